What follows belongs to an exercise in optimizing a design on an open flow for small area; a production flow would make more cautious choices.
Only simulation tests tie the RTL to the original design; equivalence was not proved.
Order is by start time. A run may have started before the one above it ended, and the first run may already hold edits.
Not every run is shown, and edits may drop behaviour that the tests do not exercise.
The clock cells of runs 5 to 10 come from the design's own scripts or RTL, not from TritonCTS.
The clock port is modelled as an ideal driver, which makes a skipped or thinned clock tree look cheaper than it is; a real chip needs a root buffer or a tree.
Power and IR drop assume default switching activity.

===== flow/design.v =====
`timescale 1ns / 1ps
module parking_meter(
	input add1,
	input add2,
	input add3,
	input add4,
	input rst1,
	input rst2,
	input clk,
	input rst,
	output [6:0] led_seg,
	output a1,
	output a2,
	output a3,
	output a4,
	output [3:0] val1,
	output [3:0] val2,
	output [3:0] val3,
	output [3:0] val4
   );
	reg clk_div_100_reg;
	reg [13:0] bin_time;
	reg [1:0] flash;
	wire clk_div_100;
	reg [6:0] counter;
	always @(posedge clk) begin
		if (rst) begin
			counter <= 7'b000_0000;
			clk_div_100_reg <= 0;
		end
		else begin
			if (counter == 7'b110_0010) begin
				clk_div_100_reg <= ~clk_div_100_reg;
				counter <= counter + 1'b1;
			end
			else if (counter == 7'b110_0011) begin
				counter <= 7'b000_0000;
				clk_div_100_reg <= ~clk_div_100_reg;
			end
			else
				counter <= counter + 1'b1;
		end
	end
	assign clk_div_100 = clk_div_100_reg;
	always @(posedge clk) begin
		if (rst)
			bin_time <= 0;
		else if (rst1)
			bin_time <= 16;
		else if (rst2)
			bin_time <= 150;
		else if (add1) begin
			if (9999-bin_time >= 60)
				bin_time <= bin_time + 60;
			else
				bin_time <= 9999;
		end
		else if (add2) begin
			if (9999-bin_time >= 120)
				bin_time <= bin_time + 120;
			else
				bin_time <= 9999;
		end
		else if (add3) begin
			if (9999-bin_time >= 180)
				bin_time <= bin_time + 180;
			else
				bin_time <= 9999;
		end
		else if (add4) begin
			if (9999-bin_time >= 300)
				bin_time <= bin_time + 300;
			else
				bin_time <= 9999;
		end
		else if (clk_div_100) begin
			if (bin_time != 0)
				bin_time <= bin_time - 1;
		end
	end
	always @(*) begin
		if (bin_time == 0)
			flash = 2'b01;
		else if (bin_time <= 180)
			flash = 2'b10;
		else
			flash = 2'b00;
	end
	reg [6:0] count;
	reg off;
	always @(posedge clk) begin
		if (rst) begin
			count <= 7'b000_0000;
			off <= 0;
		end
		else if (flash == 2'b00)
			off <= 0;
		else if (flash == 2'b01) begin
			if (count == 7'b011_0001) begin
				off <= ~off;
				count <= 7'b000_0000;
			end
			else
				count <= count + 1;
		end
		else if (flash == 2'b10)
			off <= 0;
	end
	BCDencoder bcd_test(.bin_time(bin_time), .val1(val1), .val2(val2), .val3(val3), .val4(val4));
	sevenseg led_test(.bin_time(bin_time), .clk(clk), .rst(rst), .off(off), .flash(flash), .clk_div_100(clk_div_100),
							.dig1(val1), .dig2(val2), .dig3(val3), .dig4(val4), .a1(a1), .a2(a2), .a3(a3), .a4(a4), 
							.led_seg(led_seg));
endmodule
module BCDencoder(
	input [13:0] bin_time,
	output [3:0] val1,
	output [3:0] val2,
	output [3:0] val3,
	output [3:0] val4
	);
	assign val1 = bin_time % 10;
	assign val2 = (bin_time/10) % 10;
	assign val3 = (bin_time/100) % 10;
	assign val4 = (bin_time/1000) % 10;
endmodule
module sevenseg(
	input [13:0] bin_time,
	input clk,
	input rst,
	input off,
	input [1:0] flash,
	input clk_div_100,
	input [3:0] dig1,
	input [3:0] dig2,
	input [3:0] dig3,
	input [3:0] dig4,
	output a1,
	output a2,
	output a3,
	output a4,
	output [6:0] led_seg
	);
	reg a1_reg;
	reg a2_reg;
	reg a3_reg;
	reg a4_reg;
	reg [6:0] led_seg_reg;
	function [6:0] ledsegdisplay;
		input [4:0] digit;
		begin
			case (digit)
			0: ledsegdisplay = 7'b000_0001;
			1: ledsegdisplay = 7'b100_1111;
			2: ledsegdisplay = 7'b001_0010;
			3: ledsegdisplay = 7'b000_0110;
			4: ledsegdisplay = 7'b100_1100;
			5: ledsegdisplay = 7'b010_0100;
			6: ledsegdisplay = 7'b010_0000;
			7: ledsegdisplay = 7'b000_1111;
			8: ledsegdisplay = 7'b000_0000;
			9: ledsegdisplay = 7'b000_0100;
			endcase
		end
	endfunction
	reg [1:0] counter;
	always @(posedge clk) begin
		if (rst) begin
			counter <= 0;
		end
		else
			counter <= counter + 1;
	end
	always @(*) begin
		case (counter)
		0: begin a1_reg = 0; a2_reg = 1; a3_reg = 1; a4_reg = 1; end
		1: begin a1_reg = 1; a2_reg = 0; a3_reg = 1; a4_reg = 1; end
		2: begin a1_reg = 1; a2_reg = 1; a3_reg = 0; a4_reg = 1; end
		default: begin a1_reg = 1; a2_reg = 1; a3_reg = 1; a4_reg = 0; end
		endcase
	end
	always @(*) begin
		if (off)
			led_seg_reg = 7'b111_1111;
		else if (flash == 2'b10) begin
			if ((bin_time % 2) == 1)
				led_seg_reg = 7'b111_1111;
			else begin
				case (counter)
			0: begin
				led_seg_reg = ledsegdisplay(dig1);
				end
			1: begin
				led_seg_reg = ledsegdisplay(dig2);
				end
			2: begin
				led_seg_reg = ledsegdisplay(dig3);
				end
			3: begin
				led_seg_reg = ledsegdisplay(dig4);
				end
			endcase
			end
		end
		else begin
			case (counter)
			0: begin
				led_seg_reg = ledsegdisplay(dig1);
				end
			1: begin
				led_seg_reg = ledsegdisplay(dig2);
				end
			2: begin
				led_seg_reg = ledsegdisplay(dig3);
				end
			3: begin
				led_seg_reg = ledsegdisplay(dig4);
				end
			endcase
		end
	end
	assign a1 = a1_reg;
	assign a2 = a2_reg;
	assign a3 = a3_reg;
	assign a4 = a4_reg;
	assign led_seg = led_seg_reg;
endmodule

===== flow/run.sh =====
#!/bin/bash
# synth_recipe.tcl (not shown) runs the flow's synth.tcl, then flattens the netlist and writes it again
# the make line also repeats each setting of config.mk as NAME=value (left out here)
make -C /OpenROAD-flow-scripts/flow DESIGN_CONFIG=/design/flow/config.mk WORK_HOME=/design/flow/orfs CLKGATE_MAP_FILE= SYNTH_SCRIPT=/design/flow/synth_recipe.tcl finish

===== flow/config.mk =====
export PLATFORM = sky130hd
export DESIGN_NAME = parking_meter
export DESIGN_NICKNAME = parking_meter
export VERILOG_FILES = /design/flow/design.v
export SDC_FILE = /design/flow/constraint.sdc
export NUM_CORES = 4
export LEC_CHECK = 0
export ABC_AREA = 1
export CAP_MARGIN = 20
export CORE_MARGIN = 2
export CORE_UTILIZATION = 40
export SLEW_MARGIN = 20

===== flow/constraint.sdc =====
create_clock -name core_clock -period 20.0 [get_ports {clk}]
set_input_delay 4.0000 -clock core_clock [delete_from_list [all_inputs] [get_ports {clk}]]
set_output_delay 4.0000 -clock core_clock [all_outputs]
set_load 0.01 [all_outputs]

==> reports/results.tsv, run 1 <==
metric	value	unit
run status	finished clean	
power per standard cell area	124	nW/um^2
final worst path period need	15.11	ns
area of the mapped netlist	10000	um^2
Synth warnings	2	
post-CTS setup-driven buffer insertion count	0	
total CTS buffers	5	
Worst Max-Slew Pin Slew	1.03	ns
DRT iter0 DRCs	873	
adder-cell share of the synthesized area	4.86	%
largest incremental delay on the critical path	0.75	ns
Core Box Area	24500	um^2
placed wire-length estimate	23.9	mm
Synth async-reset ratio	0	%
max FFs per register	14	
CTS clk-pin slew, worst paths	0.06	ns
starting density of the core	41.1	%
Max clock buf depth	2	
wire length per cell after detailed routing	13.6	um
XOR/XNOR Fraction of Synth Area	6.79	%
number of top-level pins	35	
finished layout cell area	10700	um^2
synthesized flop and latch total	32	
synthesized instance count	1890	
die area	26400	um^2
CP startpoint kind	flop	
endpoint class of the critical path	output port	
maximum operating frequency	0.0662	GHz
EDFF count, synth	0	
most common cell type on the critical path	nand2_1	
biggest area consumer among synthesized cells	nand2_1	
CTS tree	yes	
global-route usage over all layers	22.8	%
biggest area contributors in the synthesized netlist	nand2_1 (21%), nand3_1 (9.2%), inv_1 (9.0%), nor2_1 (7.7%), dfxtp_1 (6.4%)	
final RePlAce weighted congestion	0.944	
site row count	57	
leakage	0.00589	uW
first-pass GRT wire length	50.8	mm
number of antenna violations at the first check in global routing	0	
growth of design area from synthesis to finish	6.45	%
insertion delay to the later sink of the worst-skew pair	0.29	ns
buffers added on ports	34	
proportion of layout cells with a drive suffix above 1	9.10	%
top-area cell type share of the netlist area	20.7	%
WS Path Type	reg2out	
main combinational cell family by area after synthesis	simple AND/OR/NAND/NOR gates	
final number of max-transition violations	0	
met3 demand-to-capacity share in global routing	1.50	%
final clock skew	0.0112	ns
Final Hold Violating Endpoints	0	
total negative slack for setup checks	0	ns
sequential cell area fraction in the yosys report	6.38	%
list of most frequent post-synthesis cells	nand2_1 (555), inv_1 (242), nor2_1 (207)	
predominant post-synthesis flop cell	dfxtp_1	
net count of the finished layout	1937	
overflow left after global routing	0	
met2 capacity usage during global routing	39.1	%
die outline width	162	um
maximum level of the CTS H-tree	2	
share of the clock period used by the worst path	75.5	%
count of hold buffers inserted by post-cts repair	0	
total of cells resized after clock tree synthesis	0	
Largest regs	bin_time: 14 flops, count: 7 flops, counter: 7 flops	
vias in the first global route	10700	
root buf cell	clkbuf_16	
share of synthesized cell area in and, or, nand and nor gates	53.7	%
setup-violating endpoint count in the final report	0	
required time of the critical path	16.00	ns
Crit path arrival time	11.11	ns
highest ir drop seen on vdd	104	uV
complex-gate fraction of the synthesized area	14.5	%
largest register by flop count	bin_time	
pin count of the biggest net entering global routing	40	
maximum capacitance violations	0	
routed vias/inst	5.31	
TritonCTS sink count	32	
length of the first detailed-routing pass in iterations	5	
Total Routed Length	30.2	mm
count of cell types in the netlist	66	
residual DRC count	0	
synthesized area per cell	5.31	um^2
Final ANT Viol Nets	0	
total nets after synthesis	1937	
fraction of synthesized area in multiplexers	0	%
final antenna diode count	0	
met1 demand-to-capacity share in global routing	31.2	%
Slowest-stage cell, CP	nand3b_2	
total cell area at the placement stage	10500	um^2
DR vias	11800	
max-slew headroom at the worst pin	30.6	%
Die Span Y	162	um
layer with the highest usage	met2	
RSZ-0062 raised after global routing	no	
critical path fanouts, max	39	
count leader, synth	nand2_1	
type of the most critical hold path	reg2reg	
[placed cells by master (no fill, tap or decap), types with 11 or more instances in the layout]
| cell | count |
|---|---|
| nand2_1 | 555 |
| inv_1 | 242 |
| nor2_1 | 207 |
| nand3_1 | 185 |
| o21ai_0 | 86 |
| xor2_1 | 65 |
| a21oi_1 | 63 |
| nand4_1 | 60 |
| nand2_2 | 46 |
| ha_1 | 39 |
| clkdlybuf4s50_1 | 34 |
| inv_2 | 32 |
| dfxtp_1 | 32 |
| nand3_2 | 20 |
| nor2_2 | 19 |
| o21ai_1 | 15 |
| nor3_1 | 15 |
| a31oi_1 | 12 |
| nand3b_1 | 12 |
| clkinv_1 | 11 |
| xnor2_1 | 11 |
[layer usage]
layer	routed length, um	up-vias	share of wire, %
met2	13800	288	46
met4	605	0	2.0
met3	1410	37	4.7
li1	-	6142	-
met5	0	-	0
met1	14300	5299	47
[power breakdown]
group	switching, uW	total [uW]	internal (uW)	leakage [uW]
sequential	4.01	70.4	66.4	0.000261
combinational	778	1160	384	0.00555
clock	32.5	91.0	58.5	0.0000798
total	814	1320	509	0.00589
[metrics by stage]
step	hold slack [ns]	utilization (%)	setup WS (ns)	power [uW]	cells
2_1_floorplan	0.422	-	9.35	972	1890
3_3_place_gp	0.439	43.0	5.54	1210	2207
3_5_place_dp	0.445	43.0	5.28	1210	2207
4_1_cts	0.452	43.7	4.91	1310	2215
5_1_grt	0.481	43.7	3.62	1480	2215
6_report	0.452	43.7	4.89	1320	2215
[path summary, 6_finish.rpt]
path | startpoint | endpoint | slack [ns] | cells past startpoint
worst max-delay path | bin_time[12] | led_seg[3] | 4.89 | 53
worst min-delay path | clk_div_100_reg | clk_div_100_reg | 0.45 | 1
worst max register to register | bin_time[2] | bin_time[2] | 16.27 | 11
worst min register to register | clk_div_100_reg | clk_div_100_reg | 0.45 | 1
[kinds of logic after synthesis]
group | count (synthesis)
AOI/OAI and AO/OA | 245
xor gates and xnor gates | 77
adders and majority gates | 39
buffers and inverters | 333
DFF | 32
and+or+nand+nor | 1164
[critical path, delay by kind of cell, from the launching register on]
family | cells | cell delay [ns]
flip-flops | 1 | 0.67
adder cells (fa/ha/maj) | 1 | 0.19
AO/OA/AOI/OAI | 1 | 0.23
AND/OR/NAND/NOR | 47 | 8.66
buffers and inverters | 4 | 1.02
[area by class of cell]
cell class                      instances  area [um^2]
Sequential cell                        32          641
Fill cell                            2732        13800
Clock inverter                          3         42.5
Multi-Input combinational cell       1525         8010
Timing Repair Buffer                   41          393
Inverter                              285         1070
Clock buffer                            5          125
Tap cell                              324          405
==> inputs of run 2 (changes only) <==
==> flow/design.v (replaced) <==
module parking_meter(
	input add1,
	input add2,
	input add3,
	input add4,
	input rst1,
	input rst2,
	input clk,
	input rst,
	output [6:0] led_seg,
	output a1,
	output a2,
	output a3,
	output a4,
	output [3:0] val1,
	output [3:0] val2,
	output [3:0] val3,
	output [3:0] val4
);
	reg [6:0] div;
	wire tick = div[6] & div[5] & div[1] & div[0];	 
	always @(posedge clk)
		if (rst | tick)
			div <= 7'd0;
		else
			div <= div + 1'b1;
	reg [3:0] d0, d1, d2, d3;
	wire zero = ~|{d3, d2, d1, d0};
	wire add = add1 | add2 | add3 | add4;
	wire [3:0] at = add1 ? 4'd6 : add2 ? 4'd2 : add3 ? 4'd8 : 4'd0;
	wire [1:0] ah = add1 ? 2'd0 : (add2 | add3) ? 2'd1 : 2'd3;
	wire [4:0] s1 = d1 + at;
	wire c1 = s1 >= 5'd10;
	wire [3:0] t1 = c1 ? s1 - 5'd10 : s1;
	wire [4:0] s2 = d2 + ah + c1;
	wire c2 = s2 >= 5'd10;
	wire [3:0] t2 = c2 ? s2 - 5'd10 : s2;
	wire ovf = c2 & (d3 == 4'd9);
	wire [3:0] t3 = d3 + c2;
	wire b0 = d0 == 4'd0;
	wire b1 = b0 & (d1 == 4'd0);
	wire b2 = b1 & (d2 == 4'd0);
	wire [3:0] m0 = b0 ? 4'd9 : d0 - 1'b1;
	wire [3:0] m1 = !b0 ? d1 : (d1 == 4'd0) ? 4'd9 : d1 - 1'b1;
	wire [3:0] m2 = !b1 ? d2 : (d2 == 4'd0) ? 4'd9 : d2 - 1'b1;
	wire [3:0] m3 = !b2 ? d3 : d3 - 1'b1;
	always @(posedge clk)
		if (rst)
			{d3, d2, d1, d0} <= 16'h0000;
		else if (rst1)
			{d3, d2, d1, d0} <= 16'h0016;
		else if (rst2)
			{d3, d2, d1, d0} <= 16'h0150;
		else if (add) begin
			if (ovf)
				{d3, d2, d1, d0} <= 16'h9999;
			else
				{d3, d2, d1} <= {t3, t2, t1};
		end
		else if (tick & !zero)
			{d3, d2, d1, d0} <= {m3, m2, m1, m0};
	wire le180 = (d3 == 4'd0) & ((d2 == 4'd0) |
		((d2 == 4'd1) & (!d1[3] | (!d1[0] & (d0 == 4'd0)))));
	reg [5:0] bc;
	reg off;
	always @(posedge clk)
		if (rst) begin
			bc <= 6'd0;
			off <= 1'b0;
		end
		else if (!zero)
			off <= 1'b0;
		else if (bc[5] & bc[4] & bc[0]) begin	 
			bc <= 6'd0;
			off <= ~off;
		end
		else
			bc <= bc + 1'b1;
	wire [1:0] scan = div[1:0];
	assign a1 = scan != 2'd0;
	assign a2 = scan != 2'd1;
	assign a3 = scan != 2'd2;
	assign a4 = scan != 2'd3;
	reg [3:0] dig;
	always @(*)
		case (scan)
		2'd0: dig = d0;
		2'd1: dig = d1;
		2'd2: dig = d2;
		default: dig = d3;
		endcase
	reg [6:0] seg;
	always @(*)
		case (dig)
		4'd0: seg = 7'b000_0001;
		4'd1: seg = 7'b100_1111;
		4'd2: seg = 7'b001_0010;
		4'd3: seg = 7'b000_0110;
		4'd4: seg = 7'b100_1100;
		4'd5: seg = 7'b010_0100;
		4'd6: seg = 7'b010_0000;
		4'd7: seg = 7'b000_1111;
		default: seg = dig[0] ? 7'b000_0100 : 7'b000_0000;	 
		endcase
	assign led_seg = (off | (le180 & d0[0])) ? 7'b111_1111 : seg;
	assign val1 = d0;
	assign val2 = d1;
	assign val3 = d2;
	assign val4 = d3;
endmodule
==> run 2 against run 1 <==
Non-clock buffer count decreased by 7. Global-route usage decreased by 3.2 points. Total power decreased by 87%. Count of clock-buffer cells in the layout increased by 1. Combinational power decreased by 95%. Still clean. Synthesized area decreased by 75%. Via count decreased by 80%. Largest power group is now registers. Worst hold slack improved by 0.035 ns. Sequential power decreased by 6.7%. Critical endpoint is now d3[3].
==> reports/results.tsv, run 2 <==
metric	value	unit
power per standard cell area	58.4	nW/um^2
biggest area contributors in the synthesized netlist	dfxtp_1 (24%), nand2_1 (11%), ha_1 (8.6%), inv_1 (7.3%), nor2_1 (6.8%)	
CTS tree	yes	
length of the first detailed-routing pass in iterations	4	
max-slew headroom at the worst pin	47.7	%
pin count of the biggest net entering global routing	14	
total of cells resized after clock tree synthesis	0	
Crit Reg-Reg Endpoint	d3[3]	
highest ir drop seen on vdd	34.6	uV
proportion of layout cells with a drive suffix above 1	10.8	%
synthesized area per cell	6.88	um^2
total negative slack for setup checks	0	ns
final number of max-transition violations	0	
count of hold buffers inserted by post-cts repair	0	
wire length per cell after detailed routing	12.9	um
Synth warnings	1	
end point of the most critical hold path	bc[5]	
reg2reg start	d1[1]	
biggest area consumer among synthesized cells	dfxtp_1	
post-route worst hold slack	0.487	ns
endpoint class of the critical path	flop	
maximum operating frequency	0.123	GHz
finished layout cell area	2980	um^2
run status	finished clean	
R2R Setup Slk	15.87	ns
RSZ-0062 raised after global routing	no	
TritonCTS sink count	30	
root buf cell	clkbuf_8	
final clock skew	0.00575	ns
synthesized flop and latch total	30	
WS Path Type	in2reg	
hold path startpoint	bc[5]	
Cells on Worst Hold Path	2	
buffers added on ports	34	
Total Routed Length	6.13	mm
total cell area at the placement stage	2880	um^2
CTS clk-pin slew, worst paths	0.07	ns
count leader, synth	nand2_1	
final design utilization	50.0	%
required time of the critical path	20.23	ns
starting density of the core	41.7	%
setup slack after layout	11.89	ns
placed wire-length estimate	4.87	mm
total CTS buffers	5	
final antenna diode count	0	
Core Box Area	5960	um^2
maximum capacitance violations	0	
Worst Max-Slew Pin Slew	0.781	ns
total nets after synthesis	389	
share of the clock period used by the worst path	40.5	%
CP startpoint kind	input port	
vias in the first global route	2157	
DRT iter0 DRCs	133	
growth of design area from synthesis to finish	20.0	%
worst r2r path cells	24	
most common library cell in the layout ignoring fill and taps	nand2_1	
leading cell types in the layout, fill and taps excluded	nand2_1 (72), inv_1 (48), nor2_1 (45), clkdlybuf4s50_1 (34), dfxtp_1 (30)	
first-pass GRT wire length	10.2	mm
Max clock buf depth	2	
Largest regs	div: 7 flops, bc: 6 flops	
predominant post-synthesis flop cell	dfxtp_1	
die area	6850	um^2
EDFF count, synth	0	
type of the most critical hold path	reg2reg	
top-area cell type share of the netlist area	24.2	%
die outline width	82.8	um
Final Hold Violating Endpoints	0	
Setup Slack @ Placement	11.59	ns
number of antenna violations at the first check in global routing	0	
post-CTS setup-driven buffer insertion count	0	
count of cell types in the netlist	38	
list of most frequent post-synthesis cells	nand2_1 (72), inv_1 (48), nor2_1 (45)	
critical path fanouts, max	5	
routed vias/inst	4.99	
site row count	28	
final worst path period need	8.11	ns
Final ANT Viol Nets	0	
maximum level of the CTS H-tree	2	
DR vias	2366	
insertion delay to the later sink of the worst-skew pair	0.29	ns
largest register by flop count	div	
synthesized instance count	361	
Crit path arrival time	8.34	ns
setup-violating endpoint count in the final report	0	
sequential cell area fraction in the yosys report	24.2	%
leakage	0.00132	uW
Die Span Y	82.8	um
max FFs per register	7	
net count of the finished layout	426	
global-route usage over all layers	19.6	%
final RePlAce weighted congestion	0.841	
Synth async-reset ratio	0	%
area of the mapped netlist	2480	um^2
residual DRC count	0	
number of top-level pins	35	
overflow left after global routing	0	
Crit. Startpoint	add1	
==> run 2: cell types whose count changed after synthesis, moves of 56 or more <==
cell     change
nand4_1     -56
nor2_1     -162
inv_1      -194
nand2_1    -483
o21ai_0     -62
nand3_1    -164
==> run 2: kinds of logic (layout without fill, tap and decap cells) <==
logic type / after synthesis / count (layout) / share of synthesized area [%]
AND/OR/NAND/NOR: 172 / 172 / 34.1
AO/OA/AOI/OAI: 66 / 66 / 16.1
buffers and inverters: 59 / 97 / 9.68
flip-flops: 30 / 30 / 24.2
adder cells (fa/ha/maj): 20 / 20 / 11.0
XOR/XNOR: 14 / 14 / 4.94
==> run 2: worst max-delay path: stages <==
cell and delay, ns:
clkdlybuf4s50_1 0.53, inv_1 0.10, nand2_1 0.09, ha_1 0.22, fa_1 0.48, inv_1 0.06
ha_1 0.19, nand2_1 0.07, nand2_1 0.05, nand2_1 0.15, inv_1 0.08, fa_1 0.41
fa_1 0.42, inv_1 0.08, nand2_1 0.05, nand2_1 0.07, inv_1 0.06, ha_1 0.22
o21ai_1 0.08, nand2_1 0.10, nand2_2 0.11, ha_1 0.18, nand3_1 0.09, xor2_1 0.15
o21ai_0 0.15, nor2_1 0.06, nor2_1 0.09
==> run 2: worst max-delay path by stage <==
stage                  to
floorplan           d3[3]
global placement    d3[3]
detailed placement  d3[3]
CTS                 d3[3]
global route        d3[3]
finish              d3[3]
==> run 2: where the power goes <==
group	internal [uW]	switching [uW]
Sequential	62.1	3.61
Combinational	24.0	31.4
Clock	27.6	25.2
Total	114	60.2
==> run 2: layout make-up <==
cell class,count,area [um^2]
timing repair buffer,34,340
multi-input combinational,272,1640
sequential,30,601
tap,75,93.8
clock inverter,2,12.5
clock buffer,6,82.6
inverter,55,206
fill,609,2980
==> run 2: metal layers <==
metal	vias to the layer above	part of all wire [%]	track usage (%)	wire length, um
met3	6	5.4	3.03	332
met1	1067	49	27.1	2990
met4	0	0.93	5.41	57
met5	-	0	0	0
met2	53	45	31.6	2750
li1	1240	-	-	-
==> run 2: stage by stage <==
stage	std cells	power, uW
2_1_floorplan	361	103
3_3_place_gp	466	122
3_5_place_dp	466	122
4_1_cts	474	175
5_1_grt	474	185
6_report	474	174
==> inputs of run 3 (changes only) <==
==> flow/flow/run.sh (new file) <==
#!/bin/bash
# Own layout flow: the standard synthesis, then an area-only re-mapping of the
# combinational logic between the (untouched) registers, then the standard
# layout steps with small port buffers and a small clock tree.
set -euo pipefail
W=$(pwd)
R=$W/orfs/results/$FLOW_PLATFORM/parking_meter/base
YOSYS=${YOSYS_EXE:-$FLOW_HOME/../tools/install/yosys/bin/yosys}
[ -x "$YOSYS" ] || YOSYS=yosys

bash standard.sh synth > $W/synth.log 2>&1

cp $R/1_2_yosys.v $W/std_synth.v
sed -e "s#@IN@#$W/std_synth.v#; s#@OUT@#$W/remap.v#; s#@ABC@#$W/flow/area.abc#; s#@LIB@#$FLOW_HOME/platforms/$FLOW_PLATFORM/lib/sky130_fd_sc_hd__tt_025C_1v80.lib#g" \
  flow/remap.ys > $W/remap.ys
$YOSYS -s $W/remap.ys > $W/remap.log 2>&1
cp $W/remap.v $R/1_2_yosys.v

export BUFFER_PORTS_ARGS="-buffer_cell sky130_fd_sc_hd__buf_1"
export CTS_ARGS="-sink_clustering_enable -repair_clock_nets -dont_use_dummy_load -root_buf sky130_fd_sc_hd__clkbuf_4 -buf_list sky130_fd_sc_hd__clkbuf_4 -sink_clustering_size 40 -sink_clustering_max_diameter 200"
bash standard.sh finish > $W/finish.log 2>&1
==> flow/flow/area.abc (new file) <==
strash
&get -n
&deepsyn -T 120
&put
dch -f
amap
topo
==> flow/flow/remap.ys (new file) <==
read_liberty -ignore_miss_func @LIB@
blackbox sky130_fd_sc_hd__df* sky130_fd_sc_hd__edf* sky130_fd_sc_hd__sdf* sky130_fd_sc_hd__sedf* sky130_fd_sc_hd__dl* sky130_fd_sc_hd__conb*
read_verilog @IN@
hierarchy -top parking_meter
flatten
opt_clean
techmap
opt -fast
abc -liberty @LIB@ -script @ABC@
opt_clean -purge
hilomap -singleton -hicell sky130_fd_sc_hd__conb_1 HI -locell sky130_fd_sc_hd__conb_1 LO
stat -liberty @LIB@
write_verilog -noattr -noexpr @OUT@
==> flow/standard.sh (new file) <==
#!/bin/bash
# synth_recipe.tcl (not shown) runs the flow's synth.tcl, then flattens the netlist and writes it again
# the make line also repeats each setting of config.mk as NAME=value (left out here)
make -C /OpenROAD-flow-scripts/flow DESIGN_CONFIG=/design/flow/config.mk WORK_HOME=/design/flow/orfs CLKGATE_MAP_FILE= SYNTH_SCRIPT=/design/flow/synth_recipe.tcl "${@:-finish}"
removed: flow/run.sh
==> run 3 against run 2 <==
Maximum frequency grew 20%. First-iteration DRC count decreased by 0.75%. Sequential cell count stayed put. Largest cell class unchanged. Clock power is 39% lower. Synthesized area down 33%. Utilization fell by 2.8 points. Critical endpoint is now d2[0]. Sequential share of layout area increased by 12 points. Still clean. Critical path depth is 11 lower. Combinational power shrank 61%. Final area shrank 37%. Setup slack better by 1.4 ns.
==> reports/results.tsv, run 3 <==
metric	value	unit
residual DRC count	0	
leakage	0.000674	uW
placed wire-length estimate	3.53	mm
final antenna diode count	0	
first-pass GRT wire length	7.08	mm
total negative slack for setup checks	0	ns
Final ANT Viol Nets	0	
cells traversed along the worst timing path	buf_1 > or3_1 > nor2_1 > clkinv_1 > nor2_1 > clkinv_1 > nor2_1 > clkinv_1 > nor2_1 > nand2_1 > nor2_1 > nand2_1 > o21ai_0 > a21oi_1 > nor4_1 > nor3_1	
area of the mapped netlist	1660	um^2
Final Hold Violating Endpoints	0	
CTS clk-pin slew, worst paths	0.08	ns
endpoint class of the critical path	flop	
vias in the first global route	1513	
CTS tree	yes	
TritonCTS sink count	30	
number of antenna violations at the first check in global routing	0	
final number of max-transition violations	0	
total of cells resized after clock tree synthesis	0	
Worst Max-Slew Pin Slew	0.597	ns
total CTS buffers	5	
largest register by flop count	div	
Cells on Worst Hold Path	1	
worst r2r path cells	15	
pin count of the biggest net entering global routing	11	
post-CTS setup-driven buffer insertion count	0	
DRT iter0 DRCs	132	
largest incremental delay on the critical path	0.40	ns
WS Path Type	in2reg	
share of the clock period used by the worst path	33.6	%
maximum operating frequency	0.149	GHz
family of cells with the greatest summed delay on the critical path	simple AND/OR/NAND/NOR gates	
synthesized instance count	249	
required time of the critical path	20.20	ns
root buf cell	clkbuf_4	
Max clock buf depth	2	
CP startpoint kind	input port	
length of the first detailed-routing pass in iterations	4	
wire length per cell after detailed routing	13.3	um
final clock skew	0.0209	ns
run status	finished clean	
power per standard cell area	61.6	nW/um^2
Slowest-stage cell, CP	or3_1	
combined buffer and inverter count along the critical path	4	
maximum level of the CTS H-tree	2	
count of hold buffers inserted by post-cts repair	0	
die area	4690	um^2
leading cell types in the layout, fill and taps excluded	nor2_1 (55), clkinv_1 (40), buf_1 (34), dfxtp_1 (30), nand2_1 (26)	
die outline width	68.5	um
type of the most critical hold path	reg2reg	
most common library cell in the layout ignoring fill and taps	nor2_1	
proportion of layout cells with a drive suffix above 1	1.74	%
Total Routed Length	4.50	mm
most common cell type on the critical path	nor2_1	
max FFs per register	7	
insertion delay to the later sink of the worst-skew pair	0.34	ns
DR vias	1836	
Crit path arrival time	6.93	ns
final worst path period need	6.73	ns
Die Span Y	68.5	um
max-slew headroom at the worst pin	59.8	%
RSZ-0062 raised after global routing	no	
site row count	23	
routed vias/inst	5.43	
Synth warnings	1	
maximum capacitance violations	0	
total number of cells along the worst setup path	16	
final RePlAce weighted congestion	0.827	
global-route usage over all layers	20.4	%
post-route worst hold slack	0.463	ns
net count of the finished layout	298	
buffers added on ports	34	
starting density of the core	41.5	%
synthesized area per cell	6.67	um^2
growth of design area from synthesis to finish	13.7	%
setup-violating endpoint count in the final report	0	
Largest regs	div: 7 flops, bc: 6 flops	
highest ir drop seen on vdd	40.6	uV
total nets after synthesis	257	
Core Box Area	4000	um^2
critical path fanouts, max	4	
overflow left after global routing	0	
number of top-level pins	35	
run 3: changes by cell type in the layout (fill, tap and decap cells not counted), sizes merged, moves of 18 or more:
cell           previous run  this run
buf                       0        34
nand3                    23         5
clkinv                    1        40
nand2                    82        26
clkdlybuf4s50            34         0
inv                      55         0
run 3: per-stage QoR:
stage	util, %	setup slack (ns)	instances	power, uW	cell area, um^2
after floorplan	-	13.63	249	78.7	1660
after global placement	46.3	12.86	333	85.9	1850
final	47.2	13.27	338	116	1890
after detailed placement	46.3	12.97	333	85.6	1850
after CTS	47.2	13.30	338	116	1890
after global routing	47.2	12.92	338	122	1890
run 3: layout make-up:
class / instances / area [um^2]
well taps: 50 / 62.6
repair buffers: 34 / 128
multi-input cells: 179 / 911
flip-flops and latches: 30 / 601
fillers: 409 / 2110
inverters: 40 / 150
clock buffers: 5 / 37.5
run 3: path summary, 6_finish.rpt:
kind | from | to | slack, ns
hold / removal | div[0] | div[0] | 0.46
hold reg to reg | div[0] | div[0] | 0.46
setup / recovery | add3 | d2[0] | 13.27
setup reg to reg | d1[2] | d0[1] | 16.65
run 3: metal layers:
metal / share of wire, % / vias to the layer above / GRT usage (%)
met2: 46 / 57 / 31.7
met4: 1.4 / 0 / 7.00
li1: - / 956 / -
met1: 48 / 816 / 27.7
met3: 4.7 / 7 / 4.44
met5: 0 / - / 0
run 3: power by group:
group / switching (uW) / leakage [uW] / total (uW) / internal, uW
Sequential: 1.67 / 0.000244 / 62.9 / 61.2
Combinational: 14.1 / 0.000407 / 21.5 / 7.35
Clock: 20.4 / 0.0000230 / 32.1 / 11.7
Total: 36.1 / 0.000674 / 116 / 80.3
==> inputs of run 4 (changes only) <==
==> flow/design.v (replaced) <==
module parking_meter(
	input add1,
	input add2,
	input add3,
	input add4,
	input rst1,
	input rst2,
	input clk,
	input rst,
	output [6:0] led_seg,
	output a1,
	output a2,
	output a3,
	output a4,
	output [3:0] val1,
	output [3:0] val2,
	output [3:0] val3,
	output [3:0] val4
);
	reg [1:0] j;	 
	reg [4:0] s;
	always @(posedge clk)
		if (rst) begin
			j <= 2'b00;
			s <= 5'b00000;
		end
		else begin
			j <= {j[0], ~j[1]};
			s <= {s[3], ~s[2], ~s[1], ~s[0], ~(s[0] | s[1]) ^ ~(s[3] ^ s[4])};
		end
	wire tick = j[1] & ~j[0] & s[0] & s[1] & s[2] & ~s[3];
	reg [3:0] d0, d1, d2, d3;
	wire z0 = ~(d0[0] | d0[1] | d0[2] | d0[3]);
	wire z1 = ~(d1[0] | d1[1] | d1[2] | d1[3]);
	wire z2 = ~(d2[0] | d2[1] | d2[2] | d2[3]);
	wire z3 = ~(d3[0] | d3[1] | d3[2] | d3[3]);
	wire zero = z0 & z1 & z2 & z3;
	function [3:0] dn(input [3:0] d);
		dn = {(d[3] & d[0]) | ~(d[3] | d[2] | d[1] | d[0]),
			(d[0] | d[1]) ? d[2] : (~d[2] & d[3]),
			d[0] ? d[1] : (~d[1] & (d[2] | d[3])),
			~d[0]};
	endfunction
	wire LD = rst | rst1 | rst2;
	wire K1 = ~rst & rst1;
	wire K2 = ~rst & ~rst1 & rst2;
	wire anyadd = add1 | add2 | add3 | add4;
	wire AD = ~LD & anyadd;
	wire p1 = add1;
	wire p2 = ~add1 & add2;
	wire p3 = ~add1 & ~add2 & add3;
	wire DEC = ~LD & ~anyadd & tick & ~zero;
	wire E0 = DEC, E1 = DEC & z0, E2 = E1 & z1, E3 = E2 & z2;
	wire l = d1[0];
	wire x0 = d1[1], x1 = d1[2], x2 = d1[3];
	wire [2:0] h_p1 = {x1 & x0, x1 ^ x0, ~x0 & ~x2};
	wire [2:0] h_p3 = {x0 & ~x1, ~x1 & ~x0, ~x2 & ~(x1 ^ x0)};
	wire [2:0] h_p4 = {~x2 & ~x1 & ~x0, x2 | (x1 & x0), x2 | (x1 & ~x0)};
	wire m4 = AD ? p3 : (E1 & ~l);
	wire A1 = AD & p1, A2 = AD & p2;
	wire [2:0] hn = (h_p3 & {3{A1}}) | (h_p1 & {3{A2}}) | (h_p4 & {3{m4}}) | ({x2, x1, x0} & {3{~(A1 | A2 | m4)}});
	wire c1 = p1 ? (x1 | x2) : p2 ? x2 : p3 ? (x0 | x1 | x2) : 1'b0;
	wire [1:0] v = p1 ? {1'b0, c1} : (p2 | p3) ? {c1, ~c1} : 2'd3;
	wire [4:0] s2 = {1'b0, d2} + {3'b000, v};
	wire c2 = s2 > 5'd9;
	wire [3:0] t2 = c2 ? s2[3:0] + 4'd6 : s2[3:0];
	wire SAT = AD & c2 & d3[3] & d3[0];
	wire I3 = AD & c2;	 
	wire [3:0] u3 = {d3[0] & d3[1] & d3[2], d3[0] & d3[1], d3[0] & ~d3[3], ~(d3[3] & d3[0])};
	always @(posedge clk) begin
		d0 <= (d0 & {4{~(LD | SAT | E0)}}) | (dn(d0) & {4{E0}}) | {SAT, K1, K1, SAT};
		d1 <= ({hn, l ^ E1} & {4{~(LD | SAT)}}) | {SAT, K2, 1'b0, SAT | K1 | K2};
		d2 <= (d2 & {4{~(LD | AD | E2)}}) | (dn(d2) & {4{E2}}) | (t2 & {4{AD & ~SAT}}) | {SAT, 2'b00, SAT | K2};
		d3 <= (d3 & {4{~(LD | I3 | E3)}}) | (dn(d3) & {4{E3}}) | ((d3 ^ u3) & {4{I3}});
	end
	reg [5:0] bc;
	reg off;
	always @(posedge clk)
		if (rst) begin
			bc <= 6'd0;
			off <= 1'b0;
		end
		else if (!zero)
			off <= 1'b0;
		else if (bc[5] & bc[4] & bc[0]) begin	 
			bc <= 6'd0;
			off <= ~off;
		end
		else
			bc <= bc + 1'b1;
	wire q0 = ~(j[1] | j[0]);
	wire q1 = ~j[1] & j[0];
	wire q2 = j[1] & j[0];
	wire q3 = j[1] & ~j[0];
	assign a1 = ~q0;
	assign a2 = ~q1;
	assign a3 = ~q2;
	assign a4 = ~q3;
	wire [3:0] dsel = ({4{q0}} & d0) | ({4{q1}} & d1) | ({4{q2}} & d2) | ({4{q3}} & d3);
	wire blank = off | (d0[0] & z3 & ~(d2[3] | d2[2] | d2[1]) & ~(d2[0] & d1[3]));
	wire [3:0] dig = {dsel[3] | blank, dsel[2], dsel[1] | blank, dsel[0]};
	reg [6:0] seg;
	always @(*)
		casez (dig)
		4'b0000: seg = 7'b000_0001;
		4'b0001: seg = 7'b100_1111;
		4'b0010: seg = 7'b001_0010;
		4'b0011: seg = 7'b000_0110;
		4'b0100: seg = 7'b100_1100;
		4'b0101: seg = 7'b010_0100;
		4'b0110: seg = 7'b010_0000;
		4'b0111: seg = 7'b000_1111;
		4'b1?1?: seg = 7'b111_1111;
		4'b1?00: seg = 7'b000_0000;
		default: seg = 7'b000_0100;
		endcase
	assign led_seg = seg;
	assign val1 = d0;
	assign val2 = d1;
	assign val3 = d2;
	assign val4 = d3;
endmodule
==> flow/flow/area.abc (replaced) <==
strash
&get -n
&deepsyn -T 300
&put
dch -f
amap
topo
--- a/flow/flow/remap.ys
+++ b/flow/flow/remap.ys
@@ -6,7 +6,9 @@
 opt_clean
 techmap
 opt -fast
-abc -liberty @LIB@ -script @ABC@
+abc -liberty @LIB@ -script @ABC@ -dont_use sky130_fd_sc_hd__lpflow_bleeder_1 -dont_use sky130_fd_sc_hd__lpflow_clkbufkapwr_1 -dont_use sky130_fd_sc_hd__lpflow_clkbufkapwr_16 -dont_use sky130_fd_sc_hd__lpflow_clkbufkapwr_2 -dont_use sky130_fd_sc_hd__lpflow_clkbufkapwr_4 -dont_use sky130_fd_sc_hd__lpflow_clkbufkapwr_8 -dont_use sky130_fd_sc_hd__lpflow_clkinvkapwr_1 -dont_use sky130_fd_sc_hd__lpflow_clkinvkapwr_16 -dont_use sky130_fd_sc_hd__lpflow_clkinvkapwr_2 -dont_use sky130_fd_sc_hd__lpflow_clkinvkapwr_4 -dont_use sky130_fd_sc_hd__lpflow_clkinvkapwr_8 -dont_use sky130_fd_sc_hd__lpflow_decapkapwr_12 -dont_use sky130_fd_sc_hd__lpflow_decapkapwr_3 -dont_use sky130_fd_sc_hd__lpflow_decapkapwr_4 -dont_use sky130_fd_sc_hd__lpflow_decapkapwr_6 -dont_use sky130_fd_sc_hd__lpflow_decapkapwr_8 -dont_use sky130_fd_sc_hd__lpflow_inputiso0n_1 -dont_use sky130_fd_sc_hd__lpflow_inputiso0p_1 -dont_use sky130_fd_sc_hd__lpflow_inputiso1n_1 -dont_use sky130_fd_sc_hd__lpflow_inputiso1p_1 -dont_use sky130_fd_sc_hd__lpflow_inputisolatch_1 -dont_use sky130_fd_sc_hd__lpflow_isobufsrc_1 -dont_use sky130_fd_sc_hd__lpflow_isobufsrc_16 -dont_use sky130_fd_sc_hd__lpflow_isobufsrc_2 -dont_use sky130_fd_sc_hd__lpflow_isobufsrc_4 -dont_use sky130_fd_sc_hd__lpflow_isobufsrc_8 -dont_use sky130_fd_sc_hd__lpflow_isobufsrckapwr_16 -dont_use sky130_fd_sc_hd__lpflow_lsbuf_lh_hl_isowell_tap_1 -dont_use sky130_fd_sc_hd__lpflow_lsbuf_lh_hl_isowell_tap_2 -dont_use sky130_fd_sc_hd__lpflow_lsbuf_lh_hl_isowell_tap_4 -dont_use sky130_fd_sc_hd__lpflow_lsbuf_lh_isowell_4 -dont_use sky130_fd_sc_hd__lpflow_lsbuf_lh_isowell_tap_1 -dont_use sky130_fd_sc_hd__lpflow_lsbuf_lh_isowell_tap_2 -dont_use sky130_fd_sc_hd__lpflow_lsbuf_lh_isowell_tap_4 -dont_use sky130_fd_sc_hd__probe_p_8 -dont_use sky130_fd_sc_hd__probec_p_8
+opt_clean -purge
+rename -hide w:*.*
 opt_clean -purge
 hilomap -singleton -hicell sky130_fd_sc_hd__conb_1 HI -locell sky130_fd_sc_hd__conb_1 LO
 stat -liberty @LIB@
==> run 4 against run 3 <==
Highest routed layer unchanged. Die area fell by 6.7%. Non-clock buffer count did not move. Cell count fell by 8.6%. Setup slack got worse by 0.14 ns. Synthesized cell count fell by 11%. Largest power group unchanged. Synthesized area fell by 7.2%. Final area fell by 6.4%. Worst hold slack got worse by 0.057 ns. Utilization rose by 0.70 points. Sequential power rose by 2%. Combinational power barely moved.
==> reports/results.tsv, run 4 <==
metric	value	unit
post-CTS setup-driven buffer insertion count	0	
endpoint class of the critical path	output port	
growth of design area from synthesis to finish	14.6	%
Max clock buf depth	2	
vias in the first global route	1474	
Net Sw Power	36.1	uW
overflow left after global routing	0	
power per standard cell area	66.4	nW/um^2
global-route usage over all layers	19.4	%
RSZ-0062 raised after global routing	no	
CTS tree	yes	
max-slew headroom at the worst pin	53.6	%
WS Path Type	reg2out	
wire length per cell after detailed routing	12.5	um
DRT iter0 DRCs	59	
final antenna diode count	0	
total nets after synthesis	230	
final clock skew	0.00700	ns
critical path fanouts, max	6	
sequential share of power	54.8	%
insertion delay to the later sink of the worst-skew pair	0.33	ns
routed vias/inst	5.38	
final number of max-transition violations	0	
setup-violating endpoint count in the final report	0	
final worst path period need	6.87	ns
starting density of the core	41.8	%
share of power burned in combinational logic	18.2	%
largest register by flop count	bc	
Total Routed Length	3.85	mm
total negative slack for setup checks	0	ns
Fillers	422	
buffers added on ports	34	
synthesized instance count	222	
placed wire-length estimate	2.99	mm
number of top-level pins	35	
residual DRC count	0	
family of cells with the greatest summed delay on the critical path	compound AO/OA/AOI/OAI gates	
synthesized area per cell	6.95	um^2
Final Hold Violating Endpoints	0	
total CTS buffers	5	
Final ANT Viol Nets	0	
most common cell type on the critical path	clkinv_1	
die area	4370	um^2
maximum capacitance violations	0	
leakage	0.000601	uW
Core Box Area	3690	um^2
first-pass GRT wire length	6.43	mm
type of the most critical hold path	reg2reg	
pin count of the biggest net entering global routing	18	
CP startpoint kind	flop	
total power	117	uW
Slowest-stage cell, CP	a311oi_1	
TritonCTS sink count	30	
largest incremental delay on the critical path	0.56	ns
length of the first detailed-routing pass in iterations	4	
share of the clock period used by the worst path	34.3	%
switching share of total power	30.7	%
site row count	22	
Largest regs	bc: 6 flops, s: 5 flops	
internal cell power	81.3	uW
maximum operating frequency	0.146	GHz
cells traversed along the worst timing path	clkinv_1 > nand2_1 > o22ai_1 > a311oi_1 > o221ai_1 > a41o_1 > nor2_1 > clkinv_1 > o21ai_0 > buf_1	
Crit path arrival time	2.87	ns
die outline width	66.1	um
net count of the finished layout	271	
Die Span Y	66.1	um
most common library cell in the layout ignoring fill and taps	nor2_1	
final RePlAce weighted congestion	0.889	
Worst Max-Slew Pin Slew	0.691	ns
leading cell types in the layout, fill and taps excluded	nor2_1 (48), buf_1 (34), dfxtp_1 (30), clkinv_1 (28), nand2_1 (20)	
DR vias	1662	
finished layout cell area	1770	um^2
combined buffer and inverter count along the critical path	3	
CTS clk-pin slew, worst paths	0.09	ns
Synth warnings	1	
required time of the critical path	16.00	ns
number of antenna violations at the first check in global routing	0	
highest ir drop seen on vdd	36.3	uV
area of the mapped netlist	1540	um^2
maximum level of the CTS H-tree	2	
total of cells resized after clock tree synthesis	0	
total cell area at the placement stage	1730	um^2
clock network fraction of design power	27.0	%
proportion of layout cells with a drive suffix above 1	1.92	%
run status	finished clean	
count of hold buffers inserted by post-cts repair	0	
root buf cell	clkbuf_4	
max FFs per register	6	
==> run 4: cell type report <==
cell class	count	area (um^2)	share of cell area (%)
multi-input combinational	164	837	47.3
timing repair buffer	34	128	7.22
tap	48	60.1	3.40
inverter	28	105	5.94
sequential	30	601	34.0
clock buffer	5	37.5	2.12
==> run 4: worst paths after layout <==
| path | to | cells past startpoint | slack (ns) | start |
|---|---|---|---|---|
| max | led_seg[5] | 10 | 13.13 | j[0] |
| min | s[3] | 1 | 0.41 | s[2] |
| max reg2reg | d2[3] | 12 | 17.08 | d1[3] |
| min reg2reg | s[3] | 1 | 0.41 | s[2] |
==> run 4: through the flow <==
step / hold WS, ns / setup WS (ns) / util [%] / instances
after floorplan: 0.385 / 13.47 / - / 222
after global placement: 0.390 / 12.89 / 46.9 / 304
after global routing: 0.434 / 12.87 / 47.9 / 309
after CTS: 0.405 / 13.18 / 47.9 / 309
after detailed placement: 0.396 / 12.92 / 46.9 / 304
final: 0.406 / 13.13 / 47.9 / 309
==> run 4: metal layers <==
metal  GRT usage (%)  up-vias  wire, um
met5               0        -         0
met2            30.5       34      1680
met1            25.2      755      1920
met3            4.94        6       217
li1                -      867         -
met4            7.65        0        45
==> run 4: power groups by stage <==
stage / combinational [uW] / sequential, uW / clock, uW
after CTS: 21.5 / 64.4 / 32.2
after global routing: 24.5 / 64.8 / 35.8
after detailed placement: 21.4 / 65.8 / 0
final: 21.4 / 64.3 / 31.7
after global placement: 21.4 / 65.8 / 0
after floorplan: 14.6 / 65.6 / 0
==> inputs of run 5 (changes only) <==
==> flow/flow/run.sh (replaced) <==
#!/bin/bash
# Own layout flow:
#  1. the standard synthesis (standard.sh synth), unchanged;
#  2. an area-only re-mapping of the combinational logic between the
#     registers (the registers themselves are kept as they are);
#  3. the standard floorplan and placement, with buf_1 port buffers;
#  4. a small clock tree made by hand (mcts.tcl) in place of CTS;
#  5. the standard routing and finishing steps.
# Each tool's output goes to a log file of its own in this folder.
set -euo pipefail
W=$(pwd)
R=$W/orfs/results/$FLOW_PLATFORM/parking_meter/base
YOSYS=${YOSYS_EXE:-$FLOW_HOME/../tools/install/yosys/bin/yosys}
[ -x "$YOSYS" ] || YOSYS=yosys
OPENROAD=${OPENROAD_EXE:-$FLOW_HOME/../tools/install/OpenROAD/bin/openroad}
[ -x "$OPENROAD" ] || OPENROAD=openroad

bash standard.sh synth > $W/synth.log 2>&1

cp $R/1_2_yosys.v $W/std_synth.v
sed -e "s#@IN@#$W/std_synth.v#; s#@OUT@#$W/remap.v#; s#@ABC@#$W/flow/area.abc#; s#@LIB@#$FLOW_HOME/platforms/$FLOW_PLATFORM/lib/sky130_fd_sc_hd__tt_025C_1v80.lib#g" \
  flow/remap.ys > $W/remap.ys
$YOSYS -s $W/remap.ys > $W/remap.log 2>&1
cp $W/remap.v $R/1_2_yosys.v

export BUFFER_PORTS_ARGS="-buffer_cell sky130_fd_sc_hd__buf_1"
bash standard.sh place > $W/place.log 2>&1

RESULTS=$R CLK_PORT=clk CLK_BUF=sky130_fd_sc_hd__clkbuf_8 CLK_NBUF=2 \
  $OPENROAD -no_init -exit $W/flow/mcts.tcl > $W/mcts.log 2>&1

bash standard.sh finish > $W/finish.log 2>&1
==> flow/flow/mcts.tcl (new file) <==
# Clock tree made by hand: the clock port drives a few clock buffers, each
# next to a cluster of registers (k-means on their placed positions).
set P $::env(FLOW_HOME)/platforms/$::env(FLOW_PLATFORM)
set R $::env(RESULTS)
read_lef $P/lef/sky130_fd_sc_hd.tlef
read_lef $P/lef/sky130_fd_sc_hd_merged.lef
read_liberty $P/lib/sky130_fd_sc_hd__tt_025C_1v80.lib
read_db $R/3_place.odb
read_sdc $R/3_place.sdc
source $P/setRC.tcl

set db [ord::get_db]
set block [ord::get_db_block]
set clk [$block findNet $::env(CLK_PORT)]
set master [$db findMaster $::env(CLK_BUF)]
set nb $::env(CLK_NBUF)

set sinks {}
foreach it [$clk getITerms] {
  set b [[$it getInst] getBBox]
  lappend sinks [list $it [expr {([$b xMin] + [$b xMax]) / 2.0}] [expr {([$b yMin] + [$b yMax]) / 2.0}]]
}
set n [llength $sinks]
# k-means, started from sinks spread along the sorted x order
set sorted [lsort -real -index 1 $sinks]
set cx {}; set cy {}
for {set k 0} {$k < $nb} {incr k} {
  set s [lindex $sorted [expr {int(($k + 0.5) * $n / $nb)}]]
  lappend cx [lindex $s 1]; lappend cy [lindex $s 2]
}
for {set iter 0} {$iter < 50} {incr iter} {
  # balanced assignment: nearest free cluster first, at most cap sinks each
  set cap [expr {($n + $nb - 1) / $nb}]
  set pairs {}
  set i 0
  foreach s $sinks {
    for {set k 0} {$k < $nb} {incr k} {
      lappend pairs [list $i $k [expr {abs([lindex $s 1] - [lindex $cx $k]) + abs([lindex $s 2] - [lindex $cy $k])}]]
    }
    incr i
  }
  set asg [lrepeat $n -1]
  set load [lrepeat $nb 0]
  foreach p [lsort -real -index 2 $pairs] {
    lassign $p i k d
    if {[lindex $asg $i] < 0 && [lindex $load $k] < $cap} {
      lset asg $i $k
      lset load $k [expr {[lindex $load $k] + 1}]
    }
  }
  set ncx {}; set ncy {}
  for {set k 0} {$k < $nb} {incr k} {
    set sx 0; set sy 0; set m 0
    foreach s $sinks a $asg { if {$a == $k} { set sx [expr {$sx + [lindex $s 1]}]; set sy [expr {$sy + [lindex $s 2]}]; incr m } }
    if {$m > 0} { lappend ncx [expr {$sx / $m}]; lappend ncy [expr {$sy / $m}] } else { lappend ncx [lindex $cx $k]; lappend ncy [lindex $cy $k] }
  }
  set cx $ncx; set cy $ncy
}
for {set k 0} {$k < $nb} {incr k} {
  set net [odb::dbNet_create $block clknet_${k}_$::env(CLK_PORT)]
  $net setSigType CLOCK
  set inst [odb::dbInst_create $block $master clkbuf_${k}_$::env(CLK_PORT)]
  [$inst findITerm A] connect $clk
  [$inst findITerm X] connect $net
  set w [[$inst getMaster] getWidth]
  $inst setLocation [expr {int([lindex $cx $k] - $w / 2)}] [expr {int([lindex $cy $k])}]
  $inst setPlacementStatus PLACED
  set m 0
  foreach s $sinks a $asg {
    if {$a == $k} { set it [lindex $s 0]; $it disconnect; $it connect $net; incr m }
  }
  puts "manual cts: buffer $k drives $m registers"
}
detailed_placement
check_placement -verbose
set_propagated_clock [all_clocks]
estimate_parasitics -placement
set worst 0
foreach p [get_pins -hierarchical */CLK] { set s [get_property $p slew_max]; if {$s > $worst} { set worst $s } }
puts "manual cts: worst register clock slew (placement estimate) $worst"
report_checks -path_delay min_max
write_db $R/4_1_cts.odb
unset_propagated_clock [all_clocks]
write_sdc -no_timestamp $R/4_cts.sdc
==> run 5 against run 4 <==
Still clean on timing, DRC and antenna. Clock skew is 0.012 ns higher. Global-route usage shrank 1.6 points. Setup slack got worse by 0.11 ns. Critical path depth grew 5. Sequential power about the same. Die area stayed put. Synthesized cell count did not move. Register-to-register slack barely moved. Maximum frequency fell by 1.6%. Critical endpoint is now d1[2]. Largest cell class unchanged.
==> reports/results.tsv, run 5 <==
metric	value	unit
CP startpoint kind	input port	
maximum operating frequency	0.143	GHz
type of the most critical hold path	reg2reg	
growth of design area from synthesis to finish	13.9	%
insertion delay to the later sink of the worst-skew pair	0.16	ns
length of the first detailed-routing pass in iterations	4	
number of antenna violations at the first check in global routing	0	
residual DRC count	0	
final clock skew	0.0185	ns
net count of the finished layout	268	
leakage	0.000593	uW
DR vias	1651	
share of the clock period used by the worst path	34.9	%
final antenna diode count	0	
first-pass GRT wire length	6.33	mm
max FFs per register	6	
setup-violating endpoint count in the final report	0	
CTS clk-pin slew, worst paths	0.11	ns
max-slew headroom at the worst pin	54.2	%
Total Routed Length	3.77	mm
Die Span Y	66.1	um
proportion of layout cells with a drive suffix above 1	0.775	%
starting density of the core	41.8	%
synthesized instance count	222	
largest register by flop count	bc	
Setup Slack @ Placement	12.92	ns
most common library cell in the layout ignoring fill and taps	nor2_1	
Largest regs	bc: 6 flops, s: 5 flops	
required time of the critical path	20.12	ns
final worst path period need	6.97	ns
Final ANT Viol Nets	0	
maximum capacitance violations	0	
R2R Setup Slk	17.09	ns
run status	finished clean	
final RePlAce weighted congestion	0.889	
number of top-level pins	35	
critical path fanouts, max	5	
Worst Max-Slew Pin Slew	0.683	ns
area of the mapped netlist	1540	um^2
total nets after synthesis	230	
highest ir drop seen on vdd	42.1	uV
worst r2r path cells	12	
endpoint class of the critical path	flop	
buffers added on ports	34	
pin count of the biggest net entering global routing	18	
total negative slack for setup checks	0	ns
vias in the first global route	1454	
WS Path Type	in2reg	
leading cell types in the layout, fill and taps excluded	nor2_1 (48), buf_1 (34), dfxtp_1 (30), clkinv_1 (28), nand2_1 (20)	
power per standard cell area	63.3	nW/um^2
Core Box Area	3690	um^2
RSZ-0062 raised after global routing	no	
overflow left after global routing	0	
setup slack after layout	13.03	ns
die outline width	66.1	um
Final Hold Violating Endpoints	0	
Cells on Worst Hold Path	1	
Synth warnings	1	
placed wire-length estimate	2.99	mm
wire length per cell after detailed routing	12.3	um
DRT iter0 DRCs	74	
routed vias/inst	5.40	
final number of max-transition violations	0	
synthesized area per cell	6.95	um^2
Crit path arrival time	7.09	ns
Fillers	424	
global-route usage over all layers	17.7	%
die area	4370	um^2
total power	111	uW
site row count	22	
## run 5: changes by cell type in the layout (fill, tap and decap cells not counted)
cell      delta
clkbuf_4     -5
clkbuf_8     +2
## run 5: layer usage
metal  part of all wire, %  wire [um]  global-route usage [%]
met1                    51       1910                    24.9
met2                    44       1650                    30.5
met3                   4.2        159                    1.36
met4                   1.2         47                    2.04
met5                     0          0                       0
## run 5: worst paths after layout
path / end / from
worst max-delay path: d1[2] / add1
worst min-delay path: s[3] / s[2]
worst max register to register: d2[3] / d1[3]
worst min register to register: s[3] / s[2]
## run 5: area by class of cell
type                            instances  area, um^2  area share, %
Tap cell                               48        60.1           3.42
Buffer                                  2        27.5           1.57
Inverter                               28         105           5.98
Timing Repair Buffer                   34         128           7.26
Sequential cell                        30         601           34.2
Multi-Input combinational cell        164         837           47.6
## run 5: worst max-delay path: stages
cell and delay, ns:
buf_1 0.08, nor2_1 0.25, clkinv_1 0.15, or3_1 0.43, nor3_1 0.21, nand2_1 0.17
nor2_1 0.28, clkinv_1 0.12, or3_1 0.38, nand2_1 0.12, clkinv_1 0.13, nor3_1 0.35
clkinv_1 0.12, a31oi_1 0.19, o21a_1 0.12
## run 5: report_power, final
part | internal [uW] | total (uW) | switching (uW)
logic | 7.58 | 21.4 | 13.8
clock network | 9.29 | 25.5 | 16.2
registers | 62.0 | 64.4 | 2.32
## run 5: through the flow
step	utilization, %	instance area [um^2]	std cells	hold slack (ns)
after floorplan	-	1540	222	0.385
after global placement	46.9	1730	304	0.390
after detailed placement	46.9	1730	304	0.396
after global routing	47.7	1760	306	0.438
final	47.7	1760	306	0.407
==> inputs of run 6 (changes only) <==
--- a/flow/design.v
+++ b/flow/design.v
@@ -61,10 +61,81 @@
 	wire [2:0] hn = (h_p3 & {3{A1}}) | (h_p1 & {3{A2}}) | (h_p4 & {3{m4}}) | ({x2, x1, x0} & {3{~(A1 | A2 | m4)}});
 	wire c1 = p1 ? (x1 | x2) : p2 ? x2 : p3 ? (x0 | x1 | x2) : 1'b0;
 	wire [1:0] v = p1 ? {1'b0, c1} : (p2 | p3) ? {c1, ~c1} : 2'd3;
-	wire [4:0] s2 = {1'b0, d2} + {3'b000, v};
-	wire c2 = s2 > 5'd9;
-	wire [3:0] t2 = c2 ? s2[3:0] + 4'd6 : s2[3:0];
-	wire SAT = AD & c2 & d3[3] & d3[0];
+	function [4:0] badd(input [1:0] v, input [3:0] d);
+		case ({v, d})
+		6'd0: badd = 5'b00000;
+		6'd1: badd = 5'b00001;
+		6'd2: badd = 5'b00010;
+		6'd3: badd = 5'b00011;
+		6'd4: badd = 5'b00100;
+		6'd5: badd = 5'b00101;
+		6'd6: badd = 5'b00110;
+		6'd7: badd = 5'b00111;
+		6'd8: badd = 5'b01000;
+		6'd9: badd = 5'b01001;
+		6'd10: badd = 5'b01000;
+		6'd11: badd = 5'b01001;
+		6'd12: badd = 5'b01000;
+		6'd13: badd = 5'b01001;
+		6'd14: badd = 5'b01000;
+		6'd15: badd = 5'b01001;
+		6'd16: badd = 5'b00001;
+		6'd17: badd = 5'b00010;
+		6'd18: badd = 5'b00011;
+		6'd19: badd = 5'b00100;
+		6'd20: badd = 5'b00101;
+		6'd21: badd = 5'b00110;
+		6'd22: badd = 5'b00111;
+		6'd23: badd = 5'b01000;
+		6'd24: badd = 5'b01001;
+		6'd25: badd = 5'b10000;
+		6'd26: badd = 5'b01001;
+		6'd27: badd = 5'b10000;
+		6'd28: badd = 5'b01001;
+		6'd29: badd = 5'b10000;
+		6'd30: badd = 5'b01001;
+		6'd31: badd = 5'b10000;
+		6'd32: badd = 5'b00010;
+		6'd33: badd = 5'b00011;
+		6'd34: badd = 5'b00100;
+		6'd35: badd = 5'b00101;
+		6'd36: badd = 5'b00110;
+		6'd37: badd = 5'b00111;
+		6'd38: badd = 5'b01000;
+		6'd39: badd = 5'b01001;
+		6'd40: badd = 5'b10000;
+		6'd41: badd = 5'b10001;
+		6'd42: badd = 5'b10000;
+		6'd43: badd = 5'b10001;
+		6'd44: badd = 5'b10000;
+		6'd45: badd = 5'b10001;
+		6'd46: badd = 5'b10000;
+		6'd47: badd = 5'b10001;
+		6'd48: badd = 5'b00011;
+		6'd49: badd = 5'b00100;
+		6'd50: badd = 5'b00101;
+		6'd51: badd = 5'b00110;
+		6'd52: badd = 5'b00111;
+		6'd53: badd = 5'b01000;
+		6'd54: badd = 5'b01001;
+		6'd55: badd = 5'b10000;
+		6'd56: badd = 5'b10001;
+		6'd57: badd = 5'b10010;
+		6'd58: badd = 5'b10001;
+		6'd59: badd = 5'b10010;
+		6'd60: badd = 5'b10001;
+		6'd61: badd = 5'b10010;
+		6'd62: badd = 5'b10001;
+		6'd63: badd = 5'b10010;
+		default: badd = 5'b00000;
+		endcase
+	endfunction
+	wire [4:0] bs = badd(v, d2);
+	wire c2 = bs[4];
+	wire [3:0] t2 = bs[3:0];
+	wire p4 = ~(p1 | p2 | p3);
+	wire SAT = AD & d3[3] & d3[0] & ((p1 & d2[3] & d2[0] & (d1[3] | d1[2])) | (p2 & d2[3] & (d2[0] | d1[3]))
+		| (p3 & d2[3] & (d2[0] | d1[3] | d1[2] | d1[1])) | (p4 & (d2[3] | (d2[2] & d2[1] & d2[0]))));
 	wire I3 = AD & c2;	 
 	wire [3:0] u3 = {d3[0] & d3[1] & d3[2], d3[0] & d3[1], d3[0] & ~d3[3], ~(d3[3] & d3[0])};
 	always @(posedge clk) begin
--- a/flow/flow/run.sh
+++ b/flow/flow/run.sh
@@ -18,9 +18,25 @@
 bash standard.sh synth > $W/synth.log 2>&1
 
 cp $R/1_2_yosys.v $W/std_synth.v
-sed -e "s#@IN@#$W/std_synth.v#; s#@OUT@#$W/remap.v#; s#@ABC@#$W/flow/area.abc#; s#@LIB@#$FLOW_HOME/platforms/$FLOW_PLATFORM/lib/sky130_fd_sc_hd__tt_025C_1v80.lib#g" \
-  flow/remap.ys > $W/remap.ys
-$YOSYS -s $W/remap.ys > $W/remap.log 2>&1
+LIB=$FLOW_HOME/platforms/$FLOW_PLATFORM/lib/sky130_fd_sc_hd__tt_025C_1v80.lib
+for k in 1 2 3 4; do
+  sed -e "s#@SEED@#$k#" flow/area.abc > $W/area_$k.abc
+  sed -e "s#@IN@#$W/std_synth.v#; s#@OUT@#$W/remap_$k.v#; s#@ABC@#$W/area_$k.abc#; s#@LIB@#$LIB#g" \
+    flow/remap.ys > $W/remap_$k.ys
+  $YOSYS -s $W/remap_$k.ys > $W/remap_$k.log 2>&1 &
+done
+wait
+best=
+bestarea=
+for k in 1 2 3 4; do
+  a=$(grep -o "Chip area for module '.parking_meter': [0-9.]*" $W/remap_$k.log | tail -1 | awk '{print $NF}')
+  echo "seed $k: area $a" >> $W/remap_choice.log
+  if [ -n "$a" ] && { [ -z "$bestarea" ] || awk -v a=$a -v b=$bestarea 'BEGIN{exit !(a < b)}'; }; then
+    best=$k; bestarea=$a
+  fi
+done
+echo "chosen seed $best: area $bestarea" >> $W/remap_choice.log
+cp $W/remap_$best.v $W/remap.v
 cp $W/remap.v $R/1_2_yosys.v
 
 export BUFFER_PORTS_ARGS="-buffer_cell sky130_fd_sc_hd__buf_1"
==> flow/flow/area.abc (replaced) <==
strash
&get -n
&deepsyn -T 300 -S @SEED@
&put
dch -f
amap -m
topo
==> run 6 against run 5 <==
Still clean. Register-to-register slack better by 0.19 ns. Via count is 2.9% lower. Final area is 0.78% lower. Setup slack better by 0.42 ns. Die area is 0.85% lower. Maximum frequency is 6.3% higher. Critical path depth is 2 lower. Synthesized cell count is 1.8% higher. Critical endpoint is now d3[3]. Largest cell class unchanged.
==> reports/results.tsv, run 6 <==
metric	value	unit
leading cell types in the layout, fill and taps excluded	nor2_1 (60), buf_1 (34), dfxtp_1 (30), clkinv_1 (25)	
Final Hold Violating Endpoints	0	
site row count	22	
highest ir drop seen on vdd	55.4	uV
largest incremental delay on the critical path	0.47	ns
Cells on Worst Hold Path	1	
post-layout instance count excluding filler cells	310	
endpoint class of the critical path	flop	
Fillers	390	
Slowest-stage cell, CP	or3_1	
WS Path Type	in2reg	
total nets after synthesis	234	
number of antenna violations at the first check in global routing	0	
maximum operating frequency	0.152	GHz
area of the mapped netlist	1530	um^2
vias in the first global route	1455	
net count of the finished layout	272	
Die Span Y	65.8	um
area taken by flip-flops and latches	601	um^2
CP startpoint kind	input port	
leakage	0.000597	uW
proportion of layout cells with a drive suffix above 1	0.763	%
max FFs per register	6	
final RePlAce weighted congestion	0.871	
run status	finished clean	
overflow left after global routing	0	
starting density of the core	41.8	%
global-route usage over all layers	18.3	%
most common library cell in the layout ignoring fill and taps	nor2_1	
routed vias/inst	5.17	
buffers added on ports	34	
Final ANT Viol Nets	0	
final worst path period need	6.56	ns
final clock skew	0.0176	ns
largest register by flop count	bc	
cells traversed along the worst timing path	buf_1 > or3_1 > nor4_1 > nand2_1 > nor2_1 > clkinv_1 > nor3_1 > nor2b_1 > nor2_1 > a21oi_1 > nand2_1 > a31oi_1 > nor2_1	
Crit Reg-Reg Endpoint	d3[3]	
synthesized area per cell	6.77	um^2
wire length per cell after detailed routing	12.5	um
share of the clock period used by the worst path	32.8	%
placed wire-length estimate	3.12	mm
max-slew headroom at the worst pin	61.6	%
first-pass GRT wire length	6.45	mm
Worst Max-Slew Pin Slew	0.570	ns
maximum capacitance violations	0	
synthesized instance count	226	
die outline width	65.8	um
most common cell type on the critical path	nor2_1	
pin count of the biggest net entering global routing	16	
power per standard cell area	63.3	nW/um^2
final antenna diode count	0	
reg2reg start	j[1]	
Largest regs	bc: 6 flops, s: 5 flops	
R2R Setup Slk	17.28	ns
DR vias	1603	
Synth warnings	1	
worst r2r path cells	12	
residual DRC count	0	
growth of design area from synthesis to finish	14.1	%
hold path startpoint	s[2]	
critical path fanouts, max	6	
length of the first detailed-routing pass in iterations	4	
insertion delay to the later sink of the worst-skew pair	0.16	ns
Core Box Area	3660	um^2
total negative slack for setup checks	0	ns
setup-violating endpoint count in the final report	0	
Crit path arrival time	6.62	ns
family of cells with the greatest summed delay on the critical path	simple AND/OR/NAND/NOR gates	
RSZ-0062 raised after global routing	no	
type of the most critical hold path	reg2reg	
Placed Instances	308	
die area	4330	um^2
number of top-level pins	35	
final number of max-transition violations	0	
combined buffer and inverter count along the critical path	2	
area of the multi-input gates	835	um^2
DRT iter0 DRCs	134	
CTS clk-pin slew, worst paths	0.11	ns
Total Routed Length	3.87	mm
required time of the critical path	20.06	ns
end point of the most critical hold path	s[3]	
## run 6: worst reg2reg max path, stage by stage (launching register included)
cell	delay, ns
dfxtp_1	0.43
nand2_1	0.19
nor4_1	0.34
nand2_1	0.17
nor2_1	0.23
clkinv_1	0.13
nor3_1	0.26
nor2b_1	0.31
nor2_1	0.07
a21oi_1	0.16
nand2_1	0.11
a31oi_1	0.17
nor2_1	0.05
## run 6: layout make-up
cell class | instances | area share [%]
repair buffers | 34 | 7.32
flip-flops and latches | 30 | 34.4
multi-input cells | 171 | 47.8
well taps | 48 | 3.44
plain buffers | 2 | 1.58
inverters | 25 | 5.38
## run 6: layer usage
metal | vias up | GRT usage [%] | routed length, um
li1 | 847 | - | -
met1 | 718 | 24.6 | 1810
met2 | 33 | 32.4 | 1840
met3 | 5 | 1.53 | 171
met4 | 0 | 2.86 | 54
met5 | - | 0 | 0
## run 6: worst max-delay path by stage
stage | start | to | slack [ns] | depth (start not counted)
floorplan | add2 | d3[3] | 13.73 | 12
global placement | add1 | d3[3] | 13.38 | 13
detailed placement | add1 | d3[3] | 13.28 | 13
global route | add1 | d3[3] | 13.16 | 13
finish | add1 | d3[3] | 13.44 | 13
## run 6: power breakdown
group          switching (uW)  total [uW]  internal [uW]
combinational            14.0        21.1           7.10
clock                    15.9        25.2           9.28
sequential               2.19        64.2           62.0
## run 6: stage by stage
stage / cell area [um^2] / hold slack [ns] / power [uW] / setup slack [ns] / utilization [%]
final: 1740 / 0.406 / 110 / 13.44 / 47.6
after global placement: 1720 / 0.392 / 86.5 / 13.38 / 46.9
after global routing: 1740 / 0.424 / 117 / 13.16 / 47.6
after floorplan: 1530 / 0.385 / 79.6 / 13.73 / -
after detailed placement: 1720 / 0.400 / 86.6 / 13.28 / 46.9
==> inputs of run 7 (changes only) <==
--- a/flow/design.v
+++ b/flow/design.v
@@ -169,7 +169,7 @@
 	assign a4 = ~q3;
 	wire [3:0] dsel = ({4{q0}} & d0) | ({4{q1}} & d1) | ({4{q2}} & d2) | ({4{q3}} & d3);
 	wire blank = off | (d0[0] & z3 & ~(d2[3] | d2[2] | d2[1]) & ~(d2[0] & d1[3]));
-	wire [3:0] dig = {dsel[3] | blank, dsel[2], dsel[1] | blank, dsel[0]};
+	wire [3:0] dig = {dsel[3] | blank, dsel[2] | blank, dsel[1], dsel[0]};
 	reg [6:0] seg;
 	always @(*)
 		casez (dig)
@@ -181,8 +181,8 @@
 		4'b0101: seg = 7'b010_0100;
 		4'b0110: seg = 7'b010_0000;
 		4'b0111: seg = 7'b000_1111;
-		4'b1?1?: seg = 7'b111_1111;
-		4'b1?00: seg = 7'b000_0000;
+		4'b11??: seg = 7'b111_1111;
+		4'b10?0: seg = 7'b000_0000;
 		default: seg = 7'b000_0100;
 		endcase
 	assign led_seg = seg;
--- a/flow/flow/run.sh
+++ b/flow/flow/run.sh
@@ -19,30 +19,40 @@
 
 cp $R/1_2_yosys.v $W/std_synth.v
 LIB=$FLOW_HOME/platforms/$FLOW_PLATFORM/lib/sky130_fd_sc_hd__tt_025C_1v80.lib
-for k in 1 2 3 4; do
-  sed -e "s#@SEED@#$k#" flow/area.abc > $W/area_$k.abc
-  sed -e "s#@IN@#$W/std_synth.v#; s#@OUT@#$W/remap_$k.v#; s#@ABC@#$W/area_$k.abc#; s#@LIB@#$LIB#g" \
-    flow/remap.ys > $W/remap_$k.ys
-  $YOSYS -s $W/remap_$k.ys > $W/remap_$k.log 2>&1 &
+for wave in 0 1; do
+  for j in 1 2 3 4; do
+    k=$((wave * 4 + j))
+    sed -e "s#@SEED@#$k#" flow/area.abc > $W/area_$k.abc
+    sed -e "s#@IN@#$W/std_synth.v#; s#@OUT@#$W/remap_$k.v#; s#@ABC@#$W/area_$k.abc#; s#@LIB@#$LIB#g" \
+      flow/remap.ys > $W/remap_$k.ys
+    $YOSYS -s $W/remap_$k.ys > $W/remap_$k.log 2>&1 &
+  done
+  wait
 done
-wait
 best=
 bestarea=
-for k in 1 2 3 4; do
-  a=$(grep -o "Chip area for module '.parking_meter': [0-9.]*" $W/remap_$k.log | tail -1 | awk '{print $NF}')
-  echo "seed $k: area $a" >> $W/remap_choice.log
+for k in 1 2 3 4 5 6 7 8; do
+  a=$(grep -o "Chip area for module '.parking_meter': [0-9.]*" $W/remap_$k.log | tail -1 | awk '{print $NF}' || true)
+  echo "run $k: area $a" >> $W/remap_choice.log
   if [ -n "$a" ] && { [ -z "$bestarea" ] || awk -v a=$a -v b=$bestarea 'BEGIN{exit !(a < b)}'; }; then
     best=$k; bestarea=$a
   fi
 done
-echo "chosen seed $best: area $bestarea" >> $W/remap_choice.log
+echo "chosen run $best: area $bestarea" >> $W/remap_choice.log
 cp $W/remap_$best.v $W/remap.v
 cp $W/remap.v $R/1_2_yosys.v
 
 export BUFFER_PORTS_ARGS="-buffer_cell sky130_fd_sc_hd__buf_1"
 bash standard.sh place > $W/place.log 2>&1
 
-RESULTS=$R CLK_PORT=clk CLK_BUF=sky130_fd_sc_hd__clkbuf_8 CLK_NBUF=2 \
+# three clkbuf_4 next to three equal clusters of registers; if the estimated
+# register clock slew comes out high, two clkbuf_8 instead
+RESULTS=$R CLK_PORT=clk CLK_BUF=sky130_fd_sc_hd__clkbuf_4 CLK_NBUF=3 \
   $OPENROAD -no_init -exit $W/flow/mcts.tcl > $W/mcts.log 2>&1
+slew=$(grep -o "worst register clock slew (placement estimate) [0-9.e-]*" $W/mcts.log | awk '{print $NF}' || true)
+if [ -z "$slew" ] || awk -v s=$slew 'BEGIN{exit !(s > 0.118)}'; then
+  RESULTS=$R CLK_PORT=clk CLK_BUF=sky130_fd_sc_hd__clkbuf_8 CLK_NBUF=2 \
+    $OPENROAD -no_init -exit $W/flow/mcts.tcl > $W/mcts2.log 2>&1
+fi
 
 bash standard.sh finish > $W/finish.log 2>&1
--- a/flow/config.mk
+++ b/flow/config.mk
@@ -9,4 +9,5 @@
 export CAP_MARGIN = 20
 export CORE_MARGIN = 2
 export CORE_UTILIZATION = 40
+export PLACE_DENSITY = 0.9
 export SLEW_MARGIN = 20
==> run 7 against run 6 <==
Total power up 0.29%. Maximum frequency down 4.1%. Largest cell class unchanged. Critical path type unchanged. Sequential cell count unchanged. Global-route usage up 1.0 points. Wire length up 3.6%. First-iteration DRC count up 30%. Highest routed layer unchanged. Sequential share of layout area up 0.37 points.
==> reports/results.tsv, run 7 <==
metric	value	unit
net count of the finished layout	262	
setup slack after layout	13.16	ns
Crit path arrival time	6.95	ns
total number of cells along the worst setup path	13	
hold path startpoint	s[2]	
final RePlAce weighted congestion	1.04	
maximum operating frequency	0.146	GHz
synthesized instance count	216	
area taken by flip-flops and latches	601	um^2
final clock skew	0.0126	ns
largest register by flop count	bc	
endpoint class of the critical path	flop	
R2R Setup Slk	17.11	ns
post-layout instance count excluding filler cells	300	
Die Span Y	65.4	um
wire length per cell after detailed routing	13.4	um
pin count of the biggest net entering global routing	16	
final antenna diode count	0	
buffers added on ports	34	
final number of max-transition violations	0	
power per standard cell area	64.2	nW/um^2
run status	finished clean	
critical path fanouts, max	6	
share of the clock period used by the worst path	34.2	%
number of top-level pins	35	
residual DRC count	0	
post-route worst hold slack	0.409	ns
synthesized area per cell	6.99	um^2
Worst Max-Slew Pin Slew	0.689	ns
Largest regs	bc: 6 flops, s: 5 flops	
leakage	0.000591	uW
worst r2r path cells	11	
CP startpoint kind	input port	
max-slew headroom at the worst pin	53.7	%
die outline width	65.4	um
maximum capacitance violations	0	
Total Routed Length	4.01	mm
Cells on Worst Hold Path	1	
type of the most critical hold path	reg2reg	
Final Hold Violating Endpoints	0	
site row count	22	
Placed Instances	298	
reg2reg start	d1[3]	
combined buffer and inverter count along the critical path	3	
area of the multi-input gates	805	um^2
Fillers	378	
first-pass GRT wire length	6.72	mm
area of the mapped netlist	1510	um^2
proportion of layout cells with a drive suffix above 1	0.794	%
growth of design area from synthesis to finish	14.2	%
RSZ-0062 raised after global routing	no	
WS Path Type	in2reg	
Crit. Startpoint	add1	
total nets after synthesis	224	
total negative slack for setup checks	0	ns
cells traversed along the worst timing path	buf_1 > or3_1 > nor2_1 > clkinv_1 > or3_1 > nor4_1 > nand3_1 > clkinv_1 > a21oi_1 > a221oi_1 > a21oi_1 > a31oi_1 > o221a_1	
Final ANT Viol Nets	0	
DRT iter0 DRCs	174	
final design utilization	47.5	%
vias in the first global route	1543	
global-route usage over all layers	19.3	%
highest ir drop seen on vdd	28.6	uV
required time of the critical path	20.11	ns
Setup Slack @ Placement	13.05	ns
leading cell types in the layout, fill and taps excluded	nor2_1 (51), buf_1 (34), dfxtp_1 (30), clkinv_1 (28), nand2_1 (17)	
setup-violating endpoint count in the final report	0	
starting density of the core	41.6	%
Synth warnings	1	
die area	4280	um^2
Slowest-stage cell, CP	nor4_1	
overflow left after global routing	0	
max FFs per register	6	
routed vias/inst	5.60	
placed wire-length estimate	3.11	mm
insertion delay to the later sink of the worst-skew pair	0.16	ns
number of antenna violations at the first check in global routing	0	
length of the first detailed-routing pass in iterations	4	
most common library cell in the layout ignoring fill and taps	nor2_1	
DR vias	1679	
Core Box Area	3630	um^2
final worst path period need	6.84	ns
CTS clk-pin slew, worst paths	0.10	ns
largest incremental delay on the critical path	0.57	ns
family of cells with the greatest summed delay on the critical path	simple AND/OR/NAND/NOR gates	
## run 7: area by class of cell
type / count / area share (%)
tap: 48 / 3.48
inverter: 28 / 6.09
timing repair buffer: 34 / 7.40
buffer: 2 / 1.60
multi-input combinational: 158 / 46.6
sequential: 30 / 34.8
## run 7: power by group
| group | total [uW] | leakage [uW] | internal [uW] | switching [uW] |
|---|---|---|---|---|
| Sequential | 64.1 | 0.000246 | 62.0 | 2.15 |
| Clock | 24.7 | 0.0000144 | 9.26 | 15.4 |
| Combinational | 22.0 | 0.000331 | 7.48 | 14.5 |
| Total | 111 | 0.000591 | 78.7 | 32.0 |
## run 7: path summary, 6_finish.rpt
kind | to
hold / removal | s[3]
setup reg to reg | d3[3]
setup / recovery | d1[1]
hold reg to reg | s[3]
## run 7: through the flow
| step | area [um^2] | total power, uW |
|---|---|---|
| finish | 1730 | 111 |
| global route | 1730 | 116 |
| detailed placement | 1700 | 87.0 |
| global placement | 1700 | 86.2 |
| floorplan | 1510 | 79.8 |
## run 7: per-layer routing
layer  share of wire, %  GRT usage, %
met4                1.4          5.21
met1                 44          24.4
met2                 45          34.2
met3                9.3          2.91
met5                  0             0
## run 7: worst reg2reg max path: stages, from the launching register on
cell and delay [ns]:
dfxtp_1 0.46, clkinv_1 0.16, nand2_1 0.12, nor2_1 0.07, or2_0 0.24, a31oi_1 0.26
o21ai_0 0.26, nor3_1 0.63, nor2_1 0.24, clkinv_1 0.17, o22a_1 0.16, nor2_1 0.03
==> inputs of run 8 (changes only) <==
--- a/flow/flow/run.sh
+++ b/flow/flow/run.sh
@@ -20,8 +20,8 @@
 cp $R/1_2_yosys.v $W/std_synth.v
 LIB=$FLOW_HOME/platforms/$FLOW_PLATFORM/lib/sky130_fd_sc_hd__tt_025C_1v80.lib
 for wave in 0 1; do
-  for j in 1 2 3 4; do
-    k=$((wave * 4 + j))
+  for j in 1 2 3 4 5 6 7 8; do
+    k=$((wave * 8 + j))
     sed -e "s#@SEED@#$k#" flow/area.abc > $W/area_$k.abc
     sed -e "s#@IN@#$W/std_synth.v#; s#@OUT@#$W/remap_$k.v#; s#@ABC@#$W/area_$k.abc#; s#@LIB@#$LIB#g" \
       flow/remap.ys > $W/remap_$k.ys
@@ -31,7 +31,7 @@
 done
 best=
 bestarea=
-for k in 1 2 3 4 5 6 7 8; do
+for k in $(seq 1 16); do
   a=$(grep -o "Chip area for module '.parking_meter': [0-9.]*" $W/remap_$k.log | tail -1 | awk '{print $NF}' || true)
   echo "run $k: area $a" >> $W/remap_choice.log
   if [ -n "$a" ] && { [ -z "$bestarea" ] || awk -v a=$a -v b=$bestarea 'BEGIN{exit !(a < b)}'; }; then
@@ -50,7 +50,7 @@
 RESULTS=$R CLK_PORT=clk CLK_BUF=sky130_fd_sc_hd__clkbuf_4 CLK_NBUF=3 \
   $OPENROAD -no_init -exit $W/flow/mcts.tcl > $W/mcts.log 2>&1
 slew=$(grep -o "worst register clock slew (placement estimate) [0-9.e-]*" $W/mcts.log | awk '{print $NF}' || true)
-if [ -z "$slew" ] || awk -v s=$slew 'BEGIN{exit !(s > 0.118)}'; then
+if [ -z "$slew" ] || awk -v s=$slew 'BEGIN{exit !(s > 0.124)}'; then
   RESULTS=$R CLK_PORT=clk CLK_BUF=sky130_fd_sc_hd__clkbuf_8 CLK_NBUF=2 \
     $OPENROAD -no_init -exit $W/flow/mcts.tcl > $W/mcts2.log 2>&1
 fi
==> run 8 against run 7 <==
Die area unchanged. Critical path type unchanged. Sequential power about the same. Sequential share of layout area increased by 0.10 points. Sequential cell count unchanged. Highest routed layer unchanged. Critical endpoint unchanged. Via count decreased by 0.12%. Largest power group unchanged. Total power fell by 2.4%. Synthesized area is the same. First-iteration DRC count grew 54%. Global-route usage grew 0.22 points. Synthesized cell count did not move. Combinational power about the same. Maximum frequency up 0.41%.
==> reports/results.tsv, run 8 <==
metric	value	unit
run status	finished clean	
net count of the finished layout	263	
length of the first detailed-routing pass in iterations	7	
Final ANT Viol Nets	0	
insertion delay to the later sink of the worst-skew pair	0.18	ns
routed length on met1	1.69	mm
synthesized area per cell	6.99	um^2
clock network fraction of design power	20.5	%
post-route worst hold slack	0.411	ns
Core Box Area	3630	um^2
highest ir drop seen on vdd	28.2	uV
Largest regs	bc: 6 flops, s: 5 flops	
critical path fanouts, max	6	
number of top-level pins	35	
growth of design area from synthesis to finish	13.9	%
die outline width	65.4	um
overflow left after global routing	0	
required time of the critical path	20.13	ns
DRT iter0 DRCs	268	
total negative slack for setup checks	0	ns
Total Routed Length	3.96	mm
worst r2r path cells	11	
number of antenna violations at the first check in global routing	0	
final antenna diode count	0	
Final Hold Violating Endpoints	0	
proportion of layout cells with a drive suffix above 1	1.19	%
Net Sw Power	31.4	uW
WS Path Type	in2reg	
leading cell types in the layout, fill and taps excluded	nor2_1 (51), buf_1 (34), dfxtp_1 (30), clkinv_1 (28), nand2_1 (17)	
final clock skew	0.0231	ns
setup-violating endpoint count in the final report	0	
max-slew headroom at the worst pin	54.9	%
final worst path period need	6.81	ns
endpoint class of the critical path	flop	
highest metal layer with signal wires	met4	
largest register by flop count	bc	
total nets after synthesis	224	
starting density of the core	41.6	%
switching share of total power	29.1	%
CP startpoint kind	input port	
CTS clk-pin slew, worst paths	0.12	ns
share of power burned in combinational logic	20.2	%
largest incremental delay on the critical path	0.56	ns
site row count	22	
residual DRC count	0	
share of the clock period used by the worst path	34.1	%
routed vias/inst	5.57	
Die Span Y	65.4	um
Crit path arrival time	6.94	ns
Synth warnings	1	
placed wire-length estimate	3.11	mm
cells traversed along the worst timing path	buf_1 > or3_1 > nor2_1 > clkinv_1 > or3_1 > nor4_1 > nand3_1 > clkinv_1 > a21oi_1 > a221oi_1 > a21oi_1 > a31oi_1 > o221a_1	
Slowest-stage cell, CP	nor4_1	
synthesized instance count	216	
pin count of the biggest net entering global routing	13	
total power	108	uW
routed wire length on met3	397	um
sequential share of power	59.3	%
maximum operating frequency	0.147	GHz
die area	4280	um^2
max FFs per register	6	
leakage	0.000590	uW
final number of max-transition violations	0	
buffers added on ports	34	
Worst Max-Slew Pin Slew	0.671	ns
type of the most critical hold path	reg2reg	
final RePlAce weighted congestion	1.04	
internal cell power	76.7	uW
DR vias	1677	
area of the mapped netlist	1510	um^2
Cells on Worst Hold Path	1	
DR WL met2	1.83	mm
global-route usage over all layers	19.5	%
first-pass GRT wire length	6.78	mm
RSZ-0062 raised after global routing	no	
wire length per cell after detailed routing	13.2	um
vias in the first global route	1575	
most common library cell in the layout ignoring fill and taps	nor2_1	
power per standard cell area	62.8	nW/um^2
maximum capacitance violations	0	
-- run 8: changes by cell type in the layout (fill, tap and decap cells not counted), sizes merged --
cell and change:
clkbuf +1
-- run 8: final timing paths --
check	startpoint	end	slack, ns
worst max-delay path	add1	d1[1]	13.19
worst max register to register	d1[3]	d3[3]	17.08
worst min-delay path	s[2]	s[3]	0.41
worst min register to register	s[2]	s[3]	0.41
-- run 8: cell type report --
| type | count | area, um^2 |
|---|---|---|
| flip-flops and latches | 30 | 601 |
| plain buffers | 3 | 22.5 |
| multi-input cells | 158 | 805 |
| fillers | 380 | 1910 |
| inverters | 28 | 105 |
| well taps | 48 | 60.1 |
| repair buffers | 34 | 128 |
-- run 8: power by group through the flow --
stage	clock network [uW]	logic [uW]	registers [uW]
final	22.1	21.9	64.1
after global routing	24.8	24.5	64.5
after detailed placement	0	21.6	65.4
after global placement	0	20.8	65.4
after floorplan	0	14.4	65.4
-- run 8: metal layers --
layer | vias to the layer above | global-route usage [%]
met2 | 90 | 34.7
met5 | - | 0
met4 | 0 | 5.21
met1 | 741 | 24.4
met3 | 5 | 3.25
li1 | 841 | -
-- run 8: through the flow --
step	setup WS [ns]	utilization [%]	cell area, um^2	cells
floorplan	13.45	-	1510	216
global placement	13.20	46.7	1700	298
detailed placement	13.05	46.7	1700	298
global route	12.92	47.3	1720	301
finish	13.19	47.3	1720	301
-- run 8: critical path: cells and delay by family --
family,cells,cell delay (ns)
and+or+nand+nor,5,1.73
buffers and inverters,3,0.32
AOI/OAI and AO/OA,5,0.88
==> inputs of run 9 (changes only) <==
--- a/flow/flow/run.sh
+++ b/flow/flow/run.sh
@@ -19,9 +19,10 @@
 
 cp $R/1_2_yosys.v $W/std_synth.v
 LIB=$FLOW_HOME/platforms/$FLOW_PLATFORM/lib/sky130_fd_sc_hd__tt_025C_1v80.lib
+SEEDS=(5 17 18 19 20 21 22 23 24 25 26 27 28 29 30 31)
 for wave in 0 1; do
-  for j in 1 2 3 4 5 6 7 8; do
-    k=$((wave * 8 + j))
+  for j in 0 1 2 3 4 5 6 7; do
+    k=${SEEDS[$((wave * 8 + j))]}
     sed -e "s#@SEED@#$k#" flow/area.abc > $W/area_$k.abc
     sed -e "s#@IN@#$W/std_synth.v#; s#@OUT@#$W/remap_$k.v#; s#@ABC@#$W/area_$k.abc#; s#@LIB@#$LIB#g" \
       flow/remap.ys > $W/remap_$k.ys
@@ -31,14 +32,14 @@
 done
 best=
 bestarea=
-for k in $(seq 1 16); do
+for k in ${SEEDS[@]}; do
   a=$(grep -o "Chip area for module '.parking_meter': [0-9.]*" $W/remap_$k.log | tail -1 | awk '{print $NF}' || true)
-  echo "run $k: area $a" >> $W/remap_choice.log
+  echo "seed $k: area $a" >> $W/remap_choice.log
   if [ -n "$a" ] && { [ -z "$bestarea" ] || awk -v a=$a -v b=$bestarea 'BEGIN{exit !(a < b)}'; }; then
     best=$k; bestarea=$a
   fi
 done
-echo "chosen run $best: area $bestarea" >> $W/remap_choice.log
+echo "chosen seed $best: area $bestarea" >> $W/remap_choice.log
 cp $W/remap_$best.v $W/remap.v
 cp $W/remap.v $R/1_2_yosys.v
 
==> run 9 against run 8 <==
Wire length did not move. Critical path depth stayed put. Sequential share of layout area unchanged. Register-to-register slack is essentially flat.
==> reports/results.tsv, run 9 <==
metric	value	unit
run status	finished clean	
Slowest-stage cell, CP	nor4_1	
family of cells with the greatest summed delay on the critical path	simple AND/OR/NAND/NOR gates	
Fillers	380	
Final ANT Viol Nets	0	
final antenna diode count	0	
setup slack after layout	13.19	ns
CTS clk-pin slew, worst paths	0.12	ns
number of top-level pins	35	
Final Hold Violating Endpoints	0	
highest ir drop seen on vdd	28.2	uV
largest register by flop count	bc	
net count of the finished layout	263	
final RePlAce weighted congestion	1.04	
final number of max-transition violations	0	
die outline width	65.4	um
synthesized area per cell	6.99	um^2
insertion delay to the later sink of the worst-skew pair	0.18	ns
total cell area at the placement stage	1700	um^2
routed vias/inst	5.57	
Setup Slack @ Placement	13.05	ns
type of the most critical hold path	reg2reg	
Total Routed Length	3.96	mm
Die Span Y	65.4	um
finished layout cell area	1720	um^2
growth of design area from synthesis to finish	13.9	%
R2R Setup Slk	17.08	ns
WS Path Type	in2reg	
pin count of the biggest net entering global routing	13	
maximum operating frequency	0.147	GHz
Core Box Area	3630	um^2
synthesized instance count	216	
area of the multi-input gates	805	um^2
die area	4280	um^2
residual DRC count	0	
length of the first detailed-routing pass in iterations	7	
max FFs per register	6	
global-route usage over all layers	19.5	%
CP startpoint kind	input port	
placed wire-length estimate	3.11	mm
Largest regs	bc: 6 flops, s: 5 flops	
Worst Max-Slew Pin Slew	0.671	ns
DR vias	1677	
area taken by flip-flops and latches	601	um^2
max-slew headroom at the worst pin	54.9	%
share of the clock period used by the worst path	34.1	%
vias in the first global route	1575	
setup-violating endpoint count in the final report	0	
required time of the critical path	20.13	ns
DRT iter0 DRCs	268	
Crit path arrival time	6.94	ns
endpoint class of the critical path	flop	
site row count	22	
Synth warnings	1	
wire length per cell after detailed routing	13.2	um
starting density of the core	41.6	%
power per standard cell area	62.8	nW/um^2
number of antenna violations at the first check in global routing	0	
overflow left after global routing	0	
final clock skew	0.0231	ns
most common library cell in the layout ignoring fill and taps	nor2_1	
leading cell types in the layout, fill and taps excluded	nor2_1 (51), buf_1 (34), dfxtp_1 (30), clkinv_1 (28), nand2_1 (17)	
cells traversed along the worst timing path	buf_1 > or3_1 > nor2_1 > clkinv_1 > or3_1 > nor4_1 > nand3_1 > clkinv_1 > a21oi_1 > a221oi_1 > a21oi_1 > a31oi_1 > o221a_1	
maximum capacitance violations	0	
critical path fanouts, max	6	
total nets after synthesis	224	
combined buffer and inverter count along the critical path	3	
final worst path period need	6.81	ns
area of the mapped netlist	1510	um^2
buffers added on ports	34	
RSZ-0062 raised after global routing	no	
leakage	0.000590	uW
first-pass GRT wire length	6.78	mm
proportion of layout cells with a drive suffix above 1	1.19	%
largest incremental delay on the critical path	0.56	ns
total negative slack for setup checks	0	ns
run 9: per-layer routing:
metal | vias up | global-route usage [%] | part of all wire [%]
li1 | 841 | - | -
met1 | 741 | 24.4 | 43
met2 | 90 | 34.7 | 46
met3 | 5 | 3.25 | 10
met4 | 0 | 5.21 | 1.1
met5 | - | 0 | 0
run 9: final cells by class:
cell class | instances | share of cell area [%]
buffer | 3 | 1.31
inverter | 28 | 6.11
multi-input combinational | 158 | 46.8
tap | 48 | 3.49
sequential | 30 | 34.9
timing repair buffer | 34 | 7.42
run 9: where the power goes:
part	leakage, uW	switching, uW	internal (uW)
Combinational	0.000331	14.4	7.47
Sequential	0.000246	2.10	62.0
Clock	0.0000138	14.9	7.20
run 9: worst paths after layout:
kind              start     to  depth (start not counted)
setup / recovery   add1  d1[1]                         13
hold / removal     s[2]   s[3]                          1
setup reg to reg  d1[3]  d3[3]                         11
hold reg to reg    s[2]   s[3]                          1
run 9: worst reg2reg max path, cell delays in order (launching register included):
cell and delay, ns:
dfxtp_1 0.47, clkinv_1 0.16, nand2_1 0.12, nor2_1 0.07, or2_0 0.24, a31oi_1 0.27, o21ai_0 0.26, nor3_1 0.62
nor2_1 0.24, clkinv_1 0.17, o22a_1 0.16, nor2_1 0.03
run 9: per-stage QoR:
stage / utilization, % / power [uW] / hold slack, ns / std cells
floorplan: - / 79.8 / 0.385 / 216
finish: 47.3 / 108 / 0.411 / 301
global route: 47.3 / 114 / 0.431 / 301
detailed placement: 46.7 / 87.0 / 0.403 / 298
global placement: 46.7 / 86.2 / 0.393 / 298
==> inputs of run 10 (changes only) <==
--- a/flow/design.v
+++ b/flow/design.v
@@ -144,21 +144,23 @@
 		d2 <= (d2 & {4{~(LD | AD | E2)}}) | (dn(d2) & {4{E2}}) | (t2 & {4{AD & ~SAT}}) | {SAT, 2'b00, SAT | K2};
 		d3 <= (d3 & {4{~(LD | I3 | E3)}}) | (dn(d3) & {4{E3}}) | ((d3 ^ u3) & {4{I3}});
 	end
-	reg [5:0] bc;
+	reg bp;
+	reg [4:0] bq;
 	reg off;
+	wire bwrap = bp & bq[0] & bq[1] & bq[2] & ~bq[3];
 	always @(posedge clk)
 		if (rst) begin
-			bc <= 6'd0;
+			bp <= 1'b0;
+			bq <= 5'b00000;
 			off <= 1'b0;
 		end
-		else if (!zero)
-			off <= 1'b0;
-		else if (bc[5] & bc[4] & bc[0]) begin	 
-			bc <= 6'd0;
-			off <= ~off;
+		else begin
+			if (zero) begin
+				bp <= ~bp;
+				bq <= {bq[3], ~bq[2], ~bq[1], ~bq[0], ~(bq[0] | bq[1]) ^ ~(bq[3] ^ bq[4])};
+			end
+			off <= zero & (off ^ bwrap);
 		end
-		else
-			bc <= bc + 1'b1;
 	wire q0 = ~(j[1] | j[0]);
 	wire q1 = ~j[1] & j[0];
 	wire q2 = j[1] & j[0];
--- a/flow/flow/run.sh
+++ b/flow/flow/run.sh
@@ -19,7 +19,7 @@
 
 cp $R/1_2_yosys.v $W/std_synth.v
 LIB=$FLOW_HOME/platforms/$FLOW_PLATFORM/lib/sky130_fd_sc_hd__tt_025C_1v80.lib
-SEEDS=(5 17 18 19 20 21 22 23 24 25 26 27 28 29 30 31)
+SEEDS=(1 2 3 4 5 6 7 8 9 10 11 12 13 14 15 16)
 for wave in 0 1; do
   for j in 0 1 2 3 4 5 6 7; do
     k=${SEEDS[$((wave * 8 + j))]}
==> run 10 against run 9 <==
Sequential power up 4.4%. Global-route usage down 1.5 points. Clock power about the same. Via count up 2.1%. Synthesized area up 0.83%. Synthesized cell count down 0.46%. Total power up 4.0%. Final area up 0.73%. Largest power group unchanged. Highest routed layer unchanged.
==> reports/results.tsv, run 10 <==
metric	value	unit
buffers added on ports	34	
leading cell types in the layout, fill and taps excluded	nor2_1 (51), buf_1 (34), dfxtp_1 (30), clkinv_1 (29), o21ai_0 (16)	
critical path fanouts, max	5	
DR vias	1713	
setup slack after layout	13.16	ns
final number of max-transition violations	0	
proportion of layout cells with a drive suffix above 1	1.19	%
post-route worst hold slack	0.416	ns
most common library cell in the layout ignoring fill and taps	nor2_1	
WS Path Type	in2reg	
power per standard cell area	64.9	nW/um^2
Total Routed Length	3.77	mm
cells traversed along the worst timing path	buf_1 > clkinv_1 > nand3_1 > nor2_1 > a31oi_1 > o221a_1 > o21ai_0 > a222oi_1 > nand4_1 > nor3_1 > clkinv_1 > o22ai_1 > and2_0 > nor2_1 > o221a_1	
reg2reg start	d1[2]	
area of the mapped netlist	1520	um^2
share of the clock period used by the worst path	34.2	%
Crit path arrival time	6.91	ns
vias in the first global route	1478	
placed wire-length estimate	3.01	mm
starting density of the core	41.6	%
total nets after synthesis	223	
final worst path period need	6.84	ns
Core Box Area	3660	um^2
run status	finished clean	
combined buffer and inverter count along the critical path	3	
first-pass GRT wire length	6.38	mm
CP startpoint kind	input port	
RSZ-0062 raised after global routing	no	
pin count of the biggest net entering global routing	14	
final RePlAce weighted congestion	0.885	
Worst Max-Slew Pin Slew	0.567	ns
length of the first detailed-routing pass in iterations	4	
Largest regs	bq: 5 flops, s: 5 flops	
total negative slack for setup checks	0	ns
Setup Slack @ Placement	13.04	ns
number of top-level pins	35	
required time of the critical path	20.07	ns
Synth warnings	1	
site row count	22	
Final Hold Violating Endpoints	0	
Crit. Startpoint	add1	
synthesized area per cell	7.08	um^2
synthesized instance count	215	
leakage	0.000590	uW
Slowest-stage cell, CP	a222oi_1	
worst r2r path cells	12	
overflow left after global routing	0	
maximum capacitance violations	0	
final antenna diode count	0	
CP endpoint	d3[3]	
total power	112	uW
R2R Setup Slk	16.88	ns
Die Span Y	65.7	um
number of antenna violations at the first check in global routing	0	
endpoint class of the critical path	flop	
family of cells with the greatest summed delay on the critical path	compound AO/OA/AOI/OAI gates	
routed vias/inst	5.71	
die outline width	65.7	um
final clock skew	0.0140	ns
growth of design area from synthesis to finish	13.8	%
die area	4320	um^2
wire length per cell after detailed routing	12.6	um
net count of the finished layout	262	
CTS clk-pin slew, worst paths	0.11	ns
insertion delay to the later sink of the worst-skew pair	0.17	ns
Crit Reg-Reg Endpoint	d3[3]	
residual DRC count	0	
highest ir drop seen on vdd	37.5	uV
global-route usage over all layers	18.1	%
Final ANT Viol Nets	0	
DRT iter0 DRCs	139	
max-slew headroom at the worst pin	62.2	%
total number of cells along the worst setup path	15	
setup-violating endpoint count in the final report	0	
largest incremental delay on the critical path	0.35	ns
maximum operating frequency	0.146	GHz
type of the most critical hold path	reg2reg	
run 10: area by class of cell:
| cell class | instances | area, um^2 |
|---|---|---|
| multi-input cells | 156 | 813 |
| fillers | 371 | 1930 |
| repair buffers | 34 | 128 |
| flip-flops and latches | 30 | 601 |
| inverters | 29 | 109 |
| well taps | 48 | 60.1 |
| plain buffers | 3 | 22.5 |
run 10: power breakdown:
part	internal, uW	switching [uW]	leakage, uW
clock network	7.20	14.7	0.0000138
registers	63.5	3.46	0.000246
logic	7.96	15.7	0.000330
run 10: worst min path at each step:
| stage | startpoint | endpoint | slack (ns) | depth (start not counted) |
|---|---|---|---|---|
| floorplan | s[2] | s[3] | 0.39 | 1 |
| global placement | s[2] | s[3] | 0.39 | 1 |
| detailed placement | s[2] | s[3] | 0.41 | 1 |
| global route | s[2] | s[3] | 0.44 | 1 |
| finish | s[2] | s[3] | 0.42 | 1 |
run 10: worst reg2reg max path, delay by kind of cell (launching register included):
kind | cells | cell delay [ns]
buffers and inverters | 2 | 0.36
AOI/OAI and AO/OA | 6 | 1.42
and+or+nand+nor | 4 | 0.78
DFF | 1 | 0.49
run 10: metal layers:
| layer | GRT usage, % | vias up | part of all wire (%) | routed length, um |
|---|---|---|---|---|
| met4 | 3.91 | 0 | 2.2 | 83 |
| met3 | 1.20 | 13 | 6.8 | 257 |
| met1 | 23.5 | 792 | 43 | 1630 |
| met5 | 0 | - | 0 | 0 |
| met2 | 32.4 | 62 | 48 | 1800 |
| li1 | - | 846 | - | - |
run 10: per-stage QoR:
step                      util [%]  cells  instance area (um^2)
after floorplan                  -    215                  1520
after global placement        46.7    297                  1710
after detailed placement      46.7    297                  1710
after global routing          47.3    300                  1730
final                         47.3    300                  1730

==> port drivers added, routing unchanged <==
The results above use ideal ports. As a check the final layouts listed here were re-extracted and re-timed, cells and wires unchanged.
Step 1 (the two cells are an assumption about what drives the block):
set clk [get_ports {clk}]
set_driving_cell -lib_cell sky130_fd_sc_hd__clkbuf_16 $clk
set_driving_cell -lib_cell sky130_fd_sc_hd__buf_2 [delete_from_list [all_inputs] $clk]
Step 2 adds t to the input delays and takes it off the output delays; t is the mean of the earliest and latest rising clock arrival at the registers after step 1. Input paths then give back, and output paths get back, about the clock's delay inside the block.
Slacks: ideal ports / drivers / drivers and shift; pairs: ideal ports / drivers.
run | shift t [ns] | slack for setup (ns) | worst data-port slew with drivers (ns) | pins driven straight from the clock port
run 1 | 0.321 | 4.894 / 4.861 / 5.182 | 0.05 | 1
run 2 | 0.314 | 11.894 / 11.900 / 11.586 | 0.03 | 1
run 3 | 0.357 | 13.271 / 13.271 / 12.914 | 0.03 | 1
run 4 | 0.347 | 13.134 / 13.111 / 12.860 | 0.03 | 1
run 5 | 0.189 | 13.026 / 13.040 / 12.851 | 0.03 | 2
run 6 | 0.187 | 13.441 / 13.455 / 13.268 | 0.03 | 2
run 7 | 0.185 | 13.160 / 13.174 / 12.989 | 0.03 | 2
run 8 | 0.201 | 13.188 / 13.205 / 13.004 | 0.03 | 3
run 9 | 0.201 | 13.188 / 13.205 / 13.004 | 0.03 | 3
run 10 | 0.197 | 13.163 / 13.180 / 12.983 | 0.03 | 3
After both steps setup and hold are still met in every run listed. For run 3, which loses most, drivers alone change the setup slack by 0.000 ns; drivers and shift together by -0.357 ns.
